This design comes from an exercise in tuning for small area on the open sky130 flow, not from production work. In this exercise RTL edits were held to simulation tests only and were not proved equivalent to the original. Order is by start time. A run may have started before the one above it ended, and the first run may already hold edits. The series may have gaps, and a smaller design here may also do less where the tests do not look. The clock cells of runs 11 and 12 come from the design's own scripts or RTL, not from TritonCTS. The clock input has no modelled driver; a real chip could not lean on it and would need a root buffer or a full tree.

$ cat flow/config.mk
export PLATFORM = sky130hd
export DESIGN_NAME = skin
export DESIGN_NICKNAME = skin
export VERILOG_FILES = /design/flow/design.v
export SDC_FILE = /design/flow/constraint.sdc
export NUM_CORES = 4
export LEC_CHECK = 0
export CAP_MARGIN = 20
export CORE_MARGIN = 2
export CORE_UTILIZATION = 40
export SLEW_MARGIN = 20
$ cat flow/constraint.sdc
create_clock -name core_clock -period 10.0 [get_ports {sys_clk}]
set_input_delay 2.0000 -clock core_clock [delete_from_list [all_inputs] [get_ports {sys_clk}]]
set_output_delay 2.0000 -clock core_clock [all_outputs]
set_load 0.01 [all_outputs]
$ cat flow/design.v
module uart_rx( sys_clk,
                sys_rst_n,
                bit_in,
                dout_vld,
                dout
);
input           sys_clk;
input           sys_rst_n;
input           bit_in;
output          dout_vld;
output  [7:0]   dout;
reg             en;
reg     [16:0]   clk_cnt;
reg     [3:0]   bit_cnt;
reg     [1:0]   a;
reg     [2:0]   bit_in_dly;
reg     [7:0]   dout;
reg             dout_vld;
always @(posedge sys_clk or negedge sys_rst_n) begin
if(~sys_rst_n)
    bit_in_dly <= 3'b111;
else
    bit_in_dly <= {bit_in_dly[1:0], bit_in};
end
always @(posedge sys_clk or negedge sys_rst_n) begin
if(~sys_rst_n)
    en <= 1'b0;
else if(~bit_in_dly[1])
    en <= 1'b1;
else if((clk_cnt == 17'd399) && (bit_cnt == 4'd9))
    en <= 1'b0;
end
always @(posedge sys_clk or negedge sys_rst_n) begin
if(~sys_rst_n)
    clk_cnt <= 17'd0;
else if(clk_cnt == 17'd399)
    clk_cnt <= 17'd0;
else if(en)
    clk_cnt <= clk_cnt + 1'b1;
end
always @(posedge sys_clk or negedge sys_rst_n) begin
if(~sys_rst_n)
    bit_cnt <= 4'd0;
else if((clk_cnt == 17'd399) && (bit_cnt == 4'd9))
    bit_cnt <= 4'd0;
else if(clk_cnt == 17'd399)
    bit_cnt <= bit_cnt + 1'b1;
end
always @(posedge sys_clk or negedge sys_rst_n) begin
if(~sys_rst_n)
    a <= 2'd0;
else if(clk_cnt == 17'd180 || clk_cnt == 17'd200 || clk_cnt == 17'd220)
    a <= a + bit_in_dly[2];
else if(clk_cnt == 17'd240)
    a <= 2'd0;
end
always @(posedge sys_clk or negedge sys_rst_n) begin
if(~sys_rst_n)
    dout <= 8'd0;
else if((clk_cnt == 17'd399) && (bit_cnt == 4'd9))
    dout <= 8'd0;
else if(clk_cnt == 17'd230 && bit_cnt >= 4'd1 && bit_cnt <= 4'd8)
    dout[bit_cnt[2:0]-3'd1] <= a>=2'd2 ? 1'b1 : 1'b0;
end
always @(posedge sys_clk or negedge sys_rst_n) begin
if(~sys_rst_n)
    dout_vld <= 1'b0;
else if((clk_cnt == 17'd230) && (bit_cnt == 4'd9))
    dout_vld <= 1'b1;
else
    dout_vld <= 1'b0;
end
endmodule
module uart_tx (sys_clk,		 
				sys_rst_n, 		     
				din,			 
				send_start,	     
				bit_out		     
				);
input           sys_clk;		 
input			sys_rst_n;  	     
input		[7:0]	din;    		 
input			send_start;	     
output			bit_out;	     
reg     [9:0]   din_temp;
reg             en;
reg     [16:0]   clk_cnt;
reg     [3:0]   bit_cnt;
reg             bit_out;
always @(posedge sys_clk or negedge sys_rst_n) begin
if(~sys_rst_n)
    din_temp <= 10'd0;
else if(send_start)
    din_temp <= {1'b1, din, 1'b0};
else if((clk_cnt == 17'd399) && (bit_cnt == 4'd9))
    din_temp <= 10'd0;
end
always @(posedge sys_clk or negedge sys_rst_n) begin
if(~sys_rst_n)
    en <= 1'b0;
else if(send_start)
    en <= 1'b1;
else if((clk_cnt == 17'd399) && (bit_cnt == 4'd9))
    en <= 1'b0;
end
always @(posedge sys_clk or negedge sys_rst_n) begin
if(~sys_rst_n)
    clk_cnt <= 17'd0;
else if(clk_cnt == 17'd399)
    clk_cnt <= 17'd0;
else if(en)
    clk_cnt <= clk_cnt + 1'b1;
end
always @(posedge sys_clk or negedge sys_rst_n) begin
if(~sys_rst_n)
    bit_cnt <= 4'd0;
else if((clk_cnt == 17'd399) && (bit_cnt == 4'd9))
    bit_cnt <= 4'd0;
else if(clk_cnt == 17'd399)
    bit_cnt <= bit_cnt + 1'b1;
end
always @(posedge sys_clk or negedge sys_rst_n) begin
if(~sys_rst_n)
    bit_out <= 1'b1;
else if(en)
    bit_out <= din_temp[ bit_cnt ];
else
    bit_out <= 1'b1;
end
endmodule
module whatever1 (input wire sys_clk,
                  input wire sys_rst_n,
                  input wire data_in_valid,
                  input wire [7:0] data_in,
                  output reg [7:0] r_data_out,
                  output reg [7:0] g_data_out,
                  output reg [7:0] b_data_out,
                  output reg data_out_ready);
    reg [7:0] l_shift[1:0];
    reg [1:0] count;
    always @(posedge sys_clk or negedge sys_rst_n) begin
        if (sys_rst_n == 1'b0) begin
            l_shift[1] <= 8'b0;
            l_shift[0] <= 8'b0;
        end
        else begin
            if (data_in_valid == 1'b1) begin
                l_shift[1] <= l_shift[0];
                l_shift[0] <= data_in;
            end
        end
    end
    always @(posedge sys_clk or negedge sys_rst_n) begin
        if (sys_rst_n == 1'b0) begin
            count <= 2'b0;
        end
        else begin
            if (data_in_valid == 1'b1) begin
                if (count == 2'd3) begin
                    count <= 2'd1;
                end
                else begin
                    count <= count+2'd1;
                end
            end
        end
    end
    always @(posedge sys_clk or negedge sys_rst_n) begin
        if (sys_rst_n == 1'b0) begin
            data_out_ready <= 1'b0;
        end
        else begin
            if (data_in_valid == 1'b1 && count == 2'd2) begin
                data_out_ready <= 1'b1;
            end
            else begin
                data_out_ready <= 1'b0;
            end
        end
    end
    always @(posedge sys_clk or negedge sys_rst_n) begin
        if (sys_rst_n == 1'b0) begin
            r_data_out <= 8'd0;
            g_data_out <= 8'd0;
            b_data_out <= 8'd0;
        end
        else begin
            if (data_in_valid == 1'b1 && count == 2'd2) begin
                r_data_out <= l_shift[1];
                g_data_out <= l_shift[0];
                b_data_out <= data_in;
            end
        end
    end
endmodule
module process (input wire data_in_valid,
                input wire [7:0] r_data_in,
                input wire [7:0] g_data_in,
                input wire [7:0] b_data_in,
                output reg [7:0] r_data_out,
                output reg [7:0] g_data_out,
                output reg [7:0] b_data_out,
                output wire data_out_ready);
    assign data_out_ready = data_in_valid;
    always @(*) begin
        r_data_out = r_data_in;
        g_data_out = g_data_in;
        b_data_out = b_data_in;
    end
endmodule
module whatever2 (input wire sys_clk,
                  input wire sys_rst_n,
                  input wire data_in_valid,
                  input wire [7:0] r_data_in,
                  input wire [7:0] g_data_in,
                  input wire [7:0] b_data_in,
                  output reg [7:0] data_out,
                  output reg data_out_ready);
    parameter COUNT1_MAX = 4000;
    reg [31:0] count1;
    reg [1:0] count2;
    reg [7:0] r_data;
    reg [7:0] g_data;
    reg [7:0] b_data;
    always @(posedge sys_clk or negedge sys_rst_n) begin
        if (sys_rst_n == 1'b0) begin
            r_data <= 8'b0;
            g_data <= 8'b0;
            b_data <= 8'b0;
        end
        else begin
            if (data_in_valid == 1'b1) begin
                r_data <= r_data_in;
                g_data <= g_data_in;
                b_data <= b_data_in;
            end
        end
    end
    always @(posedge sys_clk or negedge sys_rst_n) begin
        if (sys_rst_n == 1'b0) begin
            count1 <= 0;
        end
        else begin
            if (data_in_valid == 1'b1) begin
                count1 <= 0;
            end
            else begin
                if (count1 == COUNT1_MAX-1) begin
                    count1 <= 0;
                end
                else begin
                    count1 <= count1+1;
                end
            end
        end
    end
    always @(posedge sys_clk or negedge sys_rst_n) begin
        if (sys_rst_n == 1'b0) begin
            count2 <= 2'd2;
        end
        else begin
            if (data_in_valid == 1'b1) begin
                count2 <= 2'd0;
            end
            else begin
                if (count1 == COUNT1_MAX-1) begin
                    if (count2 == 2'd2) begin
                        count2 <= 2'd2;
                    end
                    else begin
                        count2 <= count2+2'd1;
                    end
                end
            end
        end
    end
    always @(posedge sys_clk or negedge sys_rst_n) begin
        if (sys_rst_n == 1'b0) begin
            data_out_ready <= 1'b0;
        end
        else begin
            if (data_in_valid == 1'b1||(count1 == COUNT1_MAX-1&&count2 < 2'd2)) begin
                data_out_ready <= 1'b1;
            end
            else begin
                data_out_ready <= 1'b0;
            end
        end
    end
    always @(*) begin
        case (count2)
            2'd0:data_out    <= r_data;
            2'd1:data_out    <= g_data;
            2'd2:data_out    <= b_data;
            default:data_out <= 8'd0;
        endcase
    end
endmodule
module skin(input sys_clk,
            input sys_rst_n,
            input bit_in,
            output bit_out);
    wire         dout_vld;
    wire  [7:0]  dout;
    wire data_out_ready1;
    wire [7:0] r_data1;
    wire [7:0] g_data1;
    wire [7:0] b_data1;
    wire data_out_ready2;
    wire [7:0] r_data2;
    wire [7:0] g_data2;
    wire [7:0] b_data2;
    wire data_in_valid;
    wire [7:0] data_in;
    wire data_out_ready;
    wire [7:0] data_out;
    assign data_in       = dout;
    assign data_in_valid = dout_vld;
    uart_rx ur(
    .sys_clk(sys_clk),
    .sys_rst_n(sys_rst_n),
    .bit_in(bit_in),
    .dout_vld(dout_vld),
    .dout(dout)
    );
    uart_tx ut(
    .sys_clk(sys_clk),
    .sys_rst_n(sys_rst_n),
    .din(data_out),
    .send_start(data_out_ready),
    .bit_out(bit_out)
    );
    whatever1
    whatever1_dut (
    .sys_clk(sys_clk),
    .sys_rst_n(sys_rst_n),
    .data_in_valid(data_in_valid),
    .data_in(data_in),
    .r_data_out(r_data1),
    .g_data_out(g_data1),
    .b_data_out(b_data1),
    .data_out_ready(data_out_ready1)
    );
    process
    process_dut(
    .data_in_valid(data_out_ready1),
    .r_data_in(r_data1),
    .g_data_in(g_data1),
    .b_data_in(b_data1),
    .r_data_out(r_data2),
    .g_data_out(g_data2),
    .b_data_out(b_data2),
    .data_out_ready(data_out_ready2)
    );
    whatever2
    #(.COUNT1_MAX (4000))
    whatever2_dut(
    .sys_clk(sys_clk),
    .sys_rst_n(sys_rst_n),
    .data_in_valid(data_out_ready2),
    .r_data_in(r_data2),
    .g_data_in(g_data2),
    .b_data_in(b_data2),
    .data_out(data_out),
    .data_out_ready(data_out_ready)
    );
endmodule
$ cat flow/run.sh
#!/bin/bash
# synth_recipe.tcl (not shown) runs the flow's synth.tcl, then flattens the netlist and writes it again
# the make line also repeats each setting of config.mk as NAME=value (left out here)
make -C /OpenROAD-flow-scripts/flow DESIGN_CONFIG=/design/flow/config.mk WORK_HOME=/design/flow/orfs CLKGATE_MAP_FILE= SYNTH_SCRIPT=/design/flow/synth_recipe.tcl finish
==> metrics.csv, run 1 <==
metric,value,unit
clk sinks,169,
Worst Hold Depth,0,
Syn Area/Cell,11.5,um^2
vias per cell,5.22,
DRC Markers,0,
worst path cell trace,clkdlybuf4s50_1,
required time of the worst setup path,8000,ps
Crit. Startpoint,ut.bit_out,
Worst-path clk slew,60,ps
largest stage delay on the critical path,520,ps
Setup crit end kind,output pin,
Die W,144,um
outcome,finished clean,
number of global-route vias before repair,5160,
Site Rows,51,
Post-Syn Area,0.00779,mm^2
vias post-DR,4976,
share of layout cells above drive strength 1,17.6,%
register bit count reported by yosys,169,
Hold Startpoint,ur.bit_in_dly[0],
RD Place Congestion,0.787,
filler instances,1777,
IO Count,4,
post-layout instance area,0.00871,mm^2
worst-case clock buffer depth,2,
family with the most delay on the worst path,buffers and inverters,
Core ar.,0.0193,mm^2
DRT Wirelength,13900,um
Post-CTS Hold Buffers,0,
number of flops mapped to enable cells by yosys,0,
Yosys cell types,50,
port bufs,3,
Layout Nets,699,
Max Slew Vio Count,0,
PostCTS Resize Cnt,0,
Buf/Inv on CP,1,
starting density of the core,40.4,%
async set-reset flop share out of synthesis,100,%
crit path launch type,register,
post-place instance area,0.00806,mm^2
grt total ovfl,0,
Max-Cap Viols,0,
DRT Pass-1 Iters,6,
dpl hpwl,9080,um
register area share after synthesis,54.4,%
RSZ-0062 raised after global routing,false,
initial antenna violation count,0,
Final Hold Viols,0,
wire length per cell,14.6,um
worst-skew pair later-pin latency,420,ps
synth warn,6,
CTS root buf,clkbuf_16,
final hold slack,357,ps
reg2reg path depth,5,
"most common cell after layout, fill and taps aside",dfrtp_1,
pre-CTS setup slack,6270,ps
cells after synthesis,679,
Crit path depth,1,
die height,144,um
TritonCTS clock tree,done,
RR Startpoint,whatever2_dut.count1[18],
Die Area,0.0206,mm^2
Max Fclk,0.290,GHz
Crit Reg-Reg Endpoint,whatever2_dut.count1[14],
most frequent cells in the layout,"dfrtp_1 (163), mux2_2 (67), nor2_1 (66)",
GRT Util Overall,15.1,%
Post-Syn Nets,702,
slew of the pin with the lowest slew margin,784,ps
number of CTS-inserted buffers,17,
Area growth syn-to-layout,11.8,%
H-Tree Depth,4,
WP data arrival,1450,ps
post-CTS setup repair buffer count,0,
first-pass GRT wire length,24900,um
First DRT Iteration DRCs,264,
Rel. slew slack,47.2,%
CP max-delay cell,clkdlybuf4s50_1,
Final ANT Viol Nets,0,
Hold EP,ur.bit_in_dly[1],
Final setup viols,0,
fin crit share,34.5,%
CP Class,reg2out,
r2r setup slk,7560,ps
Min-Delay Path Class,reg2reg,
largest net degree at the start of global routing,86,
final clock skew,6.08,ps
CP max FO,1,
final setup margin,6550,ps
Fin Setup TNS,0,ps
Synth Flop Type,dfrtp_1,
fin crit period,3450,ps
antenna cells,0,
kinds of logic after synthesis:
logic type               after synthesis  share of synthesized area [%]
XOR/XNOR                              62                           6.97
AND/OR/NAND/NOR                      244                           16.7
flip-flops                           169                           54.4
multiplexers                          73                           10.6
buffers and inverters                 45                           2.25
AO/OA/AOI/OAI                         66                           5.89
adder cells (fa/ha/maj)               20                           3.21
state kept, by name, summed over array words and instances (netlist names), 9 cells and up:
signal                 count
ut.clk_cnt                17
whatever2_dut.count1      32
ut.din_temp                9
ur.clk_cnt                17
whatever1_dut.l_shift     16
final cells by class:
type / count / area [um^2] / area share [%]
sequential: 169 / 4240 / 48.6
multi-input combinational: 465 / 3380 / 38.8
clock inverter: 13 / 200 / 2.30
inverter: 18 / 67.6 / 0.776
tap: 265 / 332 / 3.81
clock buffer: 19 / 443 / 5.08
timing repair buffer: 5 / 50.0 / 0.574
Yosys cell counts, types with 3 or more instances:
cell | number | area [um^2]
or3_1 | 9 | 56.3
nor3_1 | 10 | 50.1
dfstp_2 | 5 | 131
a21oi_1 | 7 | 35.0
dfrtp_1 | 164 | 4100
nor4_4 | 4 | 85.1
nand2_1 | 50 | 188
clkbuf_1 | 18 | 67.6
nor2b_1 | 4 | 25.0
and2_1 | 3 | 18.8
ha_1 | 20 | 250
nor4_1 | 7 | 43.8
xor2_1 | 28 | 245
buf_1 | 4 | 15.0
and4_1 | 4 | 35.0
o21ai_0 | 22 | 110
buf_2 | 5 | 25.0
nand3_1 | 37 | 185
nor3b_1 | 3 | 22.5
mux2_2 | 67 | 754
mux2i_1 | 5 | 50.1
inv_1 | 18 | 67.6
nor2_1 | 66 | 248
o2bb2ai_1 | 9 | 78.8
and3_1 | 10 | 62.6
a222oi_1 | 8 | 80.1
xnor2_1 | 34 | 298
a21boi_0 | 6 | 45.0
a21o_1 | 4 | 30.0
or4_1 | 4 | 30.0
nand4_1 | 19 | 119
worst max path at each step:
| stage | end | slack [ps] |
|---|---|---|
| global route | bit_out | 6500 |
| global placement | whatever2_dut.count1[0] | 6330 |
| CTS | bit_out | 6520 |
| finish | bit_out | 6550 |
| floorplan | bit_out | 7480 |
| detailed placement | ur.clk_cnt[10] | 6270 |
per-layer routing:
metal / wire, um / vias up / share of wire, % / global-route usage [%]
li1: - / 2401 / - / -
met1: 6700 / 2499 / 48 / 19.8
met2: 6730 / 70 / 48 / 24.8
met3: 428 / 6 / 3.1 / 3.67
met4: 88 / 0 / 0.63 / 4.75
met5: 0 / - / 0 / 0
through the flow:
stage | utilization, % | std cells
finish | 45.2 | 954
global route | 45.2 | 954
CTS | 45.2 | 954
detailed placement | 41.8 | 922
global placement | 41.8 | 922
floorplan | - | 679
Power of run 1 is not shown: the default activity estimate is doubtful for this run.
==> inputs of run 2 (changes only) <==
==> flow/design.v (replaced) <==
module skin(input sys_clk,
            input sys_rst_n,
            input bit_in,
            output bit_out);
    reg [8:0] rc;           
    reg [3:0] rb;           
    reg       s0, s1;       
    reg [1:0] g;            
    reg [7:0] d0, d1, d2;   
    wire ridle = (rb == 4'd15);
    wire rwrap = (rc == 9'd399);
    wire rend  = rwrap && (rb == 4'd9);
    wire at236 = (rc == 9'd236);
    wire wr    = at236 && !rb[3] && (rb != 4'd0) || at236 && rb == 4'd8;
    wire dlv   = at236 && (rb == 4'd9);
    wire start = dlv && (g == 2'd2);
    always @(posedge sys_clk or negedge sys_rst_n) begin
        if (!sys_rst_n) begin
            rc <= 9'd0;
            rb <= 4'd15;
        end else if (ridle || rend) begin
            rc <= 9'd0;
            rb <= {4{bit_in}};
        end else if (rwrap) begin
            rc <= 9'd0;
            rb <= rb + 4'd1;
        end else begin
            rc <= rc + 9'd1;
        end
    end
    always @(posedge sys_clk or negedge sys_rst_n) begin
        if (!sys_rst_n) begin
            s0 <= 1'b0;
            s1 <= 1'b0;
        end else begin
            if (rc == 9'd179) s0 <= bit_in;
            if (rc == 9'd199) s1 <= bit_in;
            if (rc == 9'd219) s0 <= (s0 & s1) | (bit_in & (s0 | s1));
        end
    end
    always @(posedge sys_clk or negedge sys_rst_n) begin
        if (!sys_rst_n)
            g <= 2'd0;
        else if (dlv)
            g <= (g == 2'd2) ? 2'd0 : g + 2'd1;
    end
    always @(posedge sys_clk) begin
        if (wr && g == 2'd0) d0[rb[2:0]] <= s0;
        if (wr && g == 2'd1) d1[rb[2:0]] <= s0;
        if (wr && g == 2'd2) d2[rb[2:0]] <= s0;
    end
    reg [8:0] tc;
    reg [3:0] tb;
    reg [1:0] tk;           
    always @(posedge sys_clk or negedge sys_rst_n) begin
        if (!sys_rst_n) begin
            tc <= 9'd0;
            tb <= 4'd0;
            tk <= 2'd3;
        end else if (start) begin
            tc <= 9'd0;
            tb <= 4'd0;
            tk <= 2'd0;
        end else if (tk != 2'd3) begin
            if (tc == 9'd399) begin
                tc <= 9'd0;
                if (tb == 4'd9) begin
                    tb <= 4'd0;
                    tk <= tk + 2'd1;
                end else
                    tb <= tb + 4'd1;
            end else
                tc <= tc + 9'd1;
        end
    end
    reg dbit;
    always @(*) begin
        case (tk)
            2'd0: dbit = d0[tb[2:0]];
            2'd1: dbit = d1[tb[2:0]];
            default: dbit = d2[tb[2:0]];
        endcase
    end
    assign bit_out = (tk == 2'd3) || (tb == 4'd9) || ((tb != 4'd0) && dbit);
endmodule
==> run 2 against run 1 <==
Effect of this change:
- die area down 57%
- final cell count down 55%
- clock-buffer cell count down 12
- global-route usage up 0.31 points
==> metrics.csv, run 2 <==
metric,value,unit,change
outcome,finished clean,,
area fraction of the dominant cell type after synthesis,22.4,%,-30 points
fin crit share,48.6,%,+14 points
vias post-DR,2308,,-54%
number of flops mapped to enable cells by yosys,24,,+24
register bit count reported by yosys,56,,-67%
top flop regs,"rc: 9 flops, tc: 9 flops",,
Layout Nets,343,,-51%
Max-Cap Viols,0,,unchanged
Worst-path clk slew,100,ps,+40 ps
worst-case clock buffer depth,2,,unchanged
Post-Syn Area,0.00322,mm^2,-59%
starting density of the core,41.5,%,+1.1 points
CP Class,reg2out,,
Final ANT Viol Nets,0,,unchanged
synth warn,1,,-5
GRT Util Overall,15.4,%,+0.31 points
crit path launch type,register,,
DRT Wirelength,6390,um,-54%
TritonCTS clock tree,done,,
final clock skew,10.5,ps,+4.38 ps
CTS root buf,clkbuf_8,,
Rel. slew slack,48.6,%,+1.3 points
Post-Syn Nets,343,,-51%
CP max FO,9,,+8
H-Tree Depth,2,,-2
die height,93.8,um,-35%
clk sinks,56,,-67%
IO Count,4,,unchanged
Max Slew Vio Count,0,,unchanged
RSZ-0062 raised after global routing,false,,
r2r setup slk,7240,ps,-320 ps
post-CTS setup repair buffer count,0,,unchanged
reg2reg path depth,6,,+1
required time of the worst setup path,8000,ps,about the same
Hold Startpoint,rc[0],,
number of CTS-inserted buffers,5,,-12
Post-CTS Hold Buffers,0,,unchanged
number of global-route vias before repair,2298,,-55%
DRC Markers,0,,unchanged
Final Hold Viols,0,,unchanged
Min-Delay Path Class,reg2reg,,
worst-skew pair later-pin latency,310,ps,-110 ps
crit path to,bit_out,,
Syn Area/Cell,9.92,um^2,-14%
port bufs,3,,unchanged
RR Startpoint,rb[0],,
Yosys cell types,50,,unchanged
async set-reset flop share out of synthesis,57.1,%,-43 points
wire length per cell,14.9,um,+2.2%
register area share after synthesis,47.4,%,-6.9 points
Post-Layout Cell Count,428,,-55%
grt total ovfl,0,,unchanged
largest net degree at the start of global routing,33,,-62%
synth top area cells,"edfxtp_1 (22%), dfrtp_1 (20%), ha_1 (5.8%), dfstp_2 (4.9%), a21o_1 (4.2%)",,
cells after synthesis,325,,-52%
PostCTS Resize Cnt,0,,unchanged
First DRT Iteration DRCs,83,,-69%
share of layout cells above drive strength 1,8.59,%,-9.0 points
Core ar.,0.00777,mm^2,-60%
first-pass GRT wire length,10900,um,-56%
Post-synth top cells,"nand2_1 (34), nor2_1 (31), dfrtp_1 (26)",,
Fin Setup TNS,0,ps,unchanged
Crit. Startpoint,tk[0],,
RD Place Congestion,0.794,,+0.93%
Synth Flop Type,dfrtp_1,,
Setup crit end kind,output pin,,
initial antenna violation count,0,,unchanged
most common cell in the netlist,nand2_1,,
Final setup viols,0,,unchanged
fin crit period,4860,ps,+1400 ps
Post-Place Cells,420,,-54%
Die W,93.8,um,-35%
largest area contributor in the netlist,edfxtp_1,,
"most common cell after layout, fill and taps aside",nand2_1,,
Die Area,0.00879,mm^2,-57%
WP data arrival,2860,ps,+1410 ps
most frequent cells in the layout,"nand2_1 (34), nor2_1 (31), dfrtp_1 (26)",,
dpl hpwl,4610,um,-49%
slew of the pin with the lowest slew margin,770,ps,-14.2 ps
Max Fclk,0.206,GHz,-29%
Crit Reg-Reg Endpoint,d1[7],,
DRT Pass-1 Iters,4,,-2
antenna cells,0,,unchanged
Area growth syn-to-layout,6.52,%,
Site Rows,32,,-37%
vias per cell,5.39,,+3.4%
[run 2: changes by cell type in the layout (fill, tap and decap cells not counted), sizes merged, moves of 12 or more]
cell and delta:
nand3 -25, nand2 -16, dfrtp -138, mux2 -60, clkbuf -12, a21o +14, xor2 -25, edfxtp +24
nor2 -35, nand4 -14, xnor2 -23
[run 2: layer usage]
layer | up-vias | track usage, % | routed length [um]
met5 | - | 0 | 0
met4 | 0 | 2.90 | 32
met3 | 4 | 3.13 | 178
met2 | 27 | 25.3 | 2940
met1 | 1116 | 21.3 | 3240
li1 | 1161 | - | -
[run 2: cell families (layout without fill, tap and decap cells)]
group / Yosys count / in the layout / synth area share, %
flops: 56 / 56 / 47.4
compound gates: 67 / 67 / 13.4
simple gates: 135 / 135 / 22.4
buf+inv: 28 / 29 / 3.84
fa+ha+maj: 15 / 15 / 5.82
xor+xnor: 14 / 14 / 3.80
mux: 10 / 10 / 3.38
[run 2: area by class of cell]
cell class	count	area [um^2]
tap	102	128
clock inverter	1	7.51
sequential	56	1530
fill	749	4330
timing repair buffer	6	52.6
multi-input combinational	241	1570
inverter	15	56.3
clock buffer	7	90.1
[run 2: per-stage QoR]
stage	util (%)	setup slack, ps	area, um^2	hold WS, ps
final	44.2	5140	3430	486
after global routing	44.2	5000	3430	512
after CTS	44.2	5120	3430	488
after detailed placement	43.0	5490	3340	474
after global placement	43.0	5550	3340	463
after floorplan	-	6110	3220	447
[run 2: worst min-delay path by stage]
stage | to | slack (ps) | depth (start not counted)
detailed placement | rc[0] | 470 | 1
finish | rc[0] | 490 | 1
floorplan | rc[0] | 450 | 1
CTS | rc[0] | 490 | 1
global route | rc[0] | 510 | 1
global placement | rc[0] | 460 | 1
[run 2: worst max-delay path, cell delays in order (launching register included)]
cell and delay [ps]:
dfstp_2 560, inv_1 70, ha_1 300, nor2_1 330, a221oi_1 130, or4_1 530
nand3_1 100, clkdlybuf4s50_1 530
Power of run 2 is not shown: the default activity estimate is doubtful for this run.
==> inputs of run 3 (changes only) <==
==> flow/design.v (replaced) <==
module skin(input sys_clk,
            input sys_rst_n,
            input bit_in,
            output bit_out);
    reg [8:0] rc;           
    reg [3:0] rb;           
    reg       s0, s1;       
    reg [1:0] g;            
    reg [7:0] d1, d2, d3;   
    wire ridle = (rb == 4'd0);
    wire rwrap = (rc == 9'd424);
    wire rlast = (rb == 4'd10);
    wire wr    = rwrap && (rb >= 4'd2) && (rb <= 4'd9);
    wire dlv   = rwrap && (rb == 4'd9);
    wire start = dlv && (g == 2'd3);
    always @(posedge sys_clk) begin
        if (ridle || rwrap)
            rc <= 9'd0;
        else
            rc <= {rc[7:0], ~(rc[8] ^ rc[4])};
    end
    always @(posedge sys_clk or negedge sys_rst_n) begin
        if (!sys_rst_n)
            rb <= 4'd0;
        else if (ridle || rwrap && rlast)
            rb <= {3'd0, ~bit_in};
        else if (rwrap)
            rb <= rb + 4'd1;
    end
    always @(posedge sys_clk) begin
        if (rc == 9'd178) s0 <= bit_in;
        if (rc == 9'd490) s1 <= bit_in;
        if (rc == 9'd310) s0 <= (s0 & s1) | (bit_in & (s0 | s1));
    end
    always @(posedge sys_clk or negedge sys_rst_n) begin
        if (!sys_rst_n)
            g <= 2'd1;
        else if (dlv)
            g <= (g == 2'd3) ? 2'd1 : g + 2'd1;
    end
    always @(posedge sys_clk) begin
        if (wr && g == 2'd1) d1 <= {s0, d1[7:1]};
        if (wr && g == 2'd2) d2 <= {s0, d2[7:1]};
        if (wr && g == 2'd3) d3 <= {s0, d3[7:1]};
    end
    reg [8:0] tc;
    reg [3:0] tb;           
    reg [1:0] tk;           
    wire twrap = (tc == 9'd424);
    wire tend  = twrap && (tb == 4'd10);
    always @(posedge sys_clk) begin
        if (start)
            tc <= 9'd167;
        else if (twrap)
            tc <= 9'd0;
        else
            tc <= {tc[7:0], ~(tc[8] ^ tc[4])};
        if (start)
            tb <= 4'd0;
        else if (tend)
            tb <= 4'd1;
        else if (twrap)
            tb <= tb + 4'd1;
    end
    always @(posedge sys_clk or negedge sys_rst_n) begin
        if (!sys_rst_n)
            tk <= 2'd0;
        else if (start)
            tk <= 2'd1;
        else if (tend && tk != 2'd0)
            tk <= tk + 2'd1;
    end
    wire [2:0] rbe = (g == tk && rb >= 4'd3 && rb <= 4'd9) ? rb[2:0] : 3'd2;
    wire [2:0] p   = tb[2:0] - rbe;
    reg dbit;
    always @(*) begin
        case (tk)
            2'd1: dbit = d1[p];
            2'd2: dbit = d2[p];
            default: dbit = d3[p];
        endcase
    end
    assign bit_out = (tk == 2'd0) || (tb == 4'd0) || (tb == 4'd10) || ((tb != 4'd1) && dbit);
endmodule
==> run 3 against run 2 <==
Effect of this change:
- design area shrank 18%
- die area shrank 19%
- routed wire length shrank 32%
- register-to-register slack gained 600 ps
- core utilization grew 0.15 points
- critical path depth grew 7
- synthesized cell count shrank 29%
- clock-buffer cell count shrank 2
- worst setup slack lost 1200 ps
- highest routed layer unchanged
==> metrics.csv, run 3 <==
metric,value,unit,change
Area growth syn-to-layout,8.32,%,
Post-CTS Hold Buffers,0,,unchanged
multi-input logic area,0.00109,mm^2,-30%
TritonCTS clock tree,done,,
Setup crit end kind,output pin,,
CP Class,reg2out,,
first-pass GRT wire length,7470,um,-31%
Synth Flop Type,edfxtp_1,,
outcome,finished clean,,
post-CTS setup repair buffer count,0,,unchanged
reg2reg path depth,5,,-1
Site Rows,29,,-9.4%
DRC Markers,0,,unchanged
CP max-delay cell,clkdlybuf4s50_1,,
final clock skew,9.66,ps,-0.807 ps
First DRT Iteration DRCs,93,,+12%
Final Hold Viols,0,,unchanged
crit path launch type,register,,
PostCTS Resize Cnt,0,,unchanged
most frequent cells in the layout,"edfxtp_1 (26), dfxtp_1 (22), nor2_1 (21)",,
largest net degree at the start of global routing,19,,-42%
largest area contributor in the netlist,edfxtp_1,,
CTS root buf,clkbuf_8,,
Max Fclk,0.165,GHz,-20%
worst-skew pair later-pin latency,310,ps,about the same
H-Tree Depth,2,,unchanged
register area share after synthesis,55.0,%,+7.6 points
wire length per cell,13.9,um,-6.9%
async set-reset flop share out of synthesis,14.3,%,-43 points
Die W,84.4,um,-10%
post-layout instance area,0.00280,mm^2,-18%
top flop regs,"rc: 9 flops, tc: 9 flops",,
most common cell in the netlist,edfxtp_1,,
clk sinks,56,,unchanged
DRT Pass-1 Iters,4,,unchanged
pre-CTS setup slack,4280,ps,-1210 ps
Final setup viols,0,,unchanged
register bit count reported by yosys,56,,unchanged
"most common cell after layout, fill and taps aside",edfxtp_1,,
Syn Area/Cell,11.2,um^2,+13%
starting density of the core,41.0,%,-0.55 points
Max Slew Vio Count,0,,unchanged
largest stage delay on the critical path,610,ps,+50 ps
GRT Util Overall,12.9,%,-2.6 points
Final ANT Viol Nets,0,,unchanged
filler instances,610,,-19%
Die Area,0.00713,mm^2,-19%
WP data arrival,4080,ps,+1220 ps
RSZ-0062 raised after global routing,false,,
post-place instance area,0.00269,mm^2,-20%
synth warn,1,,unchanged
synth top area cells,"edfxtp_1 (30%), dfxtp_1 (17%), ha_1 (7.7%), dfrtp_1 (6.8%), nor2_1 (3.0%)",,
DRT Wirelength,4330,um,-32%
slew of the pin with the lowest slew margin,661,ps,-109 ps
Yosys cell types,47,,-6.0%
Post-Syn Nets,250,,-27%
worst path cell trace,"inv_1, ha_1, o21ai_0, o21ai_0, nand2_1, nor2_1, ha_1, inv_1, fa_1, nor2b_1, and3_1, o41a_1, o311ai_0, clkdlybuf4s50_1",,
die height,84.4,um,-10%
Fin Setup TNS,0,ps,unchanged
CP max FO,8,,-1
vias per cell,5.23,,-3.0%
Worst-path clk slew,100,ps,about the same
Post-synth top cells,"edfxtp_1 (26), dfxtp_1 (22), nor2_1 (21)",,
flip-flop and latch area,0.00142,mm^2,-7.0%
number of CTS-inserted buffers,5,,unchanged
vias post-DR,1626,,-30%
initial antenna violation count,0,,unchanged
Layout Nets,253,,-26%
RD Place Congestion,0.771,,-3.0%
final setup margin,3920,ps,-1220 ps
Core ar.,0.00631,mm^2,-19%
share of layout cells above drive strength 1,8.12,%,-0.47 points
required time of the worst setup path,8000,ps,about the same
number of global-route vias before repair,1607,,-30%
Worst Hold Depth,0,,-1
dpl hpwl,3200,um,-31%
fin crit period,6080,ps,+1220 ps
Max-Cap Viols,0,,unchanged
fin crit share,60.8,%,+12 points
worst-case clock buffer depth,2,,unchanged
Min-Delay Path Class,reg2reg,,
port bufs,3,,unchanged
IO Count,4,,unchanged
cells after synthesis,230,,-29%
antenna cells,0,,unchanged
grt total ovfl,0,,unchanged
number of flops mapped to enable cells by yosys,26,,+8.3%
area fraction of the dominant cell type after synthesis,30.2,%,+7.8 points
Rel. slew slack,55.5,%,+6.9 points
Post-Syn Area,0.00259,mm^2,-20%
## run 3: path summary, 6_finish.rpt
| path | start | endpoint | slack [ps] |
|---|---|---|---|
| setup reg to reg | tc[2] | tk[0] | 7840 |
| setup / recovery | rb[1] | bit_out | 3920 |
| hold / removal | d1[7] | d1[6] | 460 |
| max in group asynchronous | sys_rst_n | g[0] | 7720 |
| hold reg to reg | d1[7] | d1[6] | 460 |
| min in group asynchronous | sys_rst_n | rb[2] | 1970 |
## run 3: per-layer routing
layer,up-vias,GRT usage [%],part of all wire (%)
met5,-,0,0
met4,0,4.47,0.79
met3,4,3.34,3.0
met2,23,19.8,46
met1,776,17.7,51
li1,823,-,-
## run 3: worst max-delay path, delay by kind of cell, from the launching register on
kind,cells,cell delay [ps]
compound gates,4,1090
fa+ha+maj,3,910
buf+inv,3,780
simple gates,4,500
flops,1,460
## run 3: cell type report
| class | instances | share of cell area, % |
|---|---|---|
| inverters | 11 | 1.47 |
| clock inverters | 3 | 1.70 |
| multi-input cells | 156 | 39.1 |
| flip-flops and latches | 56 | 50.8 |
| clock buffers | 5 | 2.46 |
| repair buffers | 3 | 1.07 |
| well taps | 77 | 3.44 |
## run 3: stage by stage
| step | hold WS (ps) | util (%) | instances |
|---|---|---|---|
| 2_1_floorplan | 419 | - | 230 |
| 3_3_place_gp | 434 | 42.5 | 303 |
| 3_5_place_dp | 433 | 42.5 | 303 |
| 4_1_cts | 460 | 44.4 | 311 |
| 5_1_grt | 476 | 44.4 | 311 |
| 6_report | 459 | 44.4 | 311 |
## run 3: cell families after synthesis
logic type	Yosys count	share of synthesized area (%)
AOI/OAI and AO/OA	30	8.18
and+or+nand+nor	93	19.3
xor gates and xnor gates	7	2.37
DFF	56	55.0
muxes	9	4.02
buffers and inverters	18	2.66
adders and majority gates	17	8.51
Power of run 3 is not shown: the default activity estimate is doubtful for this run.
==> inputs of run 4 (changes only) <==
==> flow/flow/run.sh (new file) <==
#!/bin/bash
# Own layout flow: the standard synthesis, then the combinational logic
# between the registers is mapped again by ABC with an area-oriented script
# (registers, their names and cell types are kept as the standard synthesis
# made them), then the standard layout from floorplan to finish.
set -euo pipefail
HERE=$(pwd)
R=$HERE/orfs/results/sky130hd/skin/base
LIB=$FLOW_HOME/platforms/sky130hd/lib/sky130_fd_sc_hd__tt_025C_1v80.lib

bash standard.sh synth > log_1_synth.txt 2>&1
cp $R/1_2_yosys.v $HERE/std_synth.v

sed -e "s#@LIB@#$LIB#g" -e "s#@IN@#$HERE/std_synth.v#g" -e "s#@OUT@#$HERE/resynth.v#g" \
    -e "s#@ABC@#$HERE/flow/area.abc#g" flow/resynth.ys > resynth.ys
yosys -s resynth.ys > log_2_resynth.txt 2>&1
cp $HERE/resynth.v $R/1_2_yosys.v
rm -f $R/1_synth.odb $R/1_synth.sdc
bash standard.sh synth > log_3_synth_odb.txt 2>&1
bash standard.sh > log_4_layout.txt 2>&1
test -f out/final.def
==> flow/flow/area.abc (new file) <==
strash
dch
map -a
strash
dch
map -a
strash
dch
map -a
==> flow/flow/resynth.ys (new file) <==
# Re-map the combinational logic of the standard synthesis netlist.
read_liberty -ignore_miss_func @LIB@
read_verilog @IN@
hierarchy -top skin
setattr -mod -set keep_hierarchy 1 sky130_fd_sc_hd__df* sky130_fd_sc_hd__edf*
flatten
opt -purge
select skin
abc -script @ABC@ -liberty @LIB@ -dont_use *probe* -dont_use *lpflow*
opt_clean -purge
stat -liberty @LIB@
write_verilog -noattr -nohex -nodec -selected @OUT@
==> flow/standard.sh (new file) <==
#!/bin/bash
# synth_recipe.tcl (not shown) runs the flow's synth.tcl, then flattens the netlist and writes it again
# the make line also repeats each setting of config.mk as NAME=value (left out here)
make -C /OpenROAD-flow-scripts/flow DESIGN_CONFIG=/design/flow/config.mk WORK_HOME=/design/flow/orfs CLKGATE_MAP_FILE= SYNTH_SCRIPT=/design/flow/synth_recipe.tcl "${@:-finish}"
removed: flow/run.sh
==> run 4 against run 3 <==
Effect of this change:
- critical endpoint unchanged
- clock-buffer cell count unchanged
- non-clock buffer count unchanged
- highest routed layer unchanged
- final cell count increased by 6.8%
- critical path depth increased by 4
- still clean
==> metrics.csv, run 4 <==
metric,value,unit,change
IO Count,4,,unchanged
cells after synthesis,249,,+8.3%
vias per cell,4.97,,-5.0%
most frequent cells in the layout,"nor2_1 (52), clkinv_1 (46), edfxtp_1 (26)",,
multi-input logic area,726,um^2,-34%
required time of the worst setup path,8000,ps,about the same
RR Startpoint,rc[7],,
RD Place Congestion,0.801,,+4.0%
largest net degree at the start of global routing,19,,unchanged
TritonCTS clock tree,done,,
First DRT Iteration DRCs,90,,-3.2%
Final ANT Viol Nets,0,,unchanged
wire length per cell,12.2,um,-12%
Min-Delay Path Class,reg2reg,,
Final setup viols,0,,unchanged
port bufs,3,,unchanged
flip-flop and latch area,0.00142,mm^2,unchanged
worst-case clock buffer depth,2,,unchanged
CTS root buf,clkbuf_8,,
PostCTS Resize Cnt,0,,unchanged
Post-Syn Nets,252,,+0.80%
Die W,80.1,um,-5.1%
outcome,finished clean,,
Crit. Startpoint,g[0],,
Fin Setup TNS,0,ps,unchanged
fin crit share,54.6,%,-6.1 points
starting density of the core,41.8,%,+0.84 points
synth warn,1,,unchanged
Site Rows,27,,-6.9%
Layout Nets,262,,+3.6%
Post-Syn Area,0.00232,mm^2,-10%
Core ar.,0.00554,mm^2,-12%
fin crit period,5460,ps,-614 ps
Rel. slew slack,52.7,%,-2.8 points
WP data arrival,3460,ps,-620 ps
Max Fclk,0.183,GHz,+11%
final clock skew,13.6,ps,+3.91 ps
crit path to,bit_out,,
CP max FO,4,,-4
grt total ovfl,0,,unchanged
Max Slew Vio Count,0,,unchanged
Die Area,0.00641,mm^2,-10%
crit path launch type,register,,
Crit Reg-Reg Endpoint,tc[6],,
H-Tree Depth,2,,unchanged
clk sinks,56,,unchanged
Setup crit end kind,output pin,,
RSZ-0062 raised after global routing,false,,
initial antenna violation count,0,,unchanged
DRT Wirelength,4050,um,-6.4%
Area growth syn-to-layout,9.24,%,
antenna cells,0,,unchanged
filler instances,553,,-9.3%
DRC Markers,0,,unchanged
Post-CTS Hold Buffers,0,,unchanged
r2r setup slk,7270,ps,-570 ps
number of global-route vias before repair,1534,,-4.5%
dpl hpwl,2970,um,-7.1%
die height,80.1,um,-5.1%
top flop regs,"rc: 9 flops, tc: 9 flops",,
Final Hold Viols,0,,unchanged
share of layout cells above drive strength 1,5.38,%,-2.7 points
slew of the pin with the lowest slew margin,706,ps,+45.0 ps
vias post-DR,1649,,+1.4%
first-pass GRT wire length,6850,um,-8.2%
Syn Area/Cell,9.30,um^2,-17%
"most common cell after layout, fill and taps aside",nor2_1,,
number of CTS-inserted buffers,5,,unchanged
Max-Cap Viols,0,,unchanged
post-CTS setup repair buffer count,0,,unchanged
CP Class,reg2out,,
worst-skew pair later-pin latency,310,ps,about the same
Worst-path clk slew,100,ps,about the same
GRT Util Overall,14.0,%,+1.1 points
reg2reg path depth,13,,+8
DRT Pass-1 Iters,4,,unchanged
==> run 4: layout make-up <==
type,count,share of cell area (%)
sequential,56,56.2
multi-input combinational,147,28.7
inverter,46,6.82
tap,72,3.56
clock buffer,5,2.72
timing repair buffer,3,1.19
clock inverter,3,0.791
==> run 4: worst min-delay path by stage <==
stage | cells past startpoint | startpoint | endpoint | slack (ps)
6_report | 2 | tc[2] | tc[3] | 430
5_1_grt | 2 | tc[3] | tc[4] | 440
4_1_cts | 2 | tc[2] | tc[3] | 430
3_5_place_dp | 2 | tc[2] | tc[3] | 420
3_3_place_gp | 2 | tc[3] | tc[4] | 410
2_1_floorplan | 2 | tc[2] | tc[3] | 400
==> run 4: metal layers <==
| metal | vias to the layer above | routed length, um | global-route usage, % |
|---|---|---|---|
| met2 | 20 | 1830 | 21.9 |
| met4 | 0 | 61 | 5.08 |
| met5 | - | 0 | 0 |
| met3 | 6 | 89 | 3.71 |
| met1 | 753 | 2070 | 18.6 |
| li1 | 870 | - | - |
==> run 4: metrics by stage <==
stage / util, % / cells / worst slack [ps] / hold WS (ps) / instance area (um^2)
floorplan: - / 249 / 5680 / 402 / 2320
global placement: 44.0 / 324 / 5050 / 412 / 2440
detailed placement: 44.0 / 324 / 4960 / 415 / 2440
CTS: 45.6 / 332 / 4600 / 429 / 2520
global route: 45.7 / 332 / 4150 / 439 / 2530
finish: 45.7 / 332 / 4540 / 428 / 2530
==> run 4: critical path, stage by stage (launching register included) <==
cell	delay (ps)
dfstp_2	570
clkinv_1	120
nor2_1	110
o21ai_0	100
nor3_1	220
nand2_1	110
nand2_1	90
clkinv_1	50
nor2_1	160
clkinv_1	130
nand2_1	80
nand2_1	80
nor2_1	190
clkinv_1	130
o22ai_1	160
o31ai_1	80
o21ai_0	180
nand3_1	100
clkdlybuf4s50_1	490
Power of run 4 is not shown: the default activity estimate is doubtful for this run.
==> inputs of run 5 (changes only) <==
--- a/flow/flow/run.sh
+++ b/flow/flow/run.sh
@@ -19,3 +19,5 @@
 bash standard.sh synth > log_3_synth_odb.txt 2>&1
-bash standard.sh > log_4_layout.txt 2>&1
+# CTS without dummy loads; port buffers of the smallest buffer.
+CTS="-sink_clustering_enable -sink_clustering_size 64 -sink_clustering_max_diameter 1000 -root_buf sky130_fd_sc_hd__clkbuf_8 -buf_list sky130_fd_sc_hd__clkbuf_8 -dont_use_dummy_load -sink_buffer_max_cap_derate 1.0 -repair_clock_nets"
+bash standard.sh "CTS_ARGS=$CTS" "BUFFER_PORTS_ARGS=-buffer_cell sky130_fd_sc_hd__buf_1" finish > log_4_layout.txt 2>&1
 test -f out/final.def
==> flow/flow/area.abc (replaced) <==
strash
&get -n
&deepsyn -T 30
&put
dch -f
map -a
strash
dch
map -a
==> run 5 against run 4 <==
Effect of this change:
- core utilization decreased by 1.3 points
- final cell count decreased by 7.5%
- sequential cell count unchanged
- sequential share of layout area increased by 2.7 points
- worst hold slack got worse by 1.3 ps
- clock-buffer cell count unchanged
- still clean on timing, DRC and antenna
- non-clock buffer count increased by 1
- area after synthesis decreased by 3.4%
- first-iteration DRC count increased by 26%
==> metrics.csv, run 5 <==
metric,value,unit,change
clk sinks,56,,unchanged
TritonCTS clock tree,done,,
r2r setup slk,6920,ps,-350 ps
DRT Wirelength,3950,um,-2.3%
Final ANT Viol Nets,0,,unchanged
GRT Util Overall,13.9,%,-0.086 points
PostCTS Resize Cnt,0,,unchanged
Syn Area/Cell,9.90,um^2,+6.4%
Die Area,0.00621,mm^2,-3.2%
Worst Hold Depth,2,,unchanged
most frequent cells in the layout,"nor2_1 (41), clkinv_1 (36), edfxtp_1 (26)",,
RR Startpoint,rc[8],,
Site Rows,27,,unchanged
worst-skew pair later-pin latency,300,ps,about the same
Crit Reg-Reg Endpoint,tc[6],,
top flop regs,"rc: 9 flops, tc: 9 flops",,
RD Place Congestion,0.902,,+13%
largest net degree at the start of global routing,17,,-2
number of global-route vias before repair,1466,,-4.4%
Layout Nets,240,,-8.4%
pre-CTS setup slack,5300,ps,+342 ps
H-Tree Depth,2,,unchanged
dpl hpwl,2920,um,-1.7%
RSZ-0062 raised after global routing,false,,
Final Hold Viols,0,,unchanged
Rel. slew slack,33.9,%,-19 points
die height,78.8,um,-1.6%
WP data arrival,3070,ps,-390 ps
fin crit share,50.7,%,-4.0 points
reg2reg path depth,11,,-2
Max Slew Vio Count,0,,unchanged
Core ar.,0.00544,mm^2,-1.8%
Fin Setup TNS,0,ps,unchanged
DRT Pass-1 Iters,4,,unchanged
First DRT Iteration DRCs,113,,+26%
CP max FO,8,,+4
antenna cells,0,,unchanged
Area growth syn-to-layout,7.94,%,
share of layout cells above drive strength 1,5.11,%,-0.28 points
Final setup viols,0,,unchanged
cells after synthesis,226,,-9.2%
IO Count,4,,unchanged
Hold EP,tc[4],,
required time of the worst setup path,8000,ps,about the same
Hold Startpoint,tc[3],,
vias post-DR,1557,,-5.6%
grt total ovfl,0,,unchanged
Setup crit end kind,output pin,,
starting density of the core,41.1,%,-0.67 points
worst-case clock buffer depth,2,,unchanged
initial antenna violation count,0,,unchanged
fin crit period,5070,ps,-395 ps
post-CTS setup repair buffer count,0,,unchanged
CP Class,reg2out,,
filler instances,497,,-10%
DRC Markers,0,,unchanged
wire length per cell,12.9,um,+5.6%
Max Fclk,0.197,GHz,+7.8%
Min-Delay Path Class,reg2reg,,
Max-Cap Viols,0,,unchanged
CTS root buf,clkbuf_8,,
Die W,78.8,um,-1.6%
outcome,finished clean,,
Post-CTS Hold Buffers,0,,unchanged
Worst-path clk slew,90,ps,about the same
synth warn,1,,unchanged
slew of the pin with the lowest slew margin,984,ps,+277 ps
port bufs,3,,unchanged
number of CTS-inserted buffers,5,,unchanged
Post-Syn Area,0.00224,mm^2,-3.4%
vias per cell,5.07,,+2.1%
Post-Syn Nets,229,,-9.1%
crit path launch type,register,,
final clock skew,10.5,ps,-3.04 ps
first-pass GRT wire length,6700,um,-2.2%
final setup margin,4930,ps,+395 ps
"most common cell after layout, fill and taps aside",nor2_1,,
run 5: final cells by class:
cell class	count	area, um^2	share of cell area [%]
clock buffers	5	68.8	2.85
repair buffers	4	18.8	0.777
inverters	36	135	5.60
well taps	72	90.1	3.73
multi-input cells	134	679	28.1
flip-flops and latches	56	1420	58.9
run 5: worst max-delay path by stage:
stage	startpoint	end	cells past startpoint	slack, ps
after global placement	tk[0]	bit_out	15	5380
after floorplan	g[0]	bit_out	13	5780
after detailed placement	tk[1]	bit_out	14	5300
after global routing	tk[1]	bit_out	15	4600
final	tk[0]	bit_out	14	4930
after CTS	tk[1]	bit_out	14	4940
run 5: stage by stage:
step           area [um^2]  util (%)  hold WS (ps)  std cells
2_1_floorplan         2240         -           403        226
3_3_place_gp          2350      43.1           413        302
3_5_place_dp          2350      43.1           418        302
4_1_cts               2410      44.4           431        307
5_1_grt               2410      44.4           449        307
6_report              2410      44.4           427        307
run 5: worst max-delay path, cell delays in order, from the launching register on:
cell,delay (ps)
dfrtp_1,510
clkinv_1,300
nand2_1,120
nand4_1,110
nor2_1,160
nand2_1,100
nand2_1,90
clkinv_1,60
nor2_1,260
xor2_1,260
o21ai_0,130
a32o_1,230
o221ai_1,140
o221ai_1,150
buf_1,150
run 5: routing by layer:
metal  vias to the layer above  wire, um  global-route usage, %
met3                         7       186                   3.07
met4                         0        54                   5.26
li1                        791         -                      -
met5                         -         0                      0
met2                        39      1760                   21.4
met1                       720      1960                   19.2
Power of run 5 is not shown: the default activity estimate is doubtful for this run.
==> inputs of run 6 (changes only) <==
--- a/flow/design.v
+++ b/flow/design.v
@@ -4,2 +4,9 @@
             output bit_out);
+    reg [2:0] ph;           
+    always @(posedge sys_clk or negedge sys_rst_n) begin
+        if (!sys_rst_n)
+            ph <= 3'd0;
+        else
+            ph <= ph + 3'd1;
+    end
     reg [8:0] rc;           
@@ -10,5 +17,5 @@
     wire ridle = (rb == 4'd0);
-    wire rwrap = (rc == 9'd424);
+    wire rwrap = ((rc & 9'd471) == 9'd341);
     wire rlast = (rb == 4'd10);
-    wire wr    = rwrap && (rb >= 4'd2) && (rb <= 4'd9);
+    wire wr    = ((rc & 9'd155) == 9'd146) && (ph == rb[2:0]) && (rb >= 4'd2) && (rb <= 4'd9);
     wire dlv   = rwrap && (rb == 4'd9);
@@ -17,5 +24,5 @@
         if (ridle || rwrap)
-            rc <= 9'd0;
+            rc <= 9'd410;
         else
-            rc <= {rc[7:0], ~(rc[8] ^ rc[4])};
+            rc <= {rc[7:0], (rc[8] ^ rc[4])};
     end
@@ -30,5 +37,5 @@
     always @(posedge sys_clk) begin
-        if (rc == 9'd178) s0 <= bit_in;
-        if (rc == 9'd490) s1 <= bit_in;
-        if (rc == 9'd310) s0 <= (s0 & s1) | (bit_in & (s0 | s1));
+        if (((rc & 9'd239) == 9'd229)) s0 <= bit_in;
+        if (((rc & 9'd383) == 9'd116)) s1 <= bit_in;
+        if (((rc & 9'd446) == 9'd160)) s0 <= (s0 & s1) | (bit_in & (s0 | s1));
     end
@@ -41,5 +48,5 @@
     always @(posedge sys_clk) begin
-        if (wr && g == 2'd1) d1 <= {s0, d1[7:1]};
-        if (wr && g == 2'd2) d2 <= {s0, d2[7:1]};
-        if (wr && g == 2'd3) d3 <= {s0, d3[7:1]};
+        d1 <= {(wr && g == 2'd1) ? s0 : d1[0], d1[7:1]};
+        d2 <= {(wr && g == 2'd2) ? s0 : d2[0], d2[7:1]};
+        d3 <= {(wr && g == 2'd3) ? s0 : d3[0], d3[7:1]};
     end
@@ -48,3 +55,3 @@
     reg [1:0] tk;           
-    wire twrap = (tc == 9'd424);
+    wire twrap = ((tc & 9'd471) == 9'd341);
     wire tend  = twrap && (tb == 4'd10);
@@ -52,7 +59,7 @@
         if (start)
-            tc <= 9'd167;
+            tc <= 9'd17;
         else if (twrap)
-            tc <= 9'd0;
+            tc <= 9'd410;
         else
-            tc <= {tc[7:0], ~(tc[8] ^ tc[4])};
+            tc <= {tc[7:0], (tc[8] ^ tc[4])};
         if (start)
@@ -72,4 +79,3 @@
     end
-    wire [2:0] rbe = (g == tk && rb >= 4'd3 && rb <= 4'd9) ? rb[2:0] : 3'd2;
-    wire [2:0] p   = tb[2:0] - rbe;
+    wire [2:0] p = tb[2:0] - ph;    
     reg dbit;
--- a/flow/flow/run.sh
+++ b/flow/flow/run.sh
@@ -4,3 +4,5 @@
 # (registers, their names and cell types are kept as the standard synthesis
-# made them), then the standard layout from floorplan to finish.
+# made them; the smallest of four differently seeded runs is kept), then
+# the standard layout from floorplan to finish, with CTS without dummy
+# loads and the smallest buffer on the ports.
 set -euo pipefail
@@ -13,9 +15,20 @@
 
-sed -e "s#@LIB@#$LIB#g" -e "s#@IN@#$HERE/std_synth.v#g" -e "s#@OUT@#$HERE/resynth.v#g" \
-    -e "s#@ABC@#$HERE/flow/area.abc#g" flow/resynth.ys > resynth.ys
-yosys -s resynth.ys > log_2_resynth.txt 2>&1
-cp $HERE/resynth.v $R/1_2_yosys.v
+for S in 1 2 3 4; do
+  sed -e "s#@SEED@#$S#" flow/area.abc > area_$S.abc
+  sed -e "s#@LIB@#$LIB#g" -e "s#@IN@#$HERE/std_synth.v#g" -e "s#@OUT@#$HERE/resynth_$S.v#g" \
+      -e "s#@ABC@#$HERE/area_$S.abc#g" flow/resynth.ys > resynth_$S.ys
+  yosys -s resynth_$S.ys > log_2_resynth_$S.txt 2>&1 &
+done
+wait
+BEST=""; BESTA=""
+for S in 1 2 3 4; do
+  A=$(grep "Chip area for module" log_2_resynth_$S.txt | tail -1 | grep -oE "[0-9.]+$" || true)
+  if [[ -n "$A" && -s resynth_$S.v ]]; then
+    if [[ -z "$BEST" ]] || awk "BEGIN{exit !($A < $BESTA)}"; then BEST=$S; BESTA=$A; fi
+  fi
+done
+echo "resynthesis: seed $BEST, area $BESTA" > resynth_choice.txt
+cp $HERE/resynth_$BEST.v $R/1_2_yosys.v
 rm -f $R/1_synth.odb $R/1_synth.sdc
 bash standard.sh synth > log_3_synth_odb.txt 2>&1
-# CTS without dummy loads; port buffers of the smallest buffer.
 CTS="-sink_clustering_enable -sink_clustering_size 64 -sink_clustering_max_diameter 1000 -root_buf sky130_fd_sc_hd__clkbuf_8 -buf_list sky130_fd_sc_hd__clkbuf_8 -dont_use_dummy_load -sink_buffer_max_cap_derate 1.0 -repair_clock_nets"
==> flow/flow/area.abc (replaced) <==
strash
&get -n
&deepsyn -S @SEED@ -T 25
&put
dch -f
map -a
strash
dch
map -a
==> run 6 against run 5 <==
Effect of this change:
- critical path depth shrank 4
- via count grew 0.90%
- clock-buffer cell count grew 4
- sequential share of layout area shrank 5.6 points
- still clean on timing, DRC and antenna
- design area shrank 2.3%
- area after synthesis shrank 4.5%
- fmax grew 16%
- routed wire length shrank 2.3%
- synthesized cell count grew 9.7%
==> metrics.csv, run 6 <==
metric,value,unit,change
DRT Wirelength,3860,um,-2.3%
antenna cells,0,,unchanged
Die W,77.1,um,-2.1%
worst path cell trace,"clkinv_1, nor2_1, clkinv_1, o211ai_1, o31ai_1, nand2_1, o311ai_0, a22oi_1, o211ai_1, buf_1",,
family with the most delay on the worst path,compound AO/OA/AOI/OAI gates,,
Worst-path clk slew,60,ps,-30 ps
CP max FO,9,,+1
clk sinks,59,,+5.4%
H-Tree Depth,3,,+1
grt total ovfl,0,,unchanged
Max Slew Vio Count,0,,unchanged
Core ar.,0.00514,mm^2,-5.5%
top flop regs,"rc: 9 flops, tc: 9 flops",,
Final Hold Viols,0,,unchanged
initial antenna violation count,0,,unchanged
Post-Syn Area,0.00214,mm^2,-4.5%
slew of the pin with the lowest slew margin,735,ps,-249 ps
wire length per cell,11.7,um,-9.1%
"most common cell after layout, fill and taps aside",nor2_1,,
Buf/Inv on CP,3,,unchanged
RSZ-0062 raised after global routing,false,,
CTS root buf,clkbuf_8,,
final setup margin,5620,ps,+683 ps
Min-Delay Path Class,reg2reg,,
DRC Markers,0,,unchanged
Site Rows,26,,-3.7%
dpl hpwl,2910,um,-0.50%
CP Class,reg2out,,
number of CTS-inserted buffers,9,,+4
Setup crit end kind,output pin,,
final clock skew,18.0,ps,+7.51 ps
first-pass GRT wire length,6890,um,+2.9%
worst-skew pair later-pin latency,330,ps,+30 ps
IO Count,4,,unchanged
RD Place Congestion,0.917,,+1.7%
fin crit period,4380,ps,-683 ps
synth warn,1,,unchanged
port bufs,3,,unchanged
Post-Syn Nets,251,,+9.6%
starting density of the core,41.6,%,+0.45 points
Rel. slew slack,50.8,%,+17 points
Fin Setup TNS,0,ps,unchanged
vias post-DR,1571,,+0.90%
PostCTS Resize Cnt,0,,unchanged
number of global-route vias before repair,1578,,+7.6%
crit path launch type,register,,
Layout Nets,265,,+10%
die height,77.1,um,-2.1%
Area growth syn-to-layout,10.4,%,
GRT Util Overall,15.3,%,+1.4 points
share of layout cells above drive strength 1,4.62,%,-0.49 points
fin crit share,43.8,%,-6.8 points
largest stage delay on the critical path,530,ps,+20 ps
worst-case clock buffer depth,2,,unchanged
CP max-delay cell,dfrtp_1,,
Final setup viols,0,,unchanged
Max-Cap Viols,0,,unchanged
cells after synthesis,248,,+9.7%
Max Fclk,0.228,GHz,+16%
vias per cell,4.76,,-6.1%
Die Area,0.00594,mm^2,-4.2%
DRT Pass-1 Iters,4,,unchanged
Post-CTS Hold Buffers,0,,unchanged
WP data arrival,2380,ps,-690 ps
outcome,finished clean,,
Syn Area/Cell,8.62,um^2,-13%
Final ANT Viol Nets,0,,unchanged
required time of the worst setup path,8000,ps,about the same
TritonCTS clock tree,done,,
most frequent cells in the layout,"nor2_1 (54), dfxtp_1 (46), clkinv_1 (42)",,
First DRT Iteration DRCs,45,,-60%
largest net degree at the start of global routing,12,,-5
pre-CTS setup slack,5990,ps,+686 ps
post-CTS setup repair buffer count,0,,unchanged
[run 6: cell count changes in the layout (fill, tap and decap cells not counted), moves of 4 or more]
cell and change:
clkbuf_8 +4, clkinv_1 +6, dfxtp_1 +24, edfxtp_1 -24, nand2_1 +4, nor2_1 +13
nor3_1 -6, o21ai_0 +7
[run 6: worst paths after layout]
path / startpoint / to / slack (ps) / depth (start not counted)
max: tk[0] / bit_out / 5620 / 10
min in group asynchronous: sys_rst_n / rb[0] / 1650 / 1
max reg2reg: rc[2] / tb[3] / 7040 / 13
max in group asynchronous: sys_rst_n / tk[1] / 7910 / 1
min reg2reg: d2[6] / d2[5] / 350 / 0
min: d2[6] / d2[5] / 350 / 0
[run 6: layer usage]
layer | vias to the layer above | part of all wire, % | GRT usage, %
li1 | 829 | - | -
met1 | 716 | 49 | 17.9
met2 | 18 | 46 | 23.5
met3 | 8 | 3.7 | 7.18
met4 | 0 | 1.9 | 7.50
met5 | - | 0 | 0
[run 6: area by class of cell]
type / instances / area, um^2
fillers: 528 / 2780
flip-flops and latches: 59 / 1260
multi-input cells: 147 / 722
inverters: 42 / 158
clock buffers: 9 / 124
well taps: 70 / 87.6
repair buffers: 3 / 11.3
[run 6: worst register-to-register path: stages, from the launching register on]
cell      delay (ps)
dfxtp_1          330
nand2_1           80
nor2_1           160
clkinv_1          80
nor4_1           300
clkinv_1         160
nor2_1           250
nand2_1          100
nor3_1           210
nand2_1          140
nor2_1           580
clkinv_1         260
nand2_1          140
nor2_1            40
[run 6: stage by stage]
stage / util, % / hold slack (ps) / instance area, um^2 / std cells
CTS: 45.9 / 349 / 2360 / 330
detailed placement: 43.5 / 343 / 2240 / 321
global route: 45.9 / 351 / 2360 / 330
global placement: 43.5 / 339 / 2240 / 321
finish: 45.9 / 347 / 2360 / 330
floorplan: - / 331 / 2140 / 248
Power of run 6 is not shown: the default activity estimate is doubtful for this run.
==> inputs of run 7 (changes only) <==
--- a/flow/design.v
+++ b/flow/design.v
@@ -79,12 +79,14 @@
     end
-    wire [2:0] p = tb[2:0] - ph;    
-    reg dbit;
-    always @(*) begin
-        case (tk)
-            2'd1: dbit = d1[p];
-            2'd2: dbit = d2[p];
-            default: dbit = d3[p];
-        endcase
+    reg nxt, cur;
+    always @(posedge sys_clk) begin
+        if (ph == tb[2:0])
+            case (tk)
+                2'd1: nxt <= d1[1];
+                2'd2: nxt <= d2[1];
+                default: nxt <= d3[1];
+            endcase
+        if (twrap)
+            cur <= nxt;
     end
-    assign bit_out = (tk == 2'd0) || (tb == 4'd0) || (tb == 4'd10) || ((tb != 4'd1) && dbit);
+    assign bit_out = (tk == 2'd0) || (tb == 4'd0) || (tb == 4'd10) || ((tb != 4'd1) && cur);
 endmodule
==> run 7 against run 6 <==
Effect of this change:
- still clean on timing, DRC and antenna
- worst hold slack worse by 26 ps
- non-clock buffer count unchanged
- die area is 5.3% lower
- core utilization rose by 0.81 points
- area after synthesis down 5.6%
- global-route usage decreased by 1.7 points
- first-iteration DRC count unchanged
- largest cell class unchanged
==> metrics.csv, run 7 <==
metric,value,unit,change
outcome,finished clean,,
required time of the worst setup path,8000,ps,about the same
Post-Syn Nets,217,,-14%
final clock skew,14.8,ps,-3.20 ps
Max-Cap Viols,0,,unchanged
cells after synthesis,214,,-14%
port bufs,3,,unchanged
RR Startpoint,rc[6],,
Syn Area/Cell,9.42,um^2,+9.4%
Hold EP,d3[3],,
number of CTS-inserted buffers,9,,unchanged
Worst Hold Depth,0,,unchanged
antenna cells,0,,unchanged
Worst-path clk slew,60,ps,about the same
"most common cell after layout, fill and taps aside",nor2_1,,
vias post-DR,1364,,-13%
die height,75.0,um,-2.7%
worst path cell trace,"o31ai_1, o2111ai_1, buf_1",,
r2r setup slk,7530,ps,+490 ps
number of global-route vias before repair,1255,,-20%
reg2reg path depth,8,,-5
Final Hold Viols,0,,unchanged
Layout Nets,231,,-13%
largest net degree at the start of global routing,12,,unchanged
final setup margin,6820,ps,+1200 ps
DRT Wirelength,3140,um,-19%
post-layout instance area,0.00224,mm^2,-5.2%
WP data arrival,1180,ps,-1200 ps
dpl hpwl,2340,um,-20%
fin crit period,3180,ps,-1200 ps
CP Class,reg2out,,
DRT Pass-1 Iters,6,,+2
worst-skew pair later-pin latency,320,ps,about the same
First DRT Iteration DRCs,45,,unchanged
slew of the pin with the lowest slew margin,716,ps,-18.5 ps
Buf/Inv on CP,1,,-2
IO Count,4,,unchanged
Crit Reg-Reg Endpoint,tc[0],,
Core ar.,0.00479,mm^2,-6.9%
Post-Syn Area,0.00202,mm^2,-5.6%
starting density of the core,42.1,%,+0.57 points
grt total ovfl,0,,unchanged
Fin Setup TNS,0,ps,unchanged
DRC Markers,0,,unchanged
most frequent cells in the layout,"nor2_1 (47), dfxtp_1 (46), clkinv_1 (37)",,
worst-case clock buffer depth,2,,unchanged
vias per cell,4.66,,-2.2%
Max Fclk,0.314,GHz,+38%
Hold Startpoint,d3[4],,
first-pass GRT wire length,5460,um,-21%
H-Tree Depth,3,,unchanged
Post-CTS Hold Buffers,0,,unchanged
initial antenna violation count,0,,unchanged
clk sinks,61,,+3.4%
CP max FO,6,,-3
crit path launch type,register,,
fin crit share,31.8,%,-12 points
Die W,75.0,um,-2.7%
TritonCTS clock tree,done,,
largest stage delay on the critical path,360,ps,-170 ps
share of layout cells above drive strength 1,5.31,%,+0.69 points
Area growth syn-to-layout,10.9,%,
Rel. slew slack,52.1,%,+1.2 points
Final setup viols,0,,unchanged
CTS root buf,clkbuf_8,,
wire length per cell,10.7,um,-8.4%
top flop regs,"rc: 9 flops, tc: 9 flops",,
Die Area,0.00563,mm^2,-5.3%
family with the most delay on the worst path,flip-flops,,
Final ANT Viol Nets,0,,unchanged
Max Slew Vio Count,0,,unchanged
pre-CTS setup slack,7140,ps,+1150 ps
post-place instance area,0.00211,mm^2,-5.5%
Site Rows,25,,-3.8%
PostCTS Resize Cnt,0,,unchanged
synth warn,1,,unchanged
RSZ-0062 raised after global routing,false,,
CP max-delay cell,dfxtp_1,,
final hold slack,321,ps,-26.4 ps
Min-Delay Path Class,reg2reg,,
RD Place Congestion,0.848,,-7.5%
post-CTS setup repair buffer count,0,,unchanged
GRT Util Overall,13.6,%,-1.7 points
Setup crit end kind,output pin,,
run 7: worst register-to-register path, cell delays in order (launching register included):
cell	delay, ps
dfxtp_1	320
clkinv_1	90
nor3_1	250
nand4_1	280
nor3_1	280
nand3_1	200
nor2_1	590
clkinv_1	260
o21ai_0	120
run 7: metrics by stage:
step,std cells,util [%]
5_1_grt,293,46.7
2_1_floorplan,214,-
3_3_place_gp,284,44.1
3_5_place_dp,284,44.1
4_1_cts,293,46.7
6_report,293,46.7
run 7: worst max path at each step:
stage	startpoint	to	slack, ps	cells past startpoint
floorplan	tb[1]	bit_out	7260	2
global placement	tb[1]	bit_out	7150	3
detailed placement	tb[1]	bit_out	7140	3
CTS	tb[1]	bit_out	6800	3
global route	tb[0]	bit_out	6710	4
finish	tb[1]	bit_out	6820	3
run 7: cell type report:
type	count	area (um^2)
Inverter	37	139
Fill cell	478	2550
Clock buffer	9	124
Multi-Input combinational cell	116	561
Tap cell	67	83.8
Timing Repair Buffer	3	11.3
Sequential cell	61	1320
run 7: routing by layer:
metal	GRT usage (%)	share of wire [%]	vias up
li1	-	-	724
met1	16.8	51	618
met2	19.7	44	17
met3	7.23	4.0	5
met4	5.95	1.1	0
met5	0	0	-
Power of run 7 is not shown: the default activity estimate is doubtful for this run.
==> inputs of run 8 (changes only) <==
--- a/flow/design.v
+++ b/flow/design.v
@@ -16,7 +16,7 @@
     reg [7:0] d1, d2, d3;   
-    wire ridle = (rb == 4'd0);
+    wire ridle = !rb[3] && rb[2] && !rb[0];
     wire rwrap = ((rc & 9'd471) == 9'd341);
-    wire rlast = (rb == 4'd10);
-    wire wr    = ((rc & 9'd155) == 9'd146) && (ph == rb[2:0]) && (rb >= 4'd2) && (rb <= 4'd9);
-    wire dlv   = rwrap && (rb == 4'd9);
+    wire rlast = !rb[3] && !rb[2];
+    wire wr    = ((rc & 9'd155) == 9'd146) && rb[3] && (ph == rb[2:0]);
+    wire dlv   = rwrap && (rb == 4'd15);
     wire start = dlv && (g == 2'd3);
@@ -30,5 +30,5 @@
         if (!sys_rst_n)
-            rb <= 4'd0;
+            rb <= 4'd4;
         else if (ridle || rwrap && rlast)
-            rb <= {3'd0, ~bit_in};
+            rb <= {1'b0, 1'b1, ~bit_in, ~bit_in};
         else if (rwrap)
@@ -56,3 +56,3 @@
     wire twrap = ((tc & 9'd471) == 9'd341);
-    wire tend  = twrap && (tb == 4'd10);
+    wire tend  = twrap && !tb[3] && !tb[2];
     always @(posedge sys_clk) begin
@@ -65,5 +65,5 @@
         if (start)
-            tb <= 4'd0;
+            tb <= 4'd6;
         else if (tend)
-            tb <= 4'd1;
+            tb <= 4'd7;
         else if (twrap)
@@ -90,3 +90,3 @@
     end
-    assign bit_out = (tk == 2'd0) || (tb == 4'd0) || (tb == 4'd10) || ((tb != 4'd1) && cur);
+    assign bit_out = (tk == 2'd0) || (tb[3] ? cur : !tb[0]);
 endmodule
--- a/flow/flow/run.sh
+++ b/flow/flow/run.sh
@@ -33,3 +33,3 @@
 bash standard.sh synth > log_3_synth_odb.txt 2>&1
-CTS="-sink_clustering_enable -sink_clustering_size 64 -sink_clustering_max_diameter 1000 -root_buf sky130_fd_sc_hd__clkbuf_8 -buf_list sky130_fd_sc_hd__clkbuf_8 -dont_use_dummy_load -sink_buffer_max_cap_derate 1.0 -repair_clock_nets"
+CTS="-sink_clustering_enable -sink_clustering_size 64 -sink_clustering_max_diameter 1000 -root_buf sky130_fd_sc_hd__clkbuf_4 -buf_list sky130_fd_sc_hd__clkbuf_4 -dont_use_dummy_load -sink_buffer_max_cap_derate 1.0 -repair_clock_nets"
 bash standard.sh "CTS_ARGS=$CTS" "BUFFER_PORTS_ARGS=-buffer_cell sky130_fd_sc_hd__buf_1" finish > log_4_layout.txt 2>&1
==> run 8 against run 7 <==
Effect of this change:
- clock-buffer cell count stayed put
- global-route usage is 0.70 points lower
- first-iteration DRC count stayed put
- critical path depth is 1 lower
- die area is 1.5% lower
- design area is 4.0% lower
- core utilization is 1.6 points lower
- register-to-register slack better by 130 ps
- routed wire length is 5.5% lower
==> metrics.csv, run 8 <==
metric,value,unit,change
final clock skew,23.9,ps,+9.02 ps
outcome,finished clean,,
WP data arrival,1170,ps,about the same
share of layout cells above drive strength 1,6.33,%,+1.0 points
PostCTS Resize Cnt,0,,unchanged
Rel. slew slack,42.5,%,-9.6 points
IO Count,4,,unchanged
antenna cells,0,,unchanged
RR Startpoint,rc[2],,
Worst Hold Depth,0,,unchanged
Post-Syn Nets,212,,-2.3%
port bufs,3,,unchanged
Worst-path clk slew,90,ps,+30 ps
Hold Startpoint,d2[4],,
cells after synthesis,209,,-2.3%
r2r setup slk,7660,ps,+130 ps
Max-Cap Viols,0,,unchanged
Max Fclk,0.315,GHz,+0.30%
DRT Pass-1 Iters,4,,-2
synth warn,1,,unchanged
CP Class,reg2out,,
initial antenna violation count,0,,unchanged
H-Tree Depth,3,,unchanged
Core ar.,0.00475,mm^2,-0.65%
Buf/Inv on CP,1,,unchanged
DRC Markers,0,,unchanged
Final setup viols,0,,unchanged
most frequent cells in the layout,"dfxtp_1 (46), nor2_1 (43), clkinv_1 (39)",,
Syn Area/Cell,9.49,um^2,+0.74%
GRT Util Overall,12.9,%,-0.70 points
Die Area,0.00554,mm^2,-1.5%
post-CTS setup repair buffer count,0,,unchanged
RD Place Congestion,0.843,,-0.61%
Layout Nets,226,,-2.2%
Fin Setup TNS,0,ps,unchanged
Final ANT Viol Nets,0,,unchanged
worst-skew pair later-pin latency,390,ps,+70 ps
fin crit period,3170,ps,-9.42 ps
grt total ovfl,0,,unchanged
RSZ-0062 raised after global routing,false,,
clk sinks,61,,unchanged
fin crit share,31.7,%,-0.094 points
number of CTS-inserted buffers,9,,unchanged
DRT Wirelength,2970,um,-5.5%
largest net degree at the start of global routing,12,,unchanged
first-pass GRT wire length,5000,um,-8.5%
reg2reg path depth,11,,+3
slew of the pin with the lowest slew margin,841,ps,+125 ps
largest stage delay on the critical path,430,ps,+70 ps
family with the most delay on the worst path,flip-flops,,
Post-Syn Area,0.00198,mm^2,-1.6%
die height,74.4,um,-0.77%
Post-CTS Hold Buffers,0,,unchanged
Hold EP,d2[3],,
worst-case clock buffer depth,2,,unchanged
wire length per cell,10.3,um,-3.8%
CP max-delay cell,dfrtp_1,,
vias post-DR,1296,,-5.0%
crit path launch type,register,,
Site Rows,25,,unchanged
Area growth syn-to-layout,8.20,%,
Die W,74.4,um,-0.77%
required time of the worst setup path,8000,ps,about the same
TritonCTS clock tree,done,,
starting density of the core,41.7,%,-0.41 points
Max Slew Vio Count,0,,unchanged
Final Hold Viols,0,,unchanged
Min-Delay Path Class,reg2reg,,
top flop regs,"rc: 9 flops, tc: 9 flops",,
number of global-route vias before repair,1142,,-9.0%
vias per cell,4.50,,-3.3%
dpl hpwl,2100,um,-10%
First DRT Iteration DRCs,45,,unchanged
worst path cell trace,"o221ai_1, buf_1",,
CTS root buf,clkbuf_4,,
Crit Reg-Reg Endpoint,tk[1],,
Setup crit end kind,output pin,,
"most common cell after layout, fill and taps aside",dfxtp_1,,
CP max FO,5,,-1
==> run 8: cell types whose count changed in the layout (fill, tap and decap cells not counted), moves of 2 or more <==
cell       change
o2111ai_1      -2
nor4_1         -2
clkinv_1       +2
clkbuf_4       +9
nand3_1        -6
nand2_1        +2
nor3_1         -3
nor2_1         -4
nand4_1        +3
clkbuf_8       -9
o21ai_0        +6
==> run 8: metrics by stage <==
step | instance area (um^2) | hold slack, ps | setup slack, ps | std cells | utilization (%)
finish | 2150 | 324 | 6830 | 288 | 45.2
detailed placement | 2080 | 312 | 7230 | 279 | 43.7
global route | 2150 | 344 | 6750 | 288 | 45.2
global placement | 2080 | 310 | 7240 | 279 | 43.7
CTS | 2150 | 326 | 6790 | 288 | 45.2
floorplan | 1980 | 310 | 7320 | 209 | -
==> run 8: final cells by class <==
class                   instances  area (um^2)
clock buffers                   9         67.6
fillers                       477         2610
well taps                      67         83.8
inverters                      39          146
flip-flops and latches         61         1320
multi-input cells             109          519
repair buffers                  3         11.3
==> run 8: routing by layer <==
| layer | GRT usage, % | vias to the layer above | share of wire, % |
|---|---|---|---|
| met5 | 0 | - | 0 |
| met4 | 10.7 | 0 | 3.3 |
| met1 | 16.6 | 584 | 53 |
| met3 | 4.47 | 9 | 3.4 |
| met2 | 17.2 | 13 | 41 |
| li1 | - | 690 | - |
==> run 8: worst register-to-register path: stages (launching register included) <==
cell      delay, ps
dfxtp_1         340
clkinv_1         80
nor3_1          240
nand2_1         110
nor4_1          350
nand4_1         190
nor2_1          300
nand3_1         180
clkinv_1        240
nor2_1          110
nand2_1          70
nand2_1          50
==> run 8: worst max path at each step <==
stage / start / endpoint / slack [ps] / cells past startpoint
after floorplan: tk[1] / bit_out / 7320 / 1
after global placement: tk[1] / bit_out / 7240 / 2
after detailed placement: tk[1] / bit_out / 7230 / 2
after CTS: tk[1] / bit_out / 6790 / 2
after global routing: tk[1] / bit_out / 6750 / 2
final: tk[1] / bit_out / 6830 / 2
Power of run 8 is not shown: the default activity estimate is doubtful for this run.
==> inputs of run 9 (changes only) <==
--- a/flow/flow/run.sh
+++ b/flow/flow/run.sh
@@ -4,3 +4,4 @@
 # (registers, their names and cell types are kept as the standard synthesis
-# made them; the smallest of four differently seeded runs is kept), then
+# made them; the smallest of eight runs with different seeds and mappers
+# is kept), then
 # the standard layout from floorplan to finish, with CTS without dummy
@@ -15,7 +16,15 @@
 
-for S in 1 2 3 4; do
-  sed -e "s#@SEED@#$S#" flow/area.abc > area_$S.abc
-  sed -e "s#@LIB@#$LIB#g" -e "s#@IN@#$HERE/std_synth.v#g" -e "s#@OUT@#$HERE/resynth_$S.v#g" \
-      -e "s#@ABC@#$HERE/area_$S.abc#g" flow/resynth.ys > resynth_$S.ys
-  yosys -s resynth_$S.ys > log_2_resynth_$S.txt 2>&1 &
+VARIANTS="amap:1 amap:2 amap:3 amap:4 nf:1 nf:2 nf:3 nf:4"
+run_variant() {
+  local M=${1%%:*} S=${1##*:}
+  sed -e "s#@SEED@#$S#" flow/area_$M.abc > area_${M}_$S.abc
+  sed -e "s#@LIB@#$LIB#g" -e "s#@IN@#$HERE/std_synth.v#g" -e "s#@OUT@#$HERE/resynth_${M}_$S.v#g" \
+      -e "s#@ABC@#$HERE/area_${M}_$S.abc#g" flow/resynth.ys > resynth_${M}_$S.ys
+  yosys -s resynth_${M}_$S.ys > log_2_resynth_${M}_$S.txt 2>&1 || true
+}
+N=0
+for V in $VARIANTS; do
+  run_variant $V &
+  N=$((N + 1))
+  if (( N % 4 == 0 )); then wait; fi
 done
@@ -23,9 +32,10 @@
 BEST=""; BESTA=""
-for S in 1 2 3 4; do
-  A=$(grep "Chip area for module" log_2_resynth_$S.txt | tail -1 | grep -oE "[0-9.]+$" || true)
-  if [[ -n "$A" && -s resynth_$S.v ]]; then
-    if [[ -z "$BEST" ]] || awk "BEGIN{exit !($A < $BESTA)}"; then BEST=$S; BESTA=$A; fi
+for V in $VARIANTS; do
+  T=${V%%:*}_${V##*:}
+  A=$(grep "Chip area for module" log_2_resynth_$T.txt | tail -1 | grep -oE "[0-9.]+$" || true)
+  if [[ -n "$A" && -s resynth_$T.v ]]; then
+    if [[ -z "$BEST" ]] || awk "BEGIN{exit !($A < $BESTA)}"; then BEST=$T; BESTA=$A; fi
   fi
 done
-echo "resynthesis: seed $BEST, area $BESTA" > resynth_choice.txt
+echo "resynthesis: $BEST, area $BESTA" > resynth_choice.txt
 cp $HERE/resynth_$BEST.v $R/1_2_yosys.v
==> flow/flow/area_amap.abc (new file) <==
strash
&get -n
&deepsyn -S @SEED@ -T 20
&put
dch -f
amap
==> flow/flow/area_nf.abc (new file) <==
strash
&get -n
&deepsyn -S @SEED@ -T 20
&dch -f
&nf -a -R 1000
&put
removed: flow/flow/area.abc
==> run 9 against run 8 <==
Effect of this change:
- critical path type unchanged
- non-clock buffer count unchanged
- first-iteration DRC count stayed put
- via count decreased by 1.2%
- sequential cell count is the same
- routed wire length increased by 1.7%
- largest cell class unchanged
- still clean on timing, DRC and antenna
- critical path depth increased by 2
- die area fell by 1.3%
- register-to-register slack lost 520 ps
- core utilization down 0.26 points
==> metrics.csv, run 9 <==
metric,value,unit,change
outcome,finished clean,,
Post-Syn Nets,192,,-9.4%
Syn Area/Cell,10.4,um^2,+9.1%
initial antenna violation count,0,,unchanged
Rel. slew slack,43.5,%,+1.0 points
Final Hold Viols,0,,unchanged
share of layout cells above drive strength 1,5.47,%,-0.86 points
Post-Syn Area,0.00196,mm^2,-1.3%
Area growth syn-to-layout,8.31,%,
worst-skew pair later-pin latency,370,ps,-20 ps
Worst-path clk slew,90,ps,about the same
post-CTS setup repair buffer count,0,,unchanged
IO Count,4,,unchanged
"most common cell after layout, fill and taps aside",dfxtp_1,,
Layout Nets,206,,-8.8%
TritonCTS clock tree,done,,
Fin Setup TNS,0,ps,unchanged
Die Area,0.00547,mm^2,-1.3%
Site Rows,25,,unchanged
Die W,74.0,um,-0.63%
post-layout instance area,0.00212,mm^2,-1.2%
Setup crit end kind,output pin,,
number of CTS-inserted buffers,9,,unchanged
crit path launch type,register,,
number of global-route vias before repair,1137,,-0.44%
final setup margin,6780,ps,-47.8 ps
die height,74.0,um,-0.63%
WP data arrival,1220,ps,+50 ps
DRT Wirelength,3020,um,+1.7%
required time of the worst setup path,8000,ps,about the same
dpl hpwl,2140,um,+2.0%
filler instances,448,,-6.1%
H-Tree Depth,3,,unchanged
grt total ovfl,0,,unchanged
pre-CTS setup slack,7160,ps,-68.4 ps
starting density of the core,41.5,%,-0.28 points
PostCTS Resize Cnt,0,,unchanged
DRC Markers,0,,unchanged
final clock skew,15.5,ps,-8.34 ps
RSZ-0062 raised after global routing,false,,
slew of the pin with the lowest slew margin,840,ps,-1.23 ps
Max Fclk,0.311,GHz,-1.5%
most frequent cells in the layout,"dfxtp_1 (46), nor2_1 (31), clkinv_1 (23)",,
first-pass GRT wire length,5220,um,+4.4%
antenna cells,0,,unchanged
clk sinks,61,,unchanged
CP max FO,5,,unchanged
Core ar.,0.00472,mm^2,-0.66%
post-place instance area,0.00205,mm^2,-1.3%
wire length per cell,11.3,um,+9.3%
Max-Cap Viols,0,,unchanged
largest net degree at the start of global routing,14,,+2
port bufs,3,,unchanged
fin crit period,3220,ps,+47.8 ps
Final ANT Viol Nets,0,,unchanged
DRT Pass-1 Iters,4,,unchanged
CP Class,reg2out,,
cells after synthesis,189,,-9.6%
GRT Util Overall,13.3,%,+0.41 points
Max Slew Vio Count,0,,unchanged
Min-Delay Path Class,reg2reg,,
First DRT Iteration DRCs,45,,unchanged
CTS root buf,clkbuf_4,,
vias per cell,4.78,,+6.1%
Post-CTS Hold Buffers,0,,unchanged
vias post-DR,1280,,-1.2%
top flop regs,"rc: 9 flops, tc: 9 flops",,
final hold slack,320,ps,-3.90 ps
synth warn,1,,unchanged
Final setup viols,0,,unchanged
RD Place Congestion,0.803,,-4.8%
fin crit share,32.2,%,+0.48 points
worst-case clock buffer depth,2,,unchanged
==> run 9: metrics by stage <==
stage / utilization (%) / std cells
2_1_floorplan: - / 189
6_report: 44.9 / 268
3_3_place_gp: 43.5 / 259
5_1_grt: 44.9 / 268
3_5_place_dp: 43.5 / 259
4_1_cts: 44.9 / 268
==> run 9: worst paths after layout <==
kind / from / to / slack [ps] / cells past startpoint
hold reg to reg: d3[2] / d3[1] / 320 / 0
min in group asynchronous: sys_rst_n / ph[2] / 1620 / 1
hold / removal: d3[2] / d3[1] / 320 / 0
setup / recovery: tb[0] / bit_out / 6780 / 4
setup reg to reg: rc[4] / tk[1] / 7140 / 12
max in group asynchronous: sys_rst_n / ph[0] / 7990 / 1
==> run 9: final cells by class <==
| class | instances | area, um^2 | share of cell area [%] |
|---|---|---|---|
| Multi-Input combinational cell | 105 | 553 | 26.1 |
| Inverter | 23 | 86.3 | 4.07 |
| Tap cell | 67 | 83.8 | 3.95 |
| Sequential cell | 61 | 1320 | 62.2 |
| Clock buffer | 9 | 67.6 | 3.19 |
| Timing Repair Buffer | 3 | 11.3 | 0.531 |
==> run 9: per-layer routing <==
metal | up-vias | global-route usage (%) | part of all wire (%)
met1 | 584 | 16.7 | 51
li1 | 674 | - | -
met3 | 5 | 6.91 | 4.3
met4 | 0 | 5.45 | 1.6
met2 | 17 | 19.4 | 43
met5 | - | 0 | 0
==> run 9: worst max-delay path: stages, from the launching register on <==
cell and delay (ps):
dfxtp_1 330, clkinv_1 130, o22ai_1 170, o21ai_0 100, buf_1 130
Power of run 9 is not shown: the default activity estimate is doubtful for this run.
==> inputs of run 10 (changes only) <==
--- a/flow/design.v
+++ b/flow/design.v
@@ -13,3 +13,3 @@
     reg [3:0] rb;           
-    reg       s0, s1;       
+    reg [1:0] a;            
     reg [1:0] g;            
@@ -37,5 +37,6 @@
     always @(posedge sys_clk) begin
-        if (((rc & 9'd239) == 9'd229)) s0 <= bit_in;
-        if (((rc & 9'd383) == 9'd116)) s1 <= bit_in;
-        if (((rc & 9'd446) == 9'd160)) s0 <= (s0 & s1) | (bit_in & (s0 | s1));
+        if (rwrap)
+            a <= 2'd0;
+        else if ((((rc & 9'd239) == 9'd229) || ((rc & 9'd383) == 9'd116) || ((rc & 9'd446) == 9'd160)) && bit_in)
+            a <= a + 2'd1;
     end
@@ -48,5 +49,5 @@
     always @(posedge sys_clk) begin
-        d1 <= {(wr && g == 2'd1) ? s0 : d1[0], d1[7:1]};
-        d2 <= {(wr && g == 2'd2) ? s0 : d2[0], d2[7:1]};
-        d3 <= {(wr && g == 2'd3) ? s0 : d3[0], d3[7:1]};
+        d1 <= {(wr && g == 2'd1) ? a[1] : d1[0], d1[7:1]};
+        d2 <= {(wr && g == 2'd2) ? a[1] : d2[0], d2[7:1]};
+        d3 <= {(wr && g == 2'd3) ? a[1] : d3[0], d3[7:1]};
     end
==> run 10 against run 9 <==
Effect of this change:
- critical path depth stayed put
- fmax is 1.8% lower
- global-route usage is 0.36 points lower
- sequential cell count stayed put
- area after synthesis is 0.96% lower
- sequential share of layout area is 0.085 points higher
- register-to-register slack worse by 380 ps
- die area is 0.90% lower
- design area is 1.7% lower
- via count is 1.5% lower
- critical path type unchanged
- core utilization is 0.45 points lower
- final cell count is 3.7% lower
==> metrics.csv, run 10 <==
metric,value,unit,change
outcome,finished clean,,
Max Slew Vio Count,0,,unchanged
vias post-DR,1261,,-1.5%
wire length per cell,11.7,um,+4.0%
post-place instance area,0.00202,mm^2,-1.7%
share of layout cells above drive strength 1,5.39,%,-0.080 points
most frequent cells in the layout,"dfxtp_1 (48), nor2_1 (32), clkinv_1 (28)",,
final clock skew,39.7,ps,+24.2 ps
IO Count,4,,unchanged
pre-CTS setup slack,6820,ps,-343 ps
Post-Place Cells,249,,-3.9%
number of CTS-inserted buffers,9,,unchanged
dpl hpwl,2140,um,-0.17%
Worst-path clk slew,90,ps,about the same
Min-Delay Path Class,reg2reg,,
Post-Layout Cell Count,258,,-3.7%
DRT Pass-1 Iters,4,,unchanged
TritonCTS clock tree,done,,
slew of the pin with the lowest slew margin,807,ps,-33.4 ps
Layout Nets,209,,+1.5%
H-Tree Depth,3,,unchanged
final setup margin,6720,ps,-59.8 ps
starting density of the core,41.3,%,-0.12 points
initial antenna violation count,0,,unchanged
vias per cell,4.89,,+2.3%
crit path launch type,register,,
post-layout instance area,0.00209,mm^2,-1.7%
Final Hold Viols,0,,unchanged
PostCTS Resize Cnt,0,,unchanged
first-pass GRT wire length,4990,um,-4.5%
Post-Syn Nets,195,,+1.6%
post-CTS setup repair buffer count,0,,unchanged
port bufs,3,,unchanged
Max-Cap Viols,0,,unchanged
fin crit period,3280,ps,+59.8 ps
RD Place Congestion,0.782,,-2.5%
Final ANT Viol Nets,0,,unchanged
required time of the worst setup path,8000,ps,about the same
fin crit share,32.8,%,+0.60 points
number of global-route vias before repair,1149,,+1.1%
Die W,73.6,um,-0.45%
First DRT Iteration DRCs,42,,-6.7%
cells after synthesis,192,,+1.6%
synth warn,1,,unchanged
CP max FO,5,,unchanged
Fin Setup TNS,0,ps,unchanged
Final setup viols,0,,unchanged
antenna cells,0,,unchanged
RSZ-0062 raised after global routing,false,,
CTS root buf,clkbuf_4,,
Die Area,0.00542,mm^2,-0.90%
"most common cell after layout, fill and taps aside",dfxtp_1,,
largest net degree at the start of global routing,14,,unchanged
WP data arrival,1280,ps,+60 ps
DRT Wirelength,3020,um,+0.13%
DRC Markers,0,,unchanged
Post-Syn Area,0.00194,mm^2,-0.96%
Max Fclk,0.305,GHz,-1.8%
Area growth syn-to-layout,7.55,%,
Post-CTS Hold Buffers,0,,unchanged
Syn Area/Cell,10.1,um^2,-2.5%
Setup crit end kind,output pin,,
GRT Util Overall,12.9,%,-0.36 points
clk sinks,61,,unchanged
grt total ovfl,0,,unchanged
top flop regs,"rc: 9 flops, tc: 9 flops",,
worst-skew pair later-pin latency,390,ps,+20 ps
Core ar.,0.00469,mm^2,-0.66%
Rel. slew slack,46.0,%,+2.5 points
CP Class,reg2out,,
worst-case clock buffer depth,2,,unchanged
die height,73.6,um,-0.45%
Site Rows,25,,unchanged
[run 10: area by class of cell]
| cell class | count | area, um^2 |
|---|---|---|
| timing repair buffer | 3 | 11.3 |
| sequential | 61 | 1300 |
| tap | 54 | 67.6 |
| fill | 477 | 2610 |
| inverter | 28 | 105 |
| clock buffer | 9 | 67.6 |
| multi-input combinational | 103 | 536 |
[run 10: through the flow]
stage	util, %	hold slack [ps]
3_3_place_gp	43.0	311
3_5_place_dp	43.0	313
4_1_cts	44.5	323
6_report	44.5	316
2_1_floorplan	-	310
5_1_grt	44.5	330
[run 10: final timing paths]
check                      endpoint      start  slack [ps]  depth (start not counted)
setup / recovery            bit_out      tb[0]        6720                          4
hold / removal                d3[5]      d3[6]         320                          0
setup reg to reg              tc[6]      rc[1]        6760                         15
hold reg to reg               d3[5]      d3[6]         320                          0
max in group asynchronous     ph[1]  sys_rst_n        8010                          1
min in group asynchronous      g[1]  sys_rst_n        1570                          1
[run 10: critical path: stages, from the launching register on]
cell and delay [ps]:
dfxtp_1 330, clkinv_1 140, o22ai_1 190, o21ai_0 110, buf_1 140
[run 10: routing by layer]
layer / wire length [um] / up-vias / GRT usage [%]
met5: 0 / - / 0
met1: 1540 / 559 / 15.6
met2: 1280 / 17 / 18.7
met3: 122 / 7 / 6.17
li1: - / 678 / -
met4: 70 / 0 / 7.88
Power of run 10 is not shown: the default activity estimate is doubtful for this run.
==> inputs of run 11 (changes only) <==
--- a/flow/flow/run.sh
+++ b/flow/flow/run.sh
@@ -6,4 +6,4 @@
 # is kept), then
-# the standard layout from floorplan to finish, with CTS without dummy
-# loads and the smallest buffer on the ports.
+# the standard layout from floorplan to finish, with the smallest buffer
+# on the ports and a hand-built clock tree.
 set -euo pipefail
@@ -43,4 +43,9 @@
 bash standard.sh synth > log_3_synth_odb.txt 2>&1
-CTS="-sink_clustering_enable -sink_clustering_size 64 -sink_clustering_max_diameter 1000 -root_buf sky130_fd_sc_hd__clkbuf_4 -buf_list sky130_fd_sc_hd__clkbuf_4 -dont_use_dummy_load -sink_buffer_max_cap_derate 1.0 -repair_clock_nets"
-bash standard.sh "CTS_ARGS=$CTS" "BUFFER_PORTS_ARGS=-buffer_cell sky130_fd_sc_hd__buf_1" finish > log_4_layout.txt 2>&1
+PORTS="BUFFER_PORTS_ARGS=-buffer_cell sky130_fd_sc_hd__buf_1"
+bash standard.sh "$PORTS" place > log_4_place.txt 2>&1
+# The clock tree is built by flow/cts.tcl instead of TritonCTS: two
+# clkbuf_16, each driving half of the registers. make is told not to
+# rebuild that step.
+LIBF=$LIB R=$R NB=2 BUF=sky130_fd_sc_hd__clkbuf_16 openroad -no_init -exit flow/cts.tcl > log_5_cts.txt 2>&1
+bash standard.sh -o $R/4_1_cts.odb "$PORTS" finish > log_6_finish.txt 2>&1
 test -f out/final.def
==> flow/flow/cts.tcl (new file) <==
# Clock tree by hand: the clock port drives NB clock buffers of type BUF,
# each driving the registers of one vertical strip of the core.
read_liberty $::env(LIBF)
read_db $::env(R)/3_place.odb
read_sdc $::env(R)/3_place.sdc
source $::env(FLOW_HOME)/platforms/sky130hd/setRC.tcl
set NB $::env(NB)
set BUF $::env(BUF)
set block [ord::get_db_block]
set net [$block findNet sys_clk]
set master [[ord::get_db] findMaster $BUF]
set sinks {}
foreach it [$net getITerms] {
  set i [$it getInst]
  set loc [$i getLocation]
  lappend sinks [list [lindex $loc 0] [lindex $loc 1] $it]
}
set sinks [lsort -integer -index 0 $sinks]
set n [llength $sinks]
for {set b 0} {$b < $NB} {incr b} {
  set lo [expr {$b * $n / $NB}]
  set hi [expr {($b + 1) * $n / $NB - 1}]
  set inst [odb::dbInst_create $block $master clkbuf_hand_$b]
  set nnet [odb::dbNet_create $block clknet_hand_$b]
  $nnet setSigType CLOCK
  set xs 0; set ys 0; set k 0
  foreach s [lrange $sinks $lo $hi] {
    set it [lindex $s 2]
    $it disconnect
    $it connect $nnet
    set xs [expr {$xs + [lindex $s 0]}]; set ys [expr {$ys + [lindex $s 1]}]; incr k
  }
  [$inst findITerm A] connect $net
  [$inst findITerm X] connect $nnet
  $inst setLocation [expr {$xs / $k}] [expr {$ys / $k}]
  $inst setPlacementStatus PLACED
}
detailed_placement
check_placement
set_propagated_clock [all_clocks]
estimate_parasitics -placement
report_clock_min_period
report_worst_slack -max
report_worst_slack -min
set_propagated_clock [all_clocks]
estimate_parasitics -placement
write_db $::env(R)/4_1_cts.odb
write_sdc $::env(R)/4_cts.sdc
==> run 11 against run 10 <==
Effect of this change:
- core utilization down 0.37 points
- design area down 0.84%
- critical path depth up 11
- worst setup slack better by 80 ps
- still clean on timing, DRC and antenna
- highest routed layer unchanged
- critical endpoint is now tc[6]
- synthesized cell count unchanged
==> metrics.csv, run 11 <==
metric,value,unit,change
port bufs,3,,unchanged
Area growth syn-to-layout,6.64,%,
RD Place Congestion,0.782,,unchanged
Post-Syn Area,0.00194,mm^2,unchanged
Syn Area/Cell,10.1,um^2,unchanged
Die W,73.6,um,unchanged
filler instances,478,,+0.21%
RSZ-0062 raised after global routing,false,,
CP max FO,13,,+8
final setup margin,6800,ps,+80.3 ps
"most common cell after layout, fill and taps aside",dfxtp_1,,
DRT Wirelength,2840,um,-6.0%
Max Fclk,0.313,GHz,+2.5%
GRT Util Overall,10.6,%,-2.3 points
Final ANT Viol Nets,0,,unchanged
multi-input logic area,536,um^2,unchanged
dpl hpwl,2140,um,unchanged
Die Area,0.00542,mm^2,unchanged
Max Slew Vio Count,0,,unchanged
crit path launch type,register,,
vias per cell,4.82,,-1.4%
fin crit share,32.0,%,-0.80 points
vias post-DR,1210,,-4.0%
pre-CTS setup slack,6820,ps,unchanged
Layout Nets,202,,-3.3%
Max-Cap Viols,0,,unchanged
worst-skew pair later-pin latency,170,ps,-220 ps
largest net degree at the start of global routing,32,,+18
first-pass GRT wire length,4750,um,-4.8%
WP data arrival,3270,ps,+1990 ps
final clock skew,11.4,ps,-28.3 ps
initial antenna violation count,0,,unchanged
slew of the pin with the lowest slew margin,809,ps,+2.68 ps
Site Rows,25,,unchanged
CP Class,reg2reg,,
First DRT Iteration DRCs,67,,+60%
most frequent cells in the layout,"dfxtp_1 (48), nor2_1 (32), clkinv_1 (28)",,
share of layout cells above drive strength 1,2.03,%,-3.4 points
starting density of the core,41.3,%,unchanged
IO Count,4,,unchanged
fin crit period,3200,ps,-80.3 ps
Min-Delay Path Class,reg2reg,,
number of global-route vias before repair,1059,,-7.8%
Core ar.,0.00469,mm^2,unchanged
Rel. slew slack,45.8,%,-0.18 points
flip-flop and latch area,0.00130,mm^2,unchanged
grt total ovfl,0,,unchanged
cells after synthesis,192,,unchanged
outcome,finished clean,,
DRC Markers,0,,unchanged
antenna cells,0,,unchanged
wire length per cell,11.3,um,-3.4%
required time of the worst setup path,10070,ps,+2070 ps
r2r setup slk,6800,ps,+40 ps
Worst-path clk slew,110,ps,+20 ps
die height,73.6,um,unchanged
Final setup viols,0,,unchanged
Final Hold Viols,0,,unchanged
DRT Pass-1 Iters,4,,unchanged
Setup crit end kind,register,,
synth warn,1,,unchanged
top flop regs,"rc: 9 flops, tc: 9 flops",,
Post-Syn Nets,195,,unchanged
Fin Setup TNS,0,ps,unchanged
run 11: layer usage:
metal / track usage, % / part of all wire, % / vias up
met5: 0 / 0 / -
met4: 0.606 / 0.74 / 0
met3: 0.823 / 1.7 / 2
met2: 17.8 / 43 / 5
met1: 15.9 / 54 / 540
li1: - / - / 663
run 11: cell type report:
type                            count  area share [%]
Sequential cell                    61            62.8
Timing Repair Buffer                3           0.544
Inverter                           28            5.08
Buffer                              2            2.42
Tap cell                           54            3.27
Multi-Input combinational cell    103            25.9
run 11: worst paths after layout:
check / start / to / depth (start not counted)
worst max-delay path: rc[1] / tc[6] / 15
worst min-delay path: d1[3] / d1[2] / 0
worst max register to register: rc[1] / tc[6] / 15
worst min register to register: d1[3] / d1[2] / 0
max in group asynchronous: sys_rst_n / rb[1] / 1
min in group asynchronous: sys_rst_n / tk[0] / 1
run 11: worst max-delay path, cell delays in order (launching register included):
cell      delay, ps
dfxtp_1         320
clkinv_1         70
nand4_1         130
nor3_1          300
clkinv_1        210
nor2_1          190
nand2_1         110
nor2_1          140
clkinv_1        100
nor2_1          130
clkinv_1        100
nor2_1          140
clkinv_1        100
nor2_1          620
clkinv_1        250
and3_1          210
run 11: metrics by stage:
stage	instances	hold slack [ps]	area (um^2)	utilization [%]
6_report	251	335	2070	44.1
3_3_place_gp	249	311	2020	43.0
3_5_place_dp	249	313	2020	43.0
2_1_floorplan	192	310	1940	-
5_1_grt	251	343	2070	44.1
Power of run 11 is not shown: the default activity estimate is doubtful for this run.
==> inputs of run 12 (changes only) <==
--- a/flow/flow/run.sh
+++ b/flow/flow/run.sh
@@ -4,3 +4,3 @@
 # (registers, their names and cell types are kept as the standard synthesis
-# made them; the smallest of eight runs with different seeds and mappers
+# made them; the smallest of twelve runs with different seeds and mappers
 # is kept), then
@@ -16,3 +16,3 @@
 
-VARIANTS="amap:1 amap:2 amap:3 amap:4 nf:1 nf:2 nf:3 nf:4"
+VARIANTS="amap:1 amap:2 amap:3 amap:4 amap:5 amap:6 nf:1 nf:2 nf:3 nf:4 nf:5 nf:6"
 run_variant() {
==> run 12 against run 11 <==
Effect of this change:
- still clean
- sequential cell count did not move
- sequential share of layout area grew 0.11 points
- routed wire length down 2.1%
- clock skew shrank 3.3 ps
- synthesized cell count fell by 2.1%
- final cell count decreased by 1.6%
- worst setup slack better by 110 ps
- first-iteration DRC count fell by 19%
- register-to-register slack better by 210 ps
- fmax up 3.7%
- largest cell class unchanged
==> metrics.csv, run 12 <==
metric,value,unit,change
synth warn,1,,unchanged
port bufs,3,,unchanged
fin crit share,30.9,%,-1.1 points
Post-Syn Nets,191,,-2.1%
DRT Pass-1 Iters,4,,unchanged
top flop regs,"rc: 9 flops, tc: 9 flops",,
crit path to,bit_out,,
dpl hpwl,2060,um,-3.8%
most frequent cells in the layout,"dfxtp_1 (48), clkinv_1 (28), nor2_1 (23)",,
GRT Util Overall,10.5,%,-0.12 points
Final ANT Viol Nets,0,,unchanged
Area growth syn-to-layout,6.66,%,about the same
Syn Area/Cell,10.3,um^2,+1.9%
Max Fclk,0.324,GHz,+3.7%
RSZ-0062 raised after global routing,false,,
DRC Markers,0,,unchanged
Die W,73.6,um,about the same
reg2reg path depth,11,,-4
Max Slew Vio Count,0,,unchanged
fin crit period,3090,ps,-114 ps
Worst-path clk slew,100,ps,about the same
filler instances,473,,-1.0%
Crit Reg-Reg Endpoint,tk[1],,
number of global-route vias before repair,1109,,+4.7%
Layout Nets,198,,-2.0%
Crit. Startpoint,tb[0],,
final setup margin,6910,ps,+114 ps
Rel. slew slack,47.1,%,+1.3 points
wire length per cell,11.3,um,-0.49%
DRT Wirelength,2780,um,-2.1%
met3 WL post-DR,66,um,+35%
First DRT Iteration DRCs,54,,-19%
final clock skew,8.10,ps,-3.27 ps
pre-CTS setup slack,6940,ps,+120 ps
outcome,finished clean,,
RD Place Congestion,0.806,,+3.0%
Die Area,0.00541,mm^2,-0.18%
slew of the pin with the lowest slew margin,790,ps,-19.3 ps
r2r setup slk,7010,ps,+210 ps
Setup crit end kind,output pin,,
Max Used Layer,met4,,
largest net degree at the start of global routing,32,,unchanged
first-pass GRT wire length,4710,um,-0.74%
grt total ovfl,0,,unchanged
die height,73.6,um,about the same
vias post-DR,1216,,+0.50%
antenna cells,0,,unchanged
vias per cell,4.92,,+2.1%
Max-Cap Viols,0,,unchanged
"most common cell after layout, fill and taps aside",dfxtp_1,,
CP max FO,5,,-8
wire length on met1,1540,um,about the same
RR Startpoint,rc[1],,
Post-Syn Area,0.00194,mm^2,-0.19%
crit path launch type,register,,
starting density of the core,41.3,%,-0.080 points
CP Class,reg2out,,
Final setup viols,0,,unchanged
Min-Delay Path Class,reg2reg,,
routed length on met2,1130,um,-7.9%
WP data arrival,1090,ps,-2180 ps
Fin Setup TNS,0,ps,unchanged
required time of the worst setup path,8000,ps,-2070 ps
Core ar.,0.00469,mm^2,unchanged
Site Rows,25,,unchanged
Util after Layout,44.0,%,-0.080 points
share of layout cells above drive strength 1,2.07,%,+0.042 points
Final Hold Viols,0,,unchanged
cells after synthesis,188,,-2.1%
initial antenna violation count,0,,unchanged
worst-skew pair later-pin latency,160,ps,about the same
IO Count,4,,unchanged
run 12: metrics by stage:
step / area (um^2) / hold slack [ps] / instances
2_1_floorplan: 1940 / 310 / 188
3_3_place_gp: 2010 / 310 / 245
3_5_place_dp: 2010 / 312 / 245
5_1_grt: 2060 / 341 / 247
6_report: 2060 / 330 / 247
run 12: area by class of cell:
cell class	count	area, um^2	area share, %
multi-input combinational	99	532	25.8
buffer	2	50.0	2.42
tap	54	67.6	3.27
sequential	61	1300	62.9
inverter	28	105	5.09
timing repair buffer	3	11.3	0.545
run 12: how the worst min path moves through the flow:
| stage | startpoint | end | slack, ps | cells past startpoint |
|---|---|---|---|---|
| 2_1_floorplan | d1[2] | d1[1] | 310 | 0 |
| 3_3_place_gp | d3[7] | d3[6] | 310 | 0 |
| 3_5_place_dp | d1[5] | d1[4] | 310 | 0 |
| 5_1_grt | d2[4] | d2[3] | 340 | 0 |
| 6_report | d3[7] | d3[6] | 330 | 0 |
run 12: per-layer routing:
| layer | track usage, % | vias to the layer above |
|---|---|---|
| li1 | - | 652 |
| met1 | 15.8 | 548 |
| met2 | 16.9 | 12 |
| met3 | 1.10 | 4 |
| met4 | 1.41 | 0 |
| met5 | 0 | - |
run 12: worst max-delay path: stages, from the launching register on:
cell and delay (ps):
dfxtp_1 350, clkinv_1 140, o22ai_1 190, o21ai_0 100
buf_1 140
Power of run 12 is not shown: the default activity estimate is doubtful for this run.

## port drivers added, routing unchanged
In the flow no input, the clock included, has a driving cell. The finished layouts below were timed again as built, in two steps.
Step 1 (the two cells are an assumption about what drives the block):
set clk [get_ports {sys_clk}]
set_driving_cell -lib_cell sky130_fd_sc_hd__clkbuf_16 $clk
set_driving_cell -lib_cell sky130_fd_sc_hd__buf_2 [delete_from_list [all_inputs] $clk]
Step 2 moves the port delays by t, midway between the first and last clock arrival at a register: inputs arrive t later, outputs are due t later. That takes back most of the time a late clock gives input paths.
a / b / c = ideal ports / drivers / drivers and shift; a / b = the first two.
| run | shift t [ns] | setup WS [ns] | slew at the worst register clock pin (ns) | worst data-port slew with drivers (ns) |
|---|---|---|---|---|
| run 1 | 0.459 | 6.546 / 6.503 / 6.721 | 0.07 / 0.07 | 0.04 |
| run 2 | 0.333 | 5.142 / 5.114 / 5.447 | 0.10 / 0.10 | 0.03 |
| run 3 | 0.337 | 3.923 / 3.892 / 4.229 | 0.10 / 0.10 | 0.03 |
| run 4 | 0.333 | 4.537 / 4.508 / 4.841 | 0.10 / 0.10 | 0.03 |
| run 5 | 0.323 | 4.932 / 4.906 / 5.229 | 0.09 / 0.09 | 0.03 |
| run 6 | 0.350 | 5.615 / 5.590 / 5.940 | 0.07 / 0.07 | 0.03 |
| run 7 | 0.342 | 6.819 / 6.792 / 7.134 | 0.06 / 0.06 | 0.03 |
| run 8 | 0.398 | 6.828 / 6.804 / 7.202 | 0.09 / 0.09 | 0.03 |
| run 9 | 0.384 | 6.780 / 6.757 / 7.141 | 0.09 / 0.09 | 0.03 |
| run 10 | 0.397 | 6.721 / 6.696 / 6.761 | 0.10 / 0.10 | 0.03 |
| run 11 | 0.203 | 6.801 / 6.801 / 6.801 | 0.11 / 0.11 | 0.03 |
| run 12 | 0.204 | 6.915 / 6.871 / 6.921 | 0.10 / 0.10 | 0.03 |
After both steps setup and hold are still met in every run listed. Setup slack includes reset recovery checks.
